This design comes from an exercise in tuning for small area on the open sky130 flow, not from production work.
Function was checked by simulation only, so behaviour that the tests miss may differ from the original.
Runs are listed by start time; runs that overlapped did not see each other's results, and the first one shown may already differ from the original design.
Some runs may be left out. An edit can pass the tests and still lose a function that they never use.
No driver is modelled on the clock port, so clock power and skew are understated where the tree is cut down; a real chip needs a root buffer or a tree.
No activity file was given, so power comes from the tool's default toggle rates.

$ cat design.v
module a9(x0,x1,x2,x3,x4,x5,x6,x7,x8,x9,h0,h1,h2,h3,h4,h5,h6,h7,h8,h9,clk,reset,y);
input [3:0] x0,x1,x2,x3,x4,x5,x6,x7,x8,x9;
input [3:0] h0,h1,h2,h3,h4,h5,h6,h7,h8,h9;
input   reset,clk;
output reg [31:0]y;
reg [3:0] arr1[0:9];
reg [3:0] arr2[0:9];
integer i;
reg [7:0] arr3[0:9];
always @(*)
begin
arr1[0] <= x0;
arr1[1] <= x1;
arr1[2] <= x2;
arr1[3] <= x3;
arr1[4] <= x4;
arr1[5] <= x5;
arr1[6] <= x6;
arr1[7] <= x7;
arr1[8] <= x8;
arr1[9] <= x9;
arr2[0] <= h0;
arr2[1] <= h1;
arr2[2] <= h2;
arr2[3] <= h3;
arr2[4] <= h4;
arr2[5] <= h5;
arr2[6] <= h6;
arr2[7] <= h7;
arr2[8] <= h8;
arr2[9] <= h9;
end
always @(posedge clk or posedge reset)
begin
     y = 0;
    if(reset)
        y = 0;
     else 
     begin
        for(i=0; i<10 ; i++)
        y = y + arr1[i]*arr2[i];   
     end
end
endmodule
$ cat run.sh
#!/bin/bash
# synth_recipe.tcl (not shown) runs the flow's synth.tcl, then flattens the netlist and writes it again
# the make line also repeats each setting of config.mk as NAME=value (left out here)
make -C /OpenROAD-flow-scripts/flow DESIGN_CONFIG=/design/flow/config.mk WORK_HOME=/design/flow/orfs CLKGATE_MAP_FILE= SYNTH_SCRIPT=/design/flow/synth_recipe.tcl finish
$ cat config.mk
export PLATFORM = sky130hd
export DESIGN_NAME = a9
export DESIGN_NICKNAME = a9
export VERILOG_FILES = /design/flow/design.v
export SDC_FILE = /design/flow/constraint.sdc
export NUM_CORES = 4
export LEC_CHECK = 0
export CAP_MARGIN = 20
export CORE_MARGIN = 2
export CORE_UTILIZATION = 40
export SLEW_MARGIN = 20
$ cat constraint.sdc
create_clock -name core_clock -period 7.5 [get_ports {clk}]
set_input_delay 1.5000 -clock core_clock [delete_from_list [all_inputs] [get_ports {clk}]]
set_output_delay 1.5000 -clock core_clock [all_outputs]
set_load 0.01 [all_outputs]
==> run notes, run 1 <==
Overflow after GRT=0; drc violations=0; clk root buf=clkbuf_16; Syn Area/Cell=9.54 um2; Post-Syn Area=6160 um2; CP startpoint=h9[3]; CP peak stage delay=540 ps; ys async rst share=100%; Finish-stage setup viols=0; CP max FO=2; Post-synth EDFFs=0; Largest register FFs=12; part of the cycle the worst path needs=97.1%; status=complete, no violations; post-synth top area share=45.9%; main area contributors after synthesis=fa_1, ha_1, inv_1; routability congestion estimate=0.896; Synth area leader=fa_1; crit path launch type=input port; Fin Setup TNS=0 ps; Final Hold Viols=0; max-slew violation count=0; synth warn=3; Die Wd=128 um; n_diodes=0; All-Layer GR Usage=16.6%; vias in the first global route=4964; CP Capture Type=flip-flop; vias per cell=4.31; ys flop type=dfrtp_1; simple-gate share of the synthesized area=14.9%; Hold WC Path Type=in -> async; per-cell routed wire length=12.5 um; number of placement rows=45; DIE AREA=16400 um2; synth cell count leaders=inv_1, fa_1, and2_1, ha_1, nand2_1; Synth Instances=645; mux cell area share after synthesis=0%; starting density of the core=40.6%; share of cells above drive strength 1=9.94%; largest net degree at the start of global routing=13; CTS tree=done; first-pass GRT wire length=22.1 mm; minimum clock period=7280 ps; Die Ht=128 um; initial antenna violation count=0; Num CTS Buffers=3; NumNets Final=1114; CP Data Required Time=7660 ps; CP endpoint=y[10]; Post-Route WL=12.4 mm; Cell variety after synth=20; initial DRC count=77; largest family of logic cells by synthesized area=adder cells; sequential area share after synthesis=4.88%; Post-DRT Antenna Nets=0; Worst Path Class, Setup=in -> reg; Port Buffers=93; most frequent cell after synthesis=inv_1; Synth Area in Compound Gates=1.48%; htree depth=1; CP arrival=7440 ps; crit-path cells=clkdlybuf4s50_1, nand2_2, fa_1, inv_1, fa_1, inv_1, fa_1, fa_1, inv_1, fa_1, fa_1, inv_1, fa_1, fa_1, inv_2, fa_2, a21o_1, o2bb2ai_2, o41ai_2, xnor2_1; Hold Buf Count CTS=0; most used cell, CP=fa_1; Sink Count=12; io pins=114; Max clock buf depth=2; Synth-to-Final Area Change=27.6%; post-synthesis register bit count=12; Reg clk slew, reported paths=40 ps; post-synthesis xor/xnor area fraction=0.996%; HPWL Detailed=12.2 mm; slowest cell on the critical path=fa_1; total number of vias=4279; Core Region=15100 um2; First-pass DRT Iterations=4; Peak Freq=137 MHz; adder-cell share of the synthesized area=63.1%; Max-Cap Viols=0
## worst min-delay path by stage
stage          startpoint  cells past startpoint  endpoint  slack (ps)
6_report            reset                      2      y[6]        1560
5_1_grt             reset                      2      y[5]        1610
4_1_cts             reset                      2      y[6]        1580
3_5_place_dp        reset                      2      y[2]        1820
3_3_place_gp        reset                      2      y[2]        1810
2_1_floorplan       reset                      1      y[0]        1360
## per-layer routing
| layer | share of wire [%] | up-vias | GRT usage, % |
|---|---|---|---|
| met5 | 0 | - | 0 |
| met4 | 0.96 | 0 | 2.33 |
| met3 | 2.1 | 11 | 0.501 |
| met2 | 52 | 73 | 30.9 |
| met1 | 45 | 2069 | 22.2 |
| li1 | - | 2126 | - |
## repair_timing
item                       CTS  global route
setup endpoints to repair    1             6
gates resized for setup      4            14
pin swaps                    9            16
cloned                       0             0
buffers inserted             0             0
## cell type report
cell class	count	area, um2
clock buffers	4	88.8
fillers	1404	7290
inverters	198	743
multi-input cells	434	5060
flip-flops and latches	12	300
well taps	188	235
repair buffers	157	1430
## stage by stage
stage	utilization, %	std cells	area [um2]	setup WS (ps)	hold WS (ps)
finish	51.8	993	7850	220	1560
detailed placement	51.0	989	7720	-305	1820
global placement	51.0	989	7720	-242	1810
global route	51.8	993	7850	-2.19	1610
floorplan	-	664	6230	394	1360
CTS	51.6	993	7820	22.4	1580
## cells by family (layout without fill, tap and decap cells)
| group | Yosys count | after routing |
|---|---|---|
| DFF | 12 | 12 |
| buffers and inverters | 218 | 359 |
| other | 1 | 20 |
| xor gates and xnor gates | 7 | 7 |
| AOI/OAI and AO/OA | 13 | 13 |
| adders and majority gates | 226 | 226 |
| and+or+nand+nor | 168 | 168 |
## cells in the final DEF, fill, tap and decap left out, types with 2 or more instances in the layout
cell	instances
fa_2	2
xnor2_1	6
fa_1	139
nor2_1	3
clkbuf_16	3
a21oi_2	2
clkdlybuf4s50_1	86
nand2_2	2
inv_1	195
conb_1	20
dfrtp_1	12
ha_1	84
buf_4	64
nand2_1	47
o21ai_0	2
inv_2	3
dlymetal6s2s_1	6
a21oi_1	3
and2_1	114
a21o_1	2
## critical path: cells and delay by family
kind                     cells  cell delay [ps]
buffers and inverters        6              740
AND/OR/NAND/NOR              1               70
XOR/XNOR                     1              150
AO/OA/AOI/OAI                3              560
adder cells (fa/ha/maj)      9             4400
Power of run 1 is not shown: default switching activity piles up to over one toggle a cycle in this logic, so the estimate is an artifact.
==> run 2: changes to the inputs <==
==> design.v (replaced) <==
module fa(a, b, ci, s, co);
input a, b, ci;
output s, co;
assign s = a ^ b ^ ci;
assign co = (a & b) | (ci & (a ^ b));
endmodule
module or2(a, b, y);
input a, b;
output y;
assign y = a | b;
endmodule
module a9(x0,x1,x2,x3,x4,x5,x6,x7,x8,x9,h0,h1,h2,h3,h4,h5,h6,h7,h8,h9,clk,reset,y);
input [3:0] x0,x1,x2,x3,x4,x5,x6,x7,x8,x9;
input [3:0] h0,h1,h2,h3,h4,h5,h6,h7,h8,h9;
input   reset,clk;
output reg [31:0] y;
wire p0_00, p0_01, p0_02, p0_03, p0_10, p0_11, p0_12, p0_13, p0_20, p0_21, p0_22, p0_23, p0_30, p0_31, p0_32, p0_33;
wire p1_00, p1_01, p1_02, p1_03, p1_10, p1_11, p1_12, p1_13, p1_20, p1_21, p1_22, p1_23, p1_30, p1_31, p1_32, p1_33;
wire p2_00, p2_01, p2_02, p2_03, p2_10, p2_11, p2_12, p2_13, p2_20, p2_21, p2_22, p2_23, p2_30, p2_31, p2_32, p2_33;
wire p3_00, p3_01, p3_02, p3_03, p3_10, p3_11, p3_12, p3_13, p3_20, p3_21, p3_22, p3_23, p3_30, p3_31, p3_32, p3_33;
wire p4_00, p4_01, p4_02, p4_03, p4_10, p4_11, p4_12, p4_13, p4_20, p4_21, p4_22, p4_23, p4_30, p4_31, p4_32, p4_33;
wire p5_00, p5_01, p5_02, p5_03, p5_10, p5_11, p5_12, p5_13, p5_20, p5_21, p5_22, p5_23, p5_30, p5_31, p5_32, p5_33;
wire p6_00, p6_01, p6_02, p6_03, p6_10, p6_11, p6_12, p6_13, p6_20, p6_21, p6_22, p6_23, p6_30, p6_31, p6_32, p6_33;
wire p7_00, p7_01, p7_02, p7_03, p7_10, p7_11, p7_12, p7_13, p7_20, p7_21, p7_22, p7_23, p7_30, p7_31, p7_32, p7_33;
wire p8_00, p8_01, p8_02, p8_03, p8_10, p8_11, p8_12, p8_13, p8_20, p8_21, p8_22, p8_23, p8_30, p8_31, p8_32, p8_33;
wire p9_00, p9_01, p9_02, p9_03, p9_10, p9_11, p9_12, p9_13, p9_20, p9_21, p9_22, p9_23, p9_30, p9_31, p9_32, p9_33;
wire s1, c2, s3, c4, s5, c6, s7, c8, c9, s10, c11, s12, c13, s14, c15, s16;
wire c17, s18, c19, s20, c21, s22, c23, s24, c25, s26, c27, s28, c29, s30, c31, s32;
wire c33, s34, c35, s36, c37, s38, c39, s40, c41, s42, c43, s44, c45, s46, c47, s48;
wire c49, s50, c51, s52, c53, s54, c55, s56, c57, s58, c59, s60, c61, s62, c63, s64;
wire c65, s66, c67, s68, c69, s70, c71, s72, c73, c74, s75, c76, s77, c78, s79, c80;
wire s81, c82, s83, c84, s85, c86, s87, c88, s89, c90, s91, c92, s93, c94, s95, c96;
wire s97, c98, s99, c100, s101, c102, s103, c104, s105, c106, s107, c108, s109, c110, s111, c112;
wire s113, c114, s115, c116, s117, c118, s119, c120, s121, c122, s123, c124, s125, c126, s127, c128;
wire s129, c130, s131, c132, s133, c134, s135, c136, s137, c138, s139, c140, s141, c142, s143, c144;
wire s145, c146, s147, c148, s149, c150, s151, c152, s153, c154, s155, c156, s157, c158, s159, c160;
wire s161, c162, s163, c164, s165, c166, s167, c168, s169, c170, s171, c172, s173, c174, s175, c176;
wire s177, c178, s179, c180, s181, c182, s183, c184, s185, c186, s187, c188, s189, c190, s191, c192;
wire c193, s194, c195, s196, c197, s198, c199, s200, c201, s202, c203, s204, c205, s206, c207, s208;
wire c209, s210, c211, s212, c213, s214, c215, s216, c217, s218, c219, s220, c221, s222, c223, s224;
wire c225, s226, c227, s228, c229, s230, c231, s232, c233, s234, c235, s236, c237, s238, c239, s240;
wire c241, c242, s243, c244, s245, c246, s247, c248, s249, c250, s251, c252, s253, c254, s255, c256;
wire s257, c258, s259, c260, s261, c262, s263, c264, s265, c266, s267, c268, s269, c270, s271, c272;
wire s273, c274, s275, c276, s277, c278, s279, c280, s281, c282, s283, c284, s285, c286, s287, c288;
wire s289, c290, s291, c292, s293, c294, s295, c296, s297, c298, c299, s300, c301, c302, c303;
wire [11:0] sum;
assign p0_00 = ~(x0[0] & h0[0]);
assign p0_01 = ~(x0[0] & h0[1]);
assign p0_02 = ~(x0[0] & h0[2]);
assign p0_03 = ~(x0[0] & h0[3]);
assign p0_10 = ~(x0[1] & h0[0]);
assign p0_11 = ~(x0[1] & h0[1]);
assign p0_12 = ~(x0[1] & h0[2]);
assign p0_13 = ~(x0[1] & h0[3]);
assign p0_20 = ~(x0[2] & h0[0]);
assign p0_21 = ~(x0[2] & h0[1]);
assign p0_22 = ~(x0[2] & h0[2]);
assign p0_23 = ~(x0[2] & h0[3]);
assign p0_30 = ~(x0[3] & h0[0]);
assign p0_31 = ~(x0[3] & h0[1]);
assign p0_32 = ~(x0[3] & h0[2]);
assign p0_33 = ~(x0[3] & h0[3]);
assign p1_00 = ~(x1[0] & h1[0]);
assign p1_01 = ~(x1[0] & h1[1]);
assign p1_02 = ~(x1[0] & h1[2]);
assign p1_03 = ~(x1[0] & h1[3]);
assign p1_10 = ~(x1[1] & h1[0]);
assign p1_11 = ~(x1[1] & h1[1]);
assign p1_12 = ~(x1[1] & h1[2]);
assign p1_13 = ~(x1[1] & h1[3]);
assign p1_20 = ~(x1[2] & h1[0]);
assign p1_21 = ~(x1[2] & h1[1]);
assign p1_22 = ~(x1[2] & h1[2]);
assign p1_23 = ~(x1[2] & h1[3]);
assign p1_30 = ~(x1[3] & h1[0]);
assign p1_31 = ~(x1[3] & h1[1]);
assign p1_32 = ~(x1[3] & h1[2]);
assign p1_33 = ~(x1[3] & h1[3]);
assign p2_00 = ~(x2[0] & h2[0]);
assign p2_01 = ~(x2[0] & h2[1]);
assign p2_02 = ~(x2[0] & h2[2]);
assign p2_03 = ~(x2[0] & h2[3]);
assign p2_10 = ~(x2[1] & h2[0]);
assign p2_11 = ~(x2[1] & h2[1]);
assign p2_12 = ~(x2[1] & h2[2]);
assign p2_13 = ~(x2[1] & h2[3]);
assign p2_20 = ~(x2[2] & h2[0]);
assign p2_21 = ~(x2[2] & h2[1]);
assign p2_22 = ~(x2[2] & h2[2]);
assign p2_23 = ~(x2[2] & h2[3]);
assign p2_30 = ~(x2[3] & h2[0]);
assign p2_31 = ~(x2[3] & h2[1]);
assign p2_32 = ~(x2[3] & h2[2]);
assign p2_33 = ~(x2[3] & h2[3]);
assign p3_00 = ~(x3[0] & h3[0]);
assign p3_01 = ~(x3[0] & h3[1]);
assign p3_02 = ~(x3[0] & h3[2]);
assign p3_03 = ~(x3[0] & h3[3]);
assign p3_10 = ~(x3[1] & h3[0]);
assign p3_11 = ~(x3[1] & h3[1]);
assign p3_12 = ~(x3[1] & h3[2]);
assign p3_13 = ~(x3[1] & h3[3]);
assign p3_20 = ~(x3[2] & h3[0]);
assign p3_21 = ~(x3[2] & h3[1]);
assign p3_22 = ~(x3[2] & h3[2]);
assign p3_23 = ~(x3[2] & h3[3]);
assign p3_30 = ~(x3[3] & h3[0]);
assign p3_31 = ~(x3[3] & h3[1]);
assign p3_32 = ~(x3[3] & h3[2]);
assign p3_33 = ~(x3[3] & h3[3]);
assign p4_00 = ~(x4[0] & h4[0]);
assign p4_01 = ~(x4[0] & h4[1]);
assign p4_02 = ~(x4[0] & h4[2]);
assign p4_03 = ~(x4[0] & h4[3]);
assign p4_10 = ~(x4[1] & h4[0]);
assign p4_11 = ~(x4[1] & h4[1]);
assign p4_12 = ~(x4[1] & h4[2]);
assign p4_13 = ~(x4[1] & h4[3]);
assign p4_20 = ~(x4[2] & h4[0]);
assign p4_21 = ~(x4[2] & h4[1]);
assign p4_22 = ~(x4[2] & h4[2]);
assign p4_23 = ~(x4[2] & h4[3]);
assign p4_30 = ~(x4[3] & h4[0]);
assign p4_31 = ~(x4[3] & h4[1]);
assign p4_32 = ~(x4[3] & h4[2]);
assign p4_33 = ~(x4[3] & h4[3]);
assign p5_00 = ~(x5[0] & h5[0]);
assign p5_01 = ~(x5[0] & h5[1]);
assign p5_02 = ~(x5[0] & h5[2]);
assign p5_03 = ~(x5[0] & h5[3]);
assign p5_10 = ~(x5[1] & h5[0]);
assign p5_11 = ~(x5[1] & h5[1]);
assign p5_12 = ~(x5[1] & h5[2]);
assign p5_13 = ~(x5[1] & h5[3]);
assign p5_20 = ~(x5[2] & h5[0]);
assign p5_21 = ~(x5[2] & h5[1]);
assign p5_22 = ~(x5[2] & h5[2]);
assign p5_23 = ~(x5[2] & h5[3]);
assign p5_30 = ~(x5[3] & h5[0]);
assign p5_31 = ~(x5[3] & h5[1]);
assign p5_32 = ~(x5[3] & h5[2]);
assign p5_33 = ~(x5[3] & h5[3]);
assign p6_00 = ~(x6[0] & h6[0]);
assign p6_01 = ~(x6[0] & h6[1]);
assign p6_02 = ~(x6[0] & h6[2]);
assign p6_03 = ~(x6[0] & h6[3]);
assign p6_10 = ~(x6[1] & h6[0]);
assign p6_11 = ~(x6[1] & h6[1]);
assign p6_12 = ~(x6[1] & h6[2]);
assign p6_13 = ~(x6[1] & h6[3]);
assign p6_20 = ~(x6[2] & h6[0]);
assign p6_21 = ~(x6[2] & h6[1]);
assign p6_22 = ~(x6[2] & h6[2]);
assign p6_23 = ~(x6[2] & h6[3]);
assign p6_30 = ~(x6[3] & h6[0]);
assign p6_31 = ~(x6[3] & h6[1]);
assign p6_32 = ~(x6[3] & h6[2]);
assign p6_33 = ~(x6[3] & h6[3]);
assign p7_00 = ~(x7[0] & h7[0]);
assign p7_01 = ~(x7[0] & h7[1]);
assign p7_02 = ~(x7[0] & h7[2]);
assign p7_03 = ~(x7[0] & h7[3]);
assign p7_10 = ~(x7[1] & h7[0]);
assign p7_11 = ~(x7[1] & h7[1]);
assign p7_12 = ~(x7[1] & h7[2]);
assign p7_13 = ~(x7[1] & h7[3]);
assign p7_20 = ~(x7[2] & h7[0]);
assign p7_21 = ~(x7[2] & h7[1]);
assign p7_22 = ~(x7[2] & h7[2]);
assign p7_23 = ~(x7[2] & h7[3]);
assign p7_30 = ~(x7[3] & h7[0]);
assign p7_31 = ~(x7[3] & h7[1]);
assign p7_32 = ~(x7[3] & h7[2]);
assign p7_33 = ~(x7[3] & h7[3]);
assign p8_00 = ~(x8[0] & h8[0]);
assign p8_01 = ~(x8[0] & h8[1]);
assign p8_02 = ~(x8[0] & h8[2]);
assign p8_03 = ~(x8[0] & h8[3]);
assign p8_10 = ~(x8[1] & h8[0]);
assign p8_11 = ~(x8[1] & h8[1]);
assign p8_12 = ~(x8[1] & h8[2]);
assign p8_13 = ~(x8[1] & h8[3]);
assign p8_20 = ~(x8[2] & h8[0]);
assign p8_21 = ~(x8[2] & h8[1]);
assign p8_22 = ~(x8[2] & h8[2]);
assign p8_23 = ~(x8[2] & h8[3]);
assign p8_30 = ~(x8[3] & h8[0]);
assign p8_31 = ~(x8[3] & h8[1]);
assign p8_32 = ~(x8[3] & h8[2]);
assign p8_33 = ~(x8[3] & h8[3]);
assign p9_00 = ~(x9[0] & h9[0]);
assign p9_01 = ~(x9[0] & h9[1]);
assign p9_02 = ~(x9[0] & h9[2]);
assign p9_03 = ~(x9[0] & h9[3]);
assign p9_10 = ~(x9[1] & h9[0]);
assign p9_11 = ~(x9[1] & h9[1]);
assign p9_12 = ~(x9[1] & h9[2]);
assign p9_13 = ~(x9[1] & h9[3]);
assign p9_20 = ~(x9[2] & h9[0]);
assign p9_21 = ~(x9[2] & h9[1]);
assign p9_22 = ~(x9[2] & h9[2]);
assign p9_23 = ~(x9[2] & h9[3]);
assign p9_30 = ~(x9[3] & h9[0]);
assign p9_31 = ~(x9[3] & h9[1]);
assign p9_32 = ~(x9[3] & h9[2]);
assign p9_33 = ~(x9[3] & h9[3]);
fa u2 (.a(p0_00), .b(p1_00), .ci(p2_00), .s(s1), .co(c2));
fa u4 (.a(p3_00), .b(p4_00), .ci(p5_00), .s(s3), .co(c4));
fa u6 (.a(p6_00), .b(p7_00), .ci(p8_00), .s(s5), .co(c6));
fa u8 (.a(p9_00), .b(s1), .ci(s3), .s(s7), .co(c8));
or2 u9 (.a(s5), .b(s7), .y(c9));
fa u11 (.a(p0_01), .b(p0_10), .ci(p1_01), .s(s10), .co(c11));
fa u13 (.a(p1_10), .b(p2_01), .ci(p2_10), .s(s12), .co(c13));
fa u15 (.a(p3_01), .b(p3_10), .ci(p4_01), .s(s14), .co(c15));
fa u17 (.a(p4_10), .b(p5_01), .ci(p5_10), .s(s16), .co(c17));
fa u19 (.a(p6_01), .b(p6_10), .ci(p7_01), .s(s18), .co(c19));
fa u21 (.a(p7_10), .b(p8_01), .ci(p8_10), .s(s20), .co(c21));
fa u23 (.a(p9_01), .b(p9_10), .ci(c2), .s(s22), .co(c23));
fa u25 (.a(c4), .b(c6), .ci(s10), .s(s24), .co(c25));
fa u27 (.a(s12), .b(s14), .ci(s16), .s(s26), .co(c27));
fa u29 (.a(s18), .b(s20), .ci(s22), .s(s28), .co(c29));
fa u31 (.a(c8), .b(s24), .ci(s26), .s(s30), .co(c31));
fa u33 (.a(c9), .b(s28), .ci(s30), .s(s32), .co(c33));
fa u35 (.a(p0_02), .b(p0_11), .ci(p0_20), .s(s34), .co(c35));
fa u37 (.a(p1_02), .b(p1_11), .ci(p1_20), .s(s36), .co(c37));
fa u39 (.a(p2_02), .b(p2_11), .ci(p2_20), .s(s38), .co(c39));
fa u41 (.a(p3_02), .b(p3_11), .ci(p3_20), .s(s40), .co(c41));
fa u43 (.a(p4_02), .b(p4_11), .ci(p4_20), .s(s42), .co(c43));
fa u45 (.a(p5_02), .b(p5_11), .ci(p5_20), .s(s44), .co(c45));
fa u47 (.a(p6_02), .b(p6_11), .ci(p6_20), .s(s46), .co(c47));
fa u49 (.a(p7_02), .b(p7_11), .ci(p7_20), .s(s48), .co(c49));
fa u51 (.a(p8_02), .b(p8_11), .ci(p8_20), .s(s50), .co(c51));
fa u53 (.a(p9_02), .b(p9_11), .ci(p9_20), .s(s52), .co(c53));
fa u55 (.a(c11), .b(c13), .ci(c15), .s(s54), .co(c55));
fa u57 (.a(c17), .b(c19), .ci(c21), .s(s56), .co(c57));
fa u59 (.a(s34), .b(s36), .ci(s38), .s(s58), .co(c59));
fa u61 (.a(s40), .b(s42), .ci(s44), .s(s60), .co(c61));
fa u63 (.a(s46), .b(s48), .ci(s50), .s(s62), .co(c63));
fa u65 (.a(s52), .b(c23), .ci(s54), .s(s64), .co(c65));
fa u67 (.a(s56), .b(c25), .ci(c27), .s(s66), .co(c67));
fa u69 (.a(s58), .b(s60), .ci(s62), .s(s68), .co(c69));
fa u71 (.a(c29), .b(c31), .ci(s64), .s(s70), .co(c71));
fa u73 (.a(s66), .b(s68), .ci(s70), .s(s72), .co(c73));
or2 u74 (.a(c33), .b(s72), .y(c74));
fa u76 (.a(p0_03), .b(p0_12), .ci(p0_21), .s(s75), .co(c76));
fa u78 (.a(p0_30), .b(p1_03), .ci(p1_12), .s(s77), .co(c78));
fa u80 (.a(p1_21), .b(p1_30), .ci(p2_03), .s(s79), .co(c80));
fa u82 (.a(p2_12), .b(p2_21), .ci(p2_30), .s(s81), .co(c82));
fa u84 (.a(p3_03), .b(p3_12), .ci(p3_21), .s(s83), .co(c84));
fa u86 (.a(p3_30), .b(p4_03), .ci(p4_12), .s(s85), .co(c86));
fa u88 (.a(p4_21), .b(p4_30), .ci(p5_03), .s(s87), .co(c88));
fa u90 (.a(p5_12), .b(p5_21), .ci(p5_30), .s(s89), .co(c90));
fa u92 (.a(p6_03), .b(p6_12), .ci(p6_21), .s(s91), .co(c92));
fa u94 (.a(p6_30), .b(p7_03), .ci(p7_12), .s(s93), .co(c94));
fa u96 (.a(p7_21), .b(p7_30), .ci(p8_03), .s(s95), .co(c96));
fa u98 (.a(p8_12), .b(p8_21), .ci(p8_30), .s(s97), .co(c98));
fa u100 (.a(p9_03), .b(p9_12), .ci(p9_21), .s(s99), .co(c100));
fa u102 (.a(p9_30), .b(c35), .ci(c37), .s(s101), .co(c102));
fa u104 (.a(c39), .b(c41), .ci(c43), .s(s103), .co(c104));
fa u106 (.a(c45), .b(c47), .ci(c49), .s(s105), .co(c106));
fa u108 (.a(c51), .b(c53), .ci(s75), .s(s107), .co(c108));
fa u110 (.a(s77), .b(s79), .ci(s81), .s(s109), .co(c110));
fa u112 (.a(s83), .b(s85), .ci(s87), .s(s111), .co(c112));
fa u114 (.a(s89), .b(s91), .ci(s93), .s(s113), .co(c114));
fa u116 (.a(s95), .b(s97), .ci(s99), .s(s115), .co(c116));
fa u118 (.a(c55), .b(c57), .ci(s101), .s(s117), .co(c118));
fa u120 (.a(s103), .b(s105), .ci(c59), .s(s119), .co(c120));
fa u122 (.a(c61), .b(c63), .ci(s107), .s(s121), .co(c122));
fa u124 (.a(s109), .b(s111), .ci(s113), .s(s123), .co(c124));
fa u126 (.a(s115), .b(c65), .ci(c67), .s(s125), .co(c126));
fa u128 (.a(c69), .b(s117), .ci(s119), .s(s127), .co(c128));
fa u130 (.a(s121), .b(s123), .ci(c71), .s(s129), .co(c130));
fa u132 (.a(s125), .b(s127), .ci(c73), .s(s131), .co(c132));
fa u134 (.a(s129), .b(c74), .ci(s131), .s(s133), .co(c134));
fa u136 (.a(p0_13), .b(p0_22), .ci(p0_31), .s(s135), .co(c136));
fa u138 (.a(p1_13), .b(p1_22), .ci(p1_31), .s(s137), .co(c138));
fa u140 (.a(p2_13), .b(p2_22), .ci(p2_31), .s(s139), .co(c140));
fa u142 (.a(p3_13), .b(p3_22), .ci(p3_31), .s(s141), .co(c142));
fa u144 (.a(p4_13), .b(p4_22), .ci(p4_31), .s(s143), .co(c144));
fa u146 (.a(p5_13), .b(p5_22), .ci(p5_31), .s(s145), .co(c146));
fa u148 (.a(p6_13), .b(p6_22), .ci(p6_31), .s(s147), .co(c148));
fa u150 (.a(p7_13), .b(p7_22), .ci(p7_31), .s(s149), .co(c150));
fa u152 (.a(p8_13), .b(p8_22), .ci(p8_31), .s(s151), .co(c152));
fa u154 (.a(p9_13), .b(p9_22), .ci(p9_31), .s(s153), .co(c154));
fa u156 (.a(c100), .b(c76), .ci(c78), .s(s155), .co(c156));
fa u158 (.a(c80), .b(c82), .ci(c84), .s(s157), .co(c158));
fa u160 (.a(c86), .b(c88), .ci(c90), .s(s159), .co(c160));
fa u162 (.a(c92), .b(c94), .ci(c96), .s(s161), .co(c162));
fa u164 (.a(c98), .b(s135), .ci(s137), .s(s163), .co(c164));
fa u166 (.a(s139), .b(s141), .ci(s143), .s(s165), .co(c166));
fa u168 (.a(s145), .b(s147), .ci(s149), .s(s167), .co(c168));
fa u170 (.a(s151), .b(s153), .ci(c102), .s(s169), .co(c170));
fa u172 (.a(c104), .b(c106), .ci(s155), .s(s171), .co(c172));
fa u174 (.a(s157), .b(s159), .ci(s161), .s(s173), .co(c174));
fa u176 (.a(c108), .b(c110), .ci(c112), .s(s175), .co(c176));
fa u178 (.a(c114), .b(c116), .ci(s163), .s(s177), .co(c178));
fa u180 (.a(s165), .b(s167), .ci(c118), .s(s179), .co(c180));
fa u182 (.a(c120), .b(s169), .ci(c122), .s(s181), .co(c182));
fa u184 (.a(c124), .b(s171), .ci(s173), .s(s183), .co(c184));
fa u186 (.a(s175), .b(s177), .ci(c126), .s(s185), .co(c186));
fa u188 (.a(s179), .b(c128), .ci(s181), .s(s187), .co(c188));
fa u190 (.a(s183), .b(c130), .ci(s185), .s(s189), .co(c190));
fa u192 (.a(s187), .b(c132), .ci(s189), .s(s191), .co(c192));
or2 u193 (.a(c134), .b(s191), .y(c193));
fa u195 (.a(p0_23), .b(p0_32), .ci(p1_23), .s(s194), .co(c195));
fa u197 (.a(p1_32), .b(p2_23), .ci(p2_32), .s(s196), .co(c197));
fa u199 (.a(p3_23), .b(p3_32), .ci(p4_23), .s(s198), .co(c199));
fa u201 (.a(p4_32), .b(p5_23), .ci(p5_32), .s(s200), .co(c201));
fa u203 (.a(p6_23), .b(p6_32), .ci(p7_23), .s(s202), .co(c203));
fa u205 (.a(p7_32), .b(p8_23), .ci(p8_32), .s(s204), .co(c205));
fa u207 (.a(p9_23), .b(p9_32), .ci(c136), .s(s206), .co(c207));
fa u209 (.a(c138), .b(c140), .ci(c142), .s(s208), .co(c209));
fa u211 (.a(c144), .b(c146), .ci(c148), .s(s210), .co(c211));
fa u213 (.a(c150), .b(c152), .ci(c154), .s(s212), .co(c213));
fa u215 (.a(s194), .b(s196), .ci(s198), .s(s214), .co(c215));
fa u217 (.a(s200), .b(s202), .ci(s204), .s(s216), .co(c217));
fa u219 (.a(c156), .b(c158), .ci(c160), .s(s218), .co(c219));
fa u221 (.a(c162), .b(s206), .ci(s208), .s(s220), .co(c221));
fa u223 (.a(s210), .b(s212), .ci(c164), .s(s222), .co(c223));
fa u225 (.a(c166), .b(c168), .ci(s214), .s(s224), .co(c225));
fa u227 (.a(s216), .b(c170), .ci(c172), .s(s226), .co(c227));
fa u229 (.a(c174), .b(c176), .ci(s218), .s(s228), .co(c229));
fa u231 (.a(c178), .b(s220), .ci(s222), .s(s230), .co(c231));
fa u233 (.a(s224), .b(c180), .ci(c182), .s(s232), .co(c233));
fa u235 (.a(c184), .b(s226), .ci(s228), .s(s234), .co(c235));
fa u237 (.a(s230), .b(c186), .ci(c188), .s(s236), .co(c237));
fa u239 (.a(s232), .b(s234), .ci(c190), .s(s238), .co(c239));
fa u241 (.a(s236), .b(c192), .ci(s238), .s(s240), .co(c241));
or2 u242 (.a(c193), .b(s240), .y(c242));
fa u244 (.a(p0_33), .b(p1_33), .ci(p2_33), .s(s243), .co(c244));
fa u246 (.a(p3_33), .b(p4_33), .ci(p5_33), .s(s245), .co(c246));
fa u248 (.a(p6_33), .b(p7_33), .ci(p8_33), .s(s247), .co(c248));
fa u250 (.a(p9_33), .b(c195), .ci(c197), .s(s249), .co(c250));
fa u252 (.a(c199), .b(c201), .ci(c203), .s(s251), .co(c252));
fa u254 (.a(c205), .b(s243), .ci(s245), .s(s253), .co(c254));
fa u256 (.a(s247), .b(c207), .ci(c209), .s(s255), .co(c256));
fa u258 (.a(c211), .b(c213), .ci(s249), .s(s257), .co(c258));
fa u260 (.a(s251), .b(c215), .ci(c217), .s(s259), .co(c260));
fa u262 (.a(s253), .b(c219), .ci(c221), .s(s261), .co(c262));
fa u264 (.a(c223), .b(s255), .ci(c225), .s(s263), .co(c264));
fa u266 (.a(s257), .b(s259), .ci(c227), .s(s265), .co(c266));
fa u268 (.a(c229), .b(s261), .ci(c231), .s(s267), .co(c268));
fa u270 (.a(s263), .b(c233), .ci(c235), .s(s269), .co(c270));
fa u272 (.a(s265), .b(s267), .ci(c237), .s(s271), .co(c272));
fa u274 (.a(s269), .b(c239), .ci(s271), .s(s273), .co(c274));
fa u276 (.a(c241), .b(s273), .ci(c242), .s(s275), .co(c276));
fa u278 (.a(c244), .b(c246), .ci(c248), .s(s277), .co(c278));
fa u280 (.a(c250), .b(c252), .ci(s277), .s(s279), .co(c280));
fa u282 (.a(c254), .b(c256), .ci(c258), .s(s281), .co(c282));
fa u284 (.a(c260), .b(s279), .ci(c262), .s(s283), .co(c284));
fa u286 (.a(c264), .b(s281), .ci(c266), .s(s285), .co(c286));
fa u288 (.a(c268), .b(s283), .ci(c270), .s(s287), .co(c288));
fa u290 (.a(s285), .b(c272), .ci(s287), .s(s289), .co(c290));
fa u292 (.a(c274), .b(s289), .ci(c276), .s(s291), .co(c292));
fa u294 (.a(c278), .b(c280), .ci(c282), .s(s293), .co(c294));
fa u296 (.a(c284), .b(s293), .ci(c286), .s(s295), .co(c296));
fa u298 (.a(c288), .b(s295), .ci(c290), .s(s297), .co(c298));
or2 u299 (.a(s297), .b(c292), .y(c299));
fa u301 (.a(c294), .b(c296), .ci(c298), .s(s300), .co(c301));
or2 u302 (.a(s300), .b(c299), .y(c302));
or2 u303 (.a(c301), .b(c302), .y(c303));
assign sum[0] = s5 ^ s7;
assign sum[1] = ~s32;
assign sum[2] = c33 ^ s72;
assign sum[3] = ~s133;
assign sum[4] = c134 ^ s191;
assign sum[5] = c193 ^ s240;
assign sum[6] = ~s275;
assign sum[7] = ~s291;
assign sum[8] = s297 ^ c292;
assign sum[9] = s300 ^ c299;
assign sum[10] = c301 ^ c302;
assign sum[11] = ~c303;
always @(posedge clk or posedge reset)
  if (reset) y <= 32'd0;
  else y <= {20'd0, sum};
endmodule
--- a/config.mk
+++ b/config.mk
@@ -9,3 +9,4 @@
 export CORE_MARGIN = 2
 export CORE_UTILIZATION = 40
 export SLEW_MARGIN = 20
+export SYNTH_HIERARCHICAL = 1
==> run 2 against run 1 <==
  * Still clean on timing, DRC and antenna
  * Synthesized cell count decreased by 44%
  * Core utilization increased by 3.7 points
  * Final area decreased by 28%
  * Final cell count decreased by 35%
  * Die area decreased by 32%
  * Hold slack improved by 18 ps
  * First-iteration DRC count increased by 35%
  * Critical path type unchanged
  * Highest routed layer unchanged
==> run notes, run 2 <==
adder-cell share of the synthesized area=71.5% (+8.3 points); Reg clk slew, reported paths=60 ps (+20 ps); io pins=114 (unchanged); most frequent cells in the layout=nand2_1, fa_1, clkdlybuf4s50_1; clk root buf=clkbuf_8; largest family of logic cells by synthesized area=adder cells; CTS tree=done; clock power share=2.4%; Overflow after GRT=0 (unchanged); Worst Path Class, Setup=in -> reg; Post-CTS Setup Bufs=0 (unchanged); Post-synth EDFFs=0 (unchanged); Max VDD drop=0.555 mV; Hold WC Path Type=in -> async; Peak Freq=137 MHz (about the same); post-synth top area share=71.5% (+26 points); Slew @ Worst Pin=504 ps; Inst Count DP=642 (-35%); First-pass DRT Iterations=4 (unchanged); Post-DRT Antenna Nets=0 (unchanged); power density of the placed cells=529 nW/um2; crit path launch type=input port; CP Capture Type=flip-flop; Pint=1.67 mW; sequential area share after synthesis=7.24% (+2.4 points); ys async rst share=100% (unchanged); ys flop type=dfrtp_1; starting density of the core=40.7% (+0.056 points); DIE AREA=11200 um2 (-32%); Hold Buf Count CTS=0 (unchanged); Sink Count=12 (unchanged); NumNets Final=741 (-33%); leakage power=2.13 nW; simple-gate share of the synthesized area=15.5% (+0.61 points); RSZ-0062 raised after global routing=false; Cell variety after synth=8 (-60%); Die Wd=106 um (-17%); Synth Instances=361 (-44%); Port Buffers=93 (unchanged); Finish-stage setup viols=0 (unchanged); final std cells w/o fill=646 (-35%); Core Region=10200 um2 (-33%); Syn Area/Cell=11.5 um2 (+20%); number of placement rows=37 (-18%); Min Hold Slack=1580 ps (+17.8 ps); Final WS setup=219 ps (-0.237 ps); first-pass GRT wire length=16.9 mm (-23%); max-slew violation count=0 (unchanged); main area contributors after synthesis=fa_1, nand2_1, dfrtp_1; Max clock buf depth=2 (unchanged); Post-Route WL=10.7 mm (-14%); Die Ht=106 um (-17%); post-synthesis xor/xnor area fraction=1.48% (+0.48 points); Comb power frac=91.7%; Num CTS Buffers=3 (unchanged); largest net degree at the start of global routing=13 (unchanged); CP max FO=3 (+1); Max-Cap Viols=0 (unchanged); Final Hold Viols=0 (unchanged); htree depth=1 (unchanged); Synth-to-Final Area Change=36.4%; synth cell count leaders=nand2_1, fa_1, buf_4, dfrtp_1; total number of vias=2920 (-32%); Max-slew headroom=66.4%; n_diodes=0 (unchanged); mux cell area share after synthesis=0% (unchanged); filler cell count=898 (-36%); vias in the first global route=3439 (-31%); share of cells above drive strength 1=12.9% (+3.0 points); Largest register FFs=12 (unchanged); vias per cell=4.52 (+4.9%); All-Layer GR Usage=20.4% (+3.8 points); CP Data Required Time=7690 ps (+30 ps); Synth area leader=fa_1; initial DRC count=104 (+35%); commonest non-fill, non-tap cell in the layout=nand2_1; HPWL Detailed=10.5 mm (-14%); post-synthesis register bit count=12 (unchanged); part of the cycle the worst path needs=97.1% (about the same); per-cell routed wire length=16.5 um (+32%); DP Worst Slack=-236 ps (+69.0 ps); synth warn=7 (+4); Switching Fraction=44.0%; status=complete, no violations; most frequent cell after synthesis=nand2_1; Post-Syn Area=4150 um2 (-33%); drc violations=0 (unchanged); CP arrival=7470 ps (+30 ps); Reg power frac=5.9%; Synth Area in Compound Gates=0% (-1.5 points); routability congestion estimate=0.940 (+4.9%); minimum clock period=7280 ps (+0.237 ps); initial antenna violation count=0 (unchanged); NetSw=1.32 mW
-- run 2: Yosys stat by module, one instance, submodules excluded --
module  cells inside  area (um2)  copies in the design
a9               206        1140                     1
fa                 1        20.0                   148
or2                1        6.26                     7
-- run 2: per-layer routing --
layer	wire length [um]	global-route usage, %
met5	0	0
met3	544	3.03
met1	4280	27.5
met4	61	1.60
met2	5780	36.8
-- run 2: final cells by class --
cell class                      count  area [um2]  share of cell area (%)
Timing Repair Buffer              146        1340                    23.7
Tap cell                          136         170                    3.01
Multi-Input combinational cell    342        3770                    66.6
Inverter                            6        22.5                   0.398
Sequential cell                    12         300                    5.31
Clock buffer                        4        55.1                   0.973
-- run 2: critical path: stages --
cell and delay (ps):
clkdlybuf4s50_1 500, nand2_1 140, fa_2 570, fa_1 430
fa_1 410, fa_1 430, fa_2 360, fa_1 410
fa_1 510, fa_1 430, or2_1 260, fa_2 350
fa_1 380, or2_1 250, or2_1 250, or2_1 230
inv_1 50
-- run 2: what timing repair did --
item | CTS | global route
endpoints found under the setup margin | 0 | 2
endpoints found under the hold margin | 0 | 0
gates resized for setup | 0 | 14
-- run 2: power by group through the flow --
stage | clock, mW | combinational [mW] | sequential, mW
2_1_floorplan | 0 | 1.68 | 0.194
4_1_cts | 0.0736 | 2.73 | 0.177
3_5_place_dp | 0 | 2.72 | 0.178
6_report | 0.0724 | 2.74 | 0.176
5_1_grt | 0.0756 | 3.11 | 0.179
3_3_place_gp | 0 | 2.67 | 0.177
-- run 2: stage by stage --
stage               power, mW  TNS (ps)  cell area, um2  util (%)
floorplan                1.87         0            4220         -
CTS                      2.98         0            5620      55.2
global placement         2.85      -287            5570      54.6
finish                   2.99         0            5660      55.5
global route             3.37         0            5660      55.5
detailed placement       2.90      -476            5570      54.6
-- run 2: cell families after synthesis --
logic type / Yosys count
xor gates and xnor gates: 7
adders and majority gates: 148
buffers and inverters: 26
DFF: 12
other: 1
and+or+nand+nor: 167
-- run 2: final timing paths --
path	start	end	cells after the start
max in group asynchronous	reset	y[8]	2
max	h5[0]	y[11]	17
min	reset	y[0]	2
min in group core_clock	h8[0]	y[0]	4
==> run 3: changes to the inputs <==
==> flow/run.sh (new file) <==
#!/bin/bash
# The standard layout, with every port buffered by the smallest buffer
# (sky130_fd_sc_hd__buf_1) instead of the one buffer_ports picks itself.
set -euo pipefail
export BUFFER_PORTS_ARGS="-buffer_cell sky130_fd_sc_hd__buf_1"
bash standard.sh synth > synth.log 2>&1
bash standard.sh finish > finish.log 2>&1
==> standard.sh (new file) <==
#!/bin/bash
# synth_recipe.tcl (not shown) runs the flow's synth.tcl, then flattens the netlist and writes it again
# the make line also repeats each setting of config.mk as NAME=value (left out here)
make -C /OpenROAD-flow-scripts/flow DESIGN_CONFIG=/design/flow/config.mk WORK_HOME=/design/flow/orfs CLKGATE_MAP_FILE= SYNTH_SCRIPT=/design/flow/synth_recipe.tcl "${@:-finish}"
removed: run.sh
==> run 3 against run 2 <==
  * Final cell count down 8.2%
  * Core utilization shrank 10 points
  * Area after synthesis unchanged
  * Flip-flop and latch count unchanged
  * Non-clock buffer count decreased by 53
  * Die area stayed put
  * Critical path depth unchanged
==> run notes, run 3 <==
Fin Setup TNS=0 ps (unchanged); synth warn=7 (unchanged); Max clock buf depth=2 (unchanged); Worst Path Class, Setup=in -> reg; NumNets Final=688 (-7.2%); io pins=114 (unchanged); CP max FO=4 (+1); vias in the first global route=3160 (-8.1%); slowest cell on the critical path=fa_1; most frequent cell after synthesis=nand2_1; status=complete, no violations; Die Wd=106 um (unchanged); FF/Latch Area=300 um2 (unchanged); Reg clk slew, reported paths=50 ps (about the same); Die Ht=106 um (unchanged); first-pass GRT wire length=16.2 mm (-4.2%); main area contributors after synthesis=fa_1, nand2_1, dfrtp_1; Final Hold Viols=0 (unchanged); Synth Instances=361 (unchanged); post-synthesis register bit count=12 (unchanged); ys flop type=dfrtp_1; htree depth=1 (unchanged); minimum clock period=7120 ps (-165 ps); number of placement rows=37 (unchanged); routability congestion estimate=0.908 (-3.4%); CP Data Required Time=7680 ps (about the same); CP arrival=7300 ps (-170 ps); Core Region=10200 um2 (unchanged); met2 usage=34.3% (-2.5 points); per-cell routed wire length=17.1 um (+3.3%); Hold Buf Count CTS=0 (unchanged); cts repair resizes=0 (unchanged); n_diodes=0 (unchanged); ys async rst share=100% (unchanged); drc violations=0 (unchanged); Synth area leader=fa_1; initial antenna violation count=0 (unchanged); Post-synth EDFFs=0 (unchanged); sequential area share after synthesis=7.24% (unchanged); Largest register FFs=12 (unchanged); most frequent cells in the layout=nand2_1, fa_1, buf_1; synth cell count leaders=nand2_1, fa_1, buf_4, dfrtp_1; total number of vias=2781 (-4.8%); All-Layer GR Usage=19.5% (-0.90 points); CP bufs+invs=2 (unchanged); M1 GR Usage=26.7% (-0.74 points); Hold WC Path Type=in -> async; filler cell count=1009 (+12%); met3 Use GR=2.97% (-0.062 points); initial DRC count=71 (-32%); Overflow after GRT=0 (unchanged); vias per cell=4.69 (+3.8%); Max-Cap Viols=0 (unchanged); crit-path leading delay family=adder cells; Post-CTS Setup Bufs=0 (unchanged); post-synth top area share=71.5% (unchanged); Port Buffers=93 (unchanged); Post-Route WL=10.1 mm (-5.2%); Post-Syn Area=4150 um2 (unchanged); share of cells above drive strength 1=0.875% (-12 points); Peak Freq=141 MHz (+2.3%); CTS tree=done; Post-DRT Antenna Nets=0 (unchanged); Num CTS Buffers=3 (unchanged); CP peak stage delay=520 ps (-50 ps); part of the cycle the worst path needs=94.9% (-2.2 points); crit path launch type=input port; HPWL Detailed=9.86 mm (-5.7%); starting density of the core=40.7% (unchanged); Sink Count=12 (unchanged); multi-input logic area=3740 um2 (-0.60%); crit-path cells=buf_1, nand2_1, fa_1, fa_1, fa_1, fa_1, fa_1, fa_1, fa_1, fa_1, or2_1, fa_1, fa_1, or2_1, or2_1, or2_1, inv_1; Cell variety after synth=8 (unchanged); clk root buf=clkbuf_8; Synth-to-Final Area Change=12.0%; most used cell, CP=fa_1; GRT busiest layer=met2; RSZ-0062 raised after global routing=false; First-pass DRT Iterations=4 (unchanged); Finish-stage setup viols=0 (unchanged); commonest non-fill, non-tap cell in the layout=nand2_1; max-slew violation count=0 (unchanged); DIE AREA=11200 um2 (unchanged); CP Capture Type=flip-flop; Syn Area/Cell=11.5 um2 (unchanged); largest net degree at the start of global routing=13 (unchanged)
run 3: cell counts after synthesis:
Identical to the previous run, type by type.
run 3: worst max path at each step:
| stage | from | end | slack (ps) | depth (start not counted) |
|---|---|---|---|---|
| final | x4[1] | y[11] | 380 | 17 |
| after global routing | h4[0] | y[11] | 120 | 17 |
| after CTS | h4[0] | y[11] | 350 | 17 |
| after detailed placement | h4[0] | y[11] | 110 | 17 |
| after global placement | h4[0] | y[11] | 180 | 17 |
| after floorplan | x4[1] | y[11] | 550 | 16 |
run 3: layout make-up:
cell class,count,share of cell area [%]
sequential,12,6.47
multi-input combinational,342,80.7
tap,136,3.67
clock buffer,4,1.19
inverter,6,0.485
timing repair buffer,93,7.52
run 3: cell families (layout without fill, tap and decap cells):
family	Yosys count	count (layout)	synth area share, %
flip-flops	12	12	7.24
buffers and inverters	26	103	4.17
XOR/XNOR	7	7	1.48
AND/OR/NAND/NOR	167	167	15.5
adder cells (fa/ha/maj)	148	148	71.5
other	1	20	0.0905
run 3: modules after synthesis (local to each module, per instance):
module  area [um2]  times used
or2           6.26           7
a9            1140           1
fa            20.0         148
run 3: through the flow:
stage	setup slack, ps	cell area [um2]	instances	hold WS (ps)	util, %
finish	385	4640	593	1250	45.6
global route	119	4640	593	1300	45.6
CTS	351	4640	593	1270	45.6
detailed placement	108	4590	589	1520	45.0
global placement	179	4590	589	1510	45.0
floorplan	548	4220	380	1360	-
run 3: routing by layer:
layer	part of all wire (%)	vias to the layer above	routed length, um
li1	-	1230	-
met1	40	1449	4060
met2	54	96	5430
met3	5.3	6	533
met4	0.88	0	89
met5	0	-	0
Power of run 3 is not shown: the default activity estimate is doubtful for this run.
==> run 4: changes to the inputs <==
==> flow/run.sh (replaced) <==
#!/bin/bash
# The standard layout, with every port buffered by the smallest buffer
# (sky130_fd_sc_hd__buf_1) instead of the one buffer_ports picks itself.
set -euo pipefail
# One tie cell drives all the constant outputs.
export SKIP_REPAIR_TIE_FANOUT=1
export BUFFER_PORTS_ARGS="-buffer_cell sky130_fd_sc_hd__buf_1"
bash standard.sh synth > synth.log 2>&1
bash standard.sh finish > finish.log 2>&1
--- a/config.mk
+++ b/config.mk
@@ -8,5 +8,8 @@
 export CAP_MARGIN = 20
 export CORE_MARGIN = 2
 export CORE_UTILIZATION = 40
+export CTS_BUF_LIST = sky130_fd_sc_hd__clkbuf_2
+export CTS_CLUSTER_DIAMETER = 500
+export CTS_CLUSTER_SIZE = 30
 export SLEW_MARGIN = 20
 export SYNTH_HIERARCHICAL = 1
==> run 4 against run 3 <==
  * Still clean on timing, DRC and antenna
  * Global-route usage shrank 0.22 points
  * Setup slack worse by 85 ps
  * Critical path depth stayed put
  * Final area decreased by 2.3%
  * Sequential share of layout area increased by 0.15 points
  * Flip-flop and latch count is the same
  * Hold slack got worse by 41 ps
  * Non-clock buffer count did not move
  * Fmax fell by 1.2%
  * Count of clock-buffer cells in the layout down 1
  * Wire length down 0.22%
  * Largest cell class unchanged
==> run notes, run 4 <==
status=complete, no violations; synth warn=7 (unchanged); Peak Freq=139 MHz (-1.2%); ys flop type=dfrtp_1; Post-CTS Setup Bufs=0 (unchanged); Fin Setup TNS=0 ps (unchanged); htree depth=1 (unchanged); CP bufs+invs=2 (unchanged); NumNets Final=669 (-2.8%); All-Layer GR Usage=19.3% (-0.22 points); crit-path cells=buf_1, nand2_1, fa_1, fa_1, fa_1, fa_1, fa_1, fa_1, fa_1, fa_1, or2_1, fa_1, fa_1, or2_1, or2_1, or2_1, inv_1; most used cell, CP=fa_1; synth cell count leaders=nand2_1, fa_1, buf_4, dfrtp_1; Cell variety after synth=8 (unchanged); HPWL Detailed=9.80 mm (-0.67%); Inst Count DP=570 (-3.2%); Max-Cap Viols=0 (unchanged); vias per cell=4.84 (+3.2%); DIE AREA=11200 um2 (unchanged); final std cells w/o fill=574 (-3.2%); clk root buf=clkbuf_2; max-slew violation count=0 (unchanged); Die Wd=106 um (unchanged); Num CTS Buffers=3 (unchanged); Sink Count=12 (unchanged); Die Ht=106 um (unchanged); crit-path leading delay family=adder cells; initial antenna violation count=0 (unchanged); post-synthesis register bit count=12 (unchanged); vias in the first global route=3176 (+0.51%); CP Data Required Time=7710 ps (+30 ps); Post-Route WL=10.1 mm (-0.22%); CTS tree=done; Syn Area/Cell=11.5 um2 (unchanged); most frequent cell after synthesis=nand2_1; io pins=114 (unchanged); cts repair resizes=0 (unchanged); Finish-stage setup viols=0 (unchanged); post-synth top area share=71.5% (unchanged); starting density of the core=40.7% (unchanged); routability congestion estimate=0.931 (+2.6%); fin util=44.5% (-1.1 points); Largest register FFs=12 (unchanged); drc violations=0 (unchanged); Port Buffers=93 (unchanged); Synth area leader=fa_1; crit path launch type=input port; Hold Buf Count CTS=0 (unchanged); minimum clock period=7200 ps (+84.9 ps); First-pass DRT Iterations=4 (unchanged); part of the cycle the worst path needs=96.0% (+1.1 points); RSZ-0062 raised after global routing=false; sequential area share after synthesis=7.24% (unchanged); initial DRC count=143 (+100%); Max clock buf depth=2 (unchanged); ys async rst share=100% (unchanged); CP arrival=7410 ps (+110 ps); Min Hold Slack=1210 ps (-41.0 ps); filler cell count=977 (-3.2%); Reg clk slew, reported paths=120 ps (+70 ps); Post-synth EDFFs=0 (unchanged); CP Capture Type=flip-flop; Post-DRT Antenna Nets=0 (unchanged); Hold WC Path Type=in -> async; share of cells above drive strength 1=0.685% (-0.19 points); commonest non-fill, non-tap cell in the layout=nand2_1; main area contributors after synthesis=fa_1, nand2_1, dfrtp_1; slowest cell on the critical path=fa_1; total number of vias=2778 (-0.11%); CP max FO=4 (unchanged); largest net degree at the start of global routing=21 (+8); Worst Path Class, Setup=in -> reg; Core Region=10200 um2 (unchanged); CP peak stage delay=560 ps (+40 ps); Overflow after GRT=0 (unchanged); per-cell routed wire length=17.6 um (+3.1%); Final Hold Viols=0 (unchanged); Post-Syn Area=4150 um2 (unchanged); n_diodes=0 (unchanged); first-pass GRT wire length=16.1 mm (-0.97%); Synth-to-Final Area Change=9.36%; number of placement rows=37 (unchanged); most frequent cells in the layout=nand2_1, fa_1, buf_1; Synth Instances=361 (unchanged)
==> run 4: cell counts after synthesis <==
Identical to the previous run, type by type.
==> run 4: modules after synthesis, one instance, submodules excluded <==
| module | flops+latches | copies in the design | cell area, um2 | cells inside |
|---|---|---|---|---|
| or2 | 0 | 7 | 6.26 | 1 |
| fa | 0 | 148 | 20.0 | 1 |
| a9 | 12 | 1 | 1140 | 206 |
==> run 4: cell families (layout without fill, tap and decap cells) <==
group | count (synthesis) | count (layout) | share of synthesized area [%]
fa+ha+maj | 148 | 148 | 71.5
xor+xnor | 7 | 7 | 1.48
buf+inv | 26 | 103 | 4.17
simple gates | 167 | 167 | 15.5
other cells | 1 | 1 | 0.0905
flops | 12 | 12 | 7.24
==> run 4: cell type report <==
cell class	count	area (um2)	area share (%)
timing repair buffer	93	349	7.70
multi-input combinational	323	3670	81.0
clock inverter	1	3.75	0.0828
tap	136	170	3.75
clock buffer	3	15.0	0.331
inverter	6	22.5	0.497
sequential	12	300	6.62
==> run 4: worst paths after layout <==
kind | slack (ps) | endpoint | from | cells after the start
setup / recovery | 300 | y[11] | h1[0] | 17
hold / removal | 1210 | y[11] | reset | 2
max in group asynchronous | 5970 | y[5] | reset | 2
min in group core_clock | 1750 | y[0] | x8[0] | 4
==> run 4: per-stage QoR <==
| step | cell area (um2) | setup WS [ps] |
|---|---|---|
| 3_5_place_dp | 4510 | 13.0 |
| 6_report | 4530 | 300 |
| 2_1_floorplan | 4150 | 548 |
| 5_1_grt | 4530 | 168 |
| 3_3_place_gp | 4510 | 90.5 |
| 4_1_cts | 4530 | 303 |
==> run 4: metal layers <==
| metal | GRT usage [%] | up-vias | share of wire, % |
|---|---|---|---|
| li1 | - | 1210 | - |
| met1 | 24.6 | 1461 | 38 |
| met2 | 36.5 | 101 | 56 |
| met3 | 2.04 | 6 | 5.0 |
| met4 | 2.35 | 0 | 0.92 |
| met5 | 0 | - | 0 |
Power of run 4 is not shown: the default activity estimate is doubtful for this run.
==> run 5: changes to the inputs <==
--- a/config.mk
+++ b/config.mk
@@ -8,7 +8,7 @@
 export CAP_MARGIN = 20
 export CORE_MARGIN = 2
 export CORE_UTILIZATION = 40
-export CTS_BUF_LIST = sky130_fd_sc_hd__clkbuf_2
+export CTS_BUF_LIST = sky130_fd_sc_hd__clkbuf_4
 export CTS_CLUSTER_DIAMETER = 500
 export CTS_CLUSTER_SIZE = 30
 export SLEW_MARGIN = 20
==> run 5 against run 4 <==
  * Wire length fell by 0.28%
  * First-iteration DRC count fell by 0.70%
  * Area after synthesis did not move
  * Setup slack improved by 18 ps
  * Core utilization rose by 0.074 points
  * Count of clock-buffer cells in the layout did not move
  * Critical endpoint unchanged
  * Final cell count did not move
  * Non-clock buffer count did not move
  * Global-route usage did not move
  * Sequential share of layout area barely moved
  * Flip-flop and latch count did not move
  * Die area did not move
  * Highest routed layer unchanged
==> run notes, run 5 <==
most used cell, CP=fa_1; total number of vias=2773 (-0.18%); Max-Cap Viols=0 (unchanged); DIE AREA=11200 um2 (unchanged); Finish-stage setup viols=0 (unchanged); Hold Buf Count CTS=0 (unchanged); sequential area share after synthesis=7.24% (unchanged); per-cell routed wire length=17.5 um (-0.28%); HPWL Detailed=9.80 mm (unchanged); RSZ-0062 raised after global routing=false; Post-DRT Antenna Nets=0 (unchanged); Max clock buf depth=2 (unchanged); Die Ht=106 um (unchanged); Post-Syn Area=4150 um2 (unchanged); CP arrival=7400 ps (about the same); Synth-to-Final Area Change=9.54%; routability congestion estimate=0.931 (unchanged); First-pass DRT Iterations=4 (unchanged); Die Wd=106 um (unchanged); share of cells above drive strength 1=0.685% (unchanged); post-synth top area share=71.5% (unchanged); largest net degree at the start of global routing=21 (unchanged); Synth Instances=361 (unchanged); synth warn=7 (unchanged); multi-input logic area=3670 um2 (unchanged); CP Capture Type=flip-flop; initial antenna violation count=0 (unchanged); ys async rst share=100% (unchanged); NumNets Final=669 (unchanged); CP Data Required Time=7720 ps (about the same); post-route cell area=4540 um2 (+0.17%); crit-path leading delay family=adder cells; number of placement rows=37 (unchanged); cts repair resizes=0 (unchanged); initial DRC count=142 (-0.70%); Post-Route WL=10.1 mm (-0.28%); Reg clk slew, reported paths=70 ps (-50 ps); All-Layer GR Usage=19.3% (unchanged); minimum clock period=7180 ps (-18.3 ps); Hold WC Path Type=in -> async; Port Buffers=93 (unchanged); Largest register FFs=12 (unchanged); Syn Area/Cell=11.5 um2 (unchanged); ys flop type=dfrtp_1; crit path launch type=input port; vias in the first global route=3176 (unchanged); most frequent cells in the layout=nand2_1, fa_1, buf_1; n_diodes=0 (unchanged); commonest non-fill, non-tap cell in the layout=nand2_1; part of the cycle the worst path needs=95.8% (-0.24 points); status=complete, no violations; WP depth=17 (unchanged); crit-path cells=buf_1, nand2_1, fa_1, fa_1, fa_1, fa_1, fa_1, fa_1, fa_1, fa_1, or2_1, fa_1, fa_1, or2_1, or2_1, or2_1, inv_1; post-synthesis register bit count=12 (unchanged); area post-placement=4510 um2 (unchanged); Cell variety after synth=8 (unchanged); starting density of the core=40.7% (unchanged); slowest cell on the critical path=fa_1; CP peak stage delay=560 ps (about the same); Fin Setup TNS=0 ps (unchanged); FF/Latch Area=300 um2 (unchanged); Final Hold Viols=0 (unchanged); max-slew violation count=0 (unchanged); Sink Count=12 (unchanged); most frequent cell after synthesis=nand2_1; Post-synth EDFFs=0 (unchanged); htree depth=1 (unchanged); Overflow after GRT=0 (unchanged); synth cell count leaders=nand2_1, fa_1, buf_4, dfrtp_1; clk root buf=clkbuf_4; Num CTS Buffers=3 (unchanged); CP endpoint=y[11]; first-pass GRT wire length=16.1 mm (unchanged); vias per cell=4.83 (-0.18%); filler cell count=976 (-0.10%); main area contributors after synthesis=fa_1, nand2_1, dfrtp_1; Worst Path Class, Setup=in -> reg; drc violations=0 (unchanged); io pins=114 (unchanged); CP bufs+invs=2 (unchanged); CP startpoint=h1[0]; Post-CTS Setup Bufs=0 (unchanged); Synth area leader=fa_1; Peak Freq=139 MHz (+0.26%); Core Region=10200 um2 (unchanged); CP max FO=4 (unchanged); CTS tree=done
[run 5: cell type report]
| class | instances | area share (%) |
|---|---|---|
| Multi-Input combinational cell | 323 | 80.9 |
| Timing Repair Buffer | 93 | 7.69 |
| Sequential cell | 12 | 6.61 |
| Tap cell | 136 | 3.75 |
| Clock buffer | 3 | 0.496 |
| Inverter | 6 | 0.496 |
| Clock inverter | 1 | 0.0827 |
[run 5: cells by family (layout without fill, tap and decap cells)]
group                      after synthesis  count (layout)  synth area share, %
xor gates and xnor gates                 7               7                 1.48
buffers and inverters                   26             103                 4.17
other                                    1               1               0.0905
and+or+nand+nor                        167             167                 15.5
DFF                                     12              12                 7.24
adders and majority gates              148             148                 71.5
[run 5: Yosys stat by module, one instance, submodules excluded]
module | flops+latches | cells | copies in the design
a9 | 12 | 206 | 1
fa | 0 | 1 | 148
or2 | 0 | 1 | 7
[run 5: how the worst min path moves through the flow]
stage	startpoint	endpoint	slack (ps)
after floorplan	reset	y[0]	1360
after global placement	reset	y[0]	1520
after detailed placement	reset	y[0]	1530
after CTS	reset	y[0]	1230
after global routing	reset	y[0]	1250
final	reset	y[11]	1210
[run 5: metrics by stage]
step / setup WS, ps / hold WS, ps / instances / utilization, %
global route: 159 / 1250 / 574 / 44.6
CTS: 300 / 1230 / 574 / 44.6
finish: 318 / 1210 / 574 / 44.6
global placement: 90.5 / 1520 / 570 / 44.3
detailed placement: 13.0 / 1530 / 570 / 44.3
floorplan: 548 / 1360 / 361 / -
[run 5: per-layer routing]
metal / track usage [%] / routed length, um
met5: 0 / 0
met4: 2.35 / 93
met3: 2.04 / 525
met2: 36.5 / 5650
met1: 24.6 / 3790
Power of run 5 is not shown: the default activity estimate is doubtful for this run.
==> run 6: changes to the inputs <==
--- a/design.v
+++ b/design.v
@@ -9,6 +9,11 @@
 output y;
 assign y = a | b;
 endmodule
+module nor2(a, b, y);
+input a, b;
+output y;
+assign y = ~(a | b);
+endmodule
 module a9(x0,x1,x2,x3,x4,x5,x6,x7,x8,x9,h0,h1,h2,h3,h4,h5,h6,h7,h8,h9,clk,reset,y);
 input [3:0] x0,x1,x2,x3,x4,x5,x6,x7,x8,x9;
 input [3:0] h0,h1,h2,h3,h4,h5,h6,h7,h8,h9;
@@ -358,7 +363,7 @@
 or2 u299 (.a(s297), .b(c292), .y(c299));
 fa u301 (.a(c294), .b(c296), .ci(c298), .s(s300), .co(c301));
 or2 u302 (.a(s300), .b(c299), .y(c302));
-or2 u303 (.a(c301), .b(c302), .y(c303));
+nor2 u303 (.a(c301), .b(c302), .y(c303));
 assign sum[0] = s5 ^ s7;
 assign sum[1] = ~s32;
 assign sum[2] = c33 ^ s72;
@@ -370,7 +375,7 @@
 assign sum[8] = s297 ^ c292;
 assign sum[9] = s300 ^ c299;
 assign sum[10] = c301 ^ c302;
-assign sum[11] = ~c303;
+assign sum[11] = c303;
 always @(posedge clk or posedge reset)
   if (reset) y <= 32'd0;
   else y <= {20'd0, sum};
==> flow/run.sh (replaced) <==
#!/bin/bash
# The standard layout (standard.sh, synthesis unchanged), with two
# changes to how it is built:
#  - every port is buffered with the smallest buffer, sky130_fd_sc_hd__buf_1,
#    instead of the one buffer_ports picks itself;
#  - the constant outputs y[31:12] share one tie cell instead of one each.
set -euo pipefail
export SKIP_REPAIR_TIE_FANOUT=1
export BUFFER_PORTS_ARGS="-buffer_cell sky130_fd_sc_hd__buf_1"
bash standard.sh synth > synth.log 2>&1
bash standard.sh finish > finish.log 2>&1
==> run 6 against run 5 <==
  * Still clean on timing, DRC and antenna
  * Wire length shrank 1.8%
  * Synthesized cell count is 0.28% lower
  * Flip-flop and latch count did not move
  * Hold slack worse by 6.7 ps
  * Final area fell by 0.14%
  * Area after synthesis decreased by 0.15%
  * Via count is 1.1% lower
  * Non-clock buffer count is the same
  * First-iteration DRC count is 0.70% lower
  * Sequential share of layout area about the same
  * Critical path type unchanged
  * Largest cell class unchanged
==> run notes, run 6 <==
Num CTS Buffers=3 (unchanged); vias in the first global route=3086 (-2.8%); main area contributors after synthesis=fa_1, nand2_1, dfrtp_1; clk root buf=clkbuf_4; post-synth top area share=71.6% (+0.11 points); crit-path cells=buf_1, nand2_1, fa_1, fa_1, fa_1, fa_1, fa_1, fa_1, fa_1, fa_1, or2_1, fa_1, fa_1, or2_1, or2_1, xor2_1; routability congestion estimate=0.890 (-4.4%); DIE AREA=11200 um2 (-0.15%); post-synthesis register bit count=12 (unchanged); io pins=114 (unchanged); Peak Freq=141 MHz (+1.2%); per-cell routed wire length=17.3 um (-1.6%); slowest cell on the critical path=fa_1; Max clock buf depth=2 (unchanged); Inst Count DP=569 (-0.18%); Finish-stage setup viols=0 (unchanged); CP Data Required Time=7660 ps (-60 ps); first-pass GRT wire length=15.7 mm (-2.3%); final std cells w/o fill=573 (-0.17%); status=complete, no violations; minimum clock period=7100 ps (-83.8 ps); Largest register FFs=12 (unchanged); synth warn=7 (unchanged); Core Region=10200 um2 (unchanged); starting density of the core=40.6% (-0.061 points); CP max FO=4 (unchanged); crit path launch type=input port; commonest non-fill, non-tap cell in the layout=nand2_1; total number of vias=2742 (-1.1%); Final Hold Viols=0 (unchanged); Synth Instances=360 (-0.28%); NumNets Final=668 (-0.15%); Final WS setup=402 ps (+83.8 ps); part of the cycle the worst path needs=94.6% (-1.1 points); Synth-to-Final Area Change=9.55% (about the same); Hold Buf Count CTS=0 (unchanged); Overflow after GRT=0 (unchanged); CP bufs+invs=1 (-1); CP arrival=7260 ps (-140 ps); cts repair resizes=0 (unchanged); crit-path leading delay family=adder cells; Cell variety after synth=9 (+1); Syn Area/Cell=11.5 um2 (+0.13%); CP peak stage delay=520 ps (-40 ps); ys flop type=dfrtp_1; Max-Cap Viols=0 (unchanged); Reg clk slew, reported paths=80 ps (about the same); Sink Count=12 (unchanged); First-pass DRT Iterations=4 (unchanged); ys async rst share=100% (unchanged); max-slew violation count=0 (unchanged); Port Buffers=93 (unchanged); initial DRC count=141 (-0.70%); RSZ-0062 raised after global routing=false; Min Hold Slack=1210 ps (-6.69 ps); largest net degree at the start of global routing=21 (unchanged); Worst Path Class, Setup=in -> reg; All-Layer GR Usage=19.0% (-0.34 points); Post-CTS Setup Bufs=0 (unchanged); most frequent cells in the layout=nand2_1, fa_1, buf_1; synth cell count leaders=nand2_1, fa_1, buf_4, dfrtp_1, xor2_1; CTS tree=done; DP Worst Slack=76.5 ps (+63.5 ps); CP startpoint=h1[0]; Fin Setup TNS=0 ps (unchanged); most frequent cell after synthesis=nand2_1; Die Wd=106 um (about the same); initial antenna violation count=0 (unchanged); Post-synth EDFFs=0 (unchanged); drc violations=0 (unchanged); share of cells above drive strength 1=0.686% (+0.0016 points); vias per cell=4.79 (-0.95%); Die Ht=106 um (about the same); Post-Route WL=9.89 mm (-1.8%); Synth area leader=fa_1; n_diodes=0 (unchanged); Hold WC Path Type=in -> async; HPWL Detailed=9.56 mm (-2.4%); Post-DRT Antenna Nets=0 (unchanged); htree depth=1 (unchanged); number of placement rows=37 (unchanged); Post-Syn Area=4140 um2 (-0.15%); CP Capture Type=flip-flop; sequential area share after synthesis=7.26% (+0.011 points); most used cell, CP=fa_1
run 6: cell types whose count changed after synthesis:
| cell | change |
|---|---|
| inv_1 | -1 |
| nor2_1 | +1 |
| or2_1 | -1 |
run 6: area by class of cell:
type,count,area [um2]
clock buffers,3,22.5
clock inverters,1,3.75
fillers,1003,5650
inverters,5,18.8
multi-input cells,323,3670
flip-flops and latches,12,300
well taps,136,170
repair buffers,93,349
run 6: cells by family after synthesis:
| kind of cell | share of synthesized area, % |
|---|---|
| flops | 7.26 |
| other cells | 0.0906 |
| fa+ha+maj | 71.6 |
| simple gates | 15.5 |
| xor+xnor | 1.48 |
| buf+inv | 4.08 |
run 6: routing by layer:
layer | GRT usage [%] | wire [um]
met3 | 1.30 | 377
met2 | 35.2 | 5440
met1 | 25.1 | 3990
met5 | 0 | 0
met4 | 2.63 | 76
run 6: per-stage QoR:
| stage | area (um2) | util [%] |
|---|---|---|
| 2_1_floorplan | 4140 | - |
| 3_3_place_gp | 4510 | 44.3 |
| 3_5_place_dp | 4510 | 44.3 |
| 4_1_cts | 4530 | 44.5 |
| 5_1_grt | 4530 | 44.5 |
| 6_report | 4530 | 44.5 |
run 6: path summary, 6_finish.rpt:
kind	end	slack (ps)	cells past startpoint
worst max-delay path	y[10]	400	16
worst min-delay path	y[8]	1210	2
max in group asynchronous	y[2]	5970	2
min in group core_clock	y[0]	1740	4
run 6: per-module statistics from Yosys (local to each module, per instance):
module | times used | cells | cell area, um2
a9 | 1 | 205 | 1130
fa | 148 | 1 | 20.0
nor2 | 1 | 1 | 3.75
or2 | 6 | 1 | 6.26
Power of run 6 is not shown: the default activity estimate is doubtful for this run.
==> run 7: changes to the inputs <==
==> flow/run.sh (replaced) <==
#!/bin/bash
# The standard layout (standard.sh, synthesis unchanged), with three
# changes to how it is built:
#  - every port is buffered with the smallest buffer, sky130_fd_sc_hd__buf_1,
#    instead of the one buffer_ports picks itself;
#  - the constant outputs y[31:12] share one tie cell instead of one each;
#  - after CTS, the clock tree of the 12 registers is collapsed into its
#    root buffer (flow/post_cts.tcl), so all registers are clocked by one
#    sky130_fd_sc_hd__clkbuf_8 placed at their centre.
set -euo pipefail
export SKIP_REPAIR_TIE_FANOUT=1
export BUFFER_PORTS_ARGS="-buffer_cell sky130_fd_sc_hd__buf_1"
export POST_CTS_TCL="$PWD/flow/post_cts.tcl"
bash standard.sh synth > synth.log 2>&1
bash standard.sh finish > finish.log 2>&1
==> flow/post_cts.tcl (new file) <==
# Collapse the clock tree CTS built for the 12 registers into its root
# buffer: every register clock pin is moved onto the root buffer's output,
# and the leaf buffers and dummy loads CTS added are removed.  The root is
# then made a sky130_fd_sc_hd__clkbuf_8, moved to the centre of its
# registers, and the placement legalised again.
set block [ord::get_db_block]
set clk_net [$block findNet clk]
set root ""
foreach it [$clk_net getITerms] {
  set inst [$it getInst]
  if {[string match sky130_fd_sc_hd__clkbuf_* [[$inst getMaster] getName]]} {
    set root $inst
  }
}
if {$root eq ""} { error "post_cts: no root clock buffer on net clk" }
set root_out ""
foreach it [$root getITerms] {
  if {[$it isOutputSignal]} { set root_out [$it getNet] }
}
puts "post_cts: root [$root getName] drives [$root_out getName]"
set moved 0
foreach it [$root_out getITerms] {
  set inst [$it getInst]
  if {$inst eq $root} { continue }
  set mname [[$inst getMaster] getName]
  if {[string match sky130_fd_sc_hd__clkbuf_* $mname]} {
    set onet ""
    foreach o [$inst getITerms] { if {[$o isOutputSignal]} { set onet [$o getNet] } }
    foreach s [$onet getITerms] {
      if {[$s getInst] eq $inst} { continue }
      set sinst [$s getInst]
      if {[string match sky130_fd_sc_hd__clkinv_* [[$sinst getMaster] getName]] && [string match clkload* [$sinst getName]]} {
        puts "post_cts: remove dummy load [$sinst getName]"
        odb::dbInst_destroy $sinst
        continue
      }
      $s disconnect
      $s connect $root_out
      incr moved
    }
    puts "post_cts: remove [$inst getName]"
    odb::dbInst_destroy $inst
    odb::dbNet_destroy $onet
  } elseif {[string match clkload* [$inst getName]]} {
    puts "post_cts: remove dummy load [$inst getName]"
    odb::dbInst_destroy $inst
  }
}
puts "post_cts: moved $moved clock pins onto [$root_out getName]"
set sx 0; set sy 0; set n 0
foreach it [$root_out getITerms] {
  set inst [$it getInst]
  if {$inst eq $root} { continue }
  set loc [$inst getLocation]
  incr sx [lindex $loc 0]; incr sy [lindex $loc 1]; incr n
}
replace_cell [$root getName] sky130_fd_sc_hd__clkbuf_8
$root setPlacementStatus PLACED
$root setLocation [expr {$sx / $n}] [expr {$sy / $n}]
detailed_placement
check_placement -verbose
estimate_parasitics -placement
report_checks -path_delay min_max -format end
--- a/config.mk
+++ b/config.mk
@@ -9,7 +9,5 @@
 export CORE_MARGIN = 2
 export CORE_UTILIZATION = 40
 export CTS_BUF_LIST = sky130_fd_sc_hd__clkbuf_4
-export CTS_CLUSTER_DIAMETER = 500
-export CTS_CLUSTER_SIZE = 30
 export SLEW_MARGIN = 20
 export SYNTH_HIERARCHICAL = 1
==> run 7 against run 6 <==
  * Core utilization shrank 0.12 points
  * Hold slack gained 130 ps
  * Critical path type unchanged
  * Synthesized cell count did not move
  * First-iteration DRC count is 23% higher
  * Final cell count decreased by 0.52%
==> run notes, run 7 <==
Fin Setup TNS=0 ps (unchanged); drc violations=0 (unchanged); Worst Path Class, Setup=in -> reg; Sink Count=12 (unchanged); CP Data Required Time=7530 ps (-130 ps); FF/Latch Area=300 um2 (unchanged); total number of vias=2752 (+0.36%); Largest register FFs=12 (unchanged); Reg clk slew, reported paths=80 ps (about the same); multi-input logic area=3670 um2 (unchanged); most frequent cell after synthesis=nand2_1; vias in the first global route=3069 (-0.55%); Syn Area/Cell=11.5 um2 (unchanged); CP peak stage delay=520 ps (about the same); routability congestion estimate=0.890 (unchanged); post-synthesis register bit count=12 (unchanged); share of cells above drive strength 1=0.230% (-0.46 points); largest net degree at the start of global routing=21 (unchanged); starting density of the core=40.6% (unchanged); Peak Freq=138 MHz (-1.8%); CP max FO=4 (unchanged); initial DRC count=173 (+23%); NumNets Final=666 (-0.30%); most used cell, CP=fa_1; Synth area leader=fa_1; crit-path cells=buf_1, nand2_1, fa_1, fa_1, fa_1, fa_1, fa_1, fa_1, fa_1, fa_1, or2_1, fa_1, fa_1, or2_1, or2_1, xor2_1; DIE AREA=11200 um2 (unchanged); most frequent cells in the layout=nand2_1, fa_1, buf_1; RSZ-0062 raised after global routing=false; Final WS setup=274 ps (-128 ps); vias per cell=4.83 (+0.89%); DP Worst Slack=76.5 ps (unchanged); Finish-stage setup viols=0 (unchanged); synth warn=7 (unchanged); Die Ht=106 um (unchanged); All-Layer GR Usage=19.2% (+0.25 points); ys flop type=dfrtp_1; Final Hold Viols=0 (unchanged); post-route cell area=4520 um2 (-0.28%); max-slew violation count=0 (unchanged); Synth Instances=360 (unchanged); Port Buffers=93 (unchanged); status=complete, no violations; Post-synth EDFFs=0 (unchanged); main area contributors after synthesis=fa_1, nand2_1, dfrtp_1; post-synth top area share=71.6% (unchanged); per-cell routed wire length=17.4 um (+0.93%); slowest cell on the critical path=fa_1; Die Wd=106 um (unchanged); fin util=44.4% (-0.12 points); part of the cycle the worst path needs=96.3% (+1.7 points); minimum clock period=7230 ps (+128 ps); Post-DRT Antenna Nets=0 (unchanged); sequential area share after synthesis=7.26% (unchanged); First-pass DRT Iterations=5 (+1); Post-Syn Area=4140 um2 (unchanged); synth cell count leaders=nand2_1, fa_1, buf_4, dfrtp_1, xor2_1; CP startpoint=h1[0]; Post-Route WL=9.93 mm (+0.40%); CP Capture Type=flip-flop; number of placement rows=37 (unchanged); first-pass GRT wire length=15.6 mm (-0.35%); Max-Cap Viols=0 (unchanged); Synth-to-Final Area Change=9.25%; CP bufs+invs=1 (unchanged); area post-placement=4510 um2 (unchanged); io pins=114 (unchanged); Overflow after GRT=0 (unchanged); commonest non-fill, non-tap cell in the layout=nand2_1; filler cell count=1003 (unchanged); Cell variety after synth=9 (unchanged); Core Region=10200 um2 (unchanged); Hold WC Path Type=in -> async; crit-path leading delay family=adder cells; n_diodes=0 (unchanged); initial antenna violation count=0 (unchanged); CP arrival=7260 ps (about the same); crit path launch type=input port; ys async rst share=100% (unchanged); HPWL Detailed=9.56 mm (unchanged)
## run 7: logic make-up after synthesis
kind of cell	synth area share, %
adders and majority gates	71.6
other	0.0906
buffers and inverters	4.08
DFF	7.26
and+or+nand+nor	15.5
xor gates and xnor gates	1.48
## run 7: layout make-up
class | count | area share (%)
multi-input cells | 323 | 81.2
clock buffers | 1 | 0.304
repair buffers | 93 | 7.72
inverters | 5 | 0.415
flip-flops and latches | 12 | 6.64
well taps | 136 | 3.76
## run 7: path summary, 6_finish.rpt
| kind | end | slack (ps) | depth (start not counted) |
|---|---|---|---|
| min in group core_clock | y[0] | 1870 | 4 |
| max in group asynchronous | y[10] | 5840 | 2 |
| worst max-delay path | y[10] | 270 | 16 |
| worst min-delay path | y[0] | 1340 | 2 |
## run 7: routing by layer
metal | global-route usage (%) | part of all wire, % | up-vias
met4 | 1.50 | 0.61 | 0
li1 | - | - | 1202
met5 | 0 | 0 | -
met1 | 26.1 | 40 | 1443
met2 | 35.8 | 55 | 103
met3 | 0.928 | 4.1 | 4
## run 7: metrics by stage
stage,cells,hold WS [ps]
after floorplan,360,1360
after global routing,570,1370
final,570,1340
after detailed placement,569,1510
after global placement,569,1510
## run 7: modules after synthesis (local to each module, per instance)
| module | flops+latches | copies in the design | cell area, um2 | cells |
|---|---|---|---|---|
| a9 | 12 | 1 | 1130 | 205 |
| nor2 | 0 | 1 | 3.75 | 1 |
| fa | 0 | 148 | 20.0 | 1 |
| or2 | 0 | 6 | 6.26 | 1 |
Power of run 7 is not shown: the default activity estimate is doubtful for this run.

afterwards: timing with drivers on the ports:
In the flow no input, the clock included, has a driving cell. The finished layouts below were timed again as built, in two steps. Step 1: set_driving_cell puts a clkbuf_16 on clk and a buf_2 on each other input, an assumption about the parent block. Step 2 also shifts input and output timing later by t, the mid clock arrival at the registers, as if the neighbouring blocks saw the same clock. a / b / c = ideal ports / drivers / drivers and shift; a / b = the first two.
| run | t (ns) | setup slack, ns | worst register clock-pin slew, ns |
|---|---|---|---|
| run 1 | 0.262 | 0.220 / 0.222 / -0.040 | 0.04 / 0.04 |
| run 2 | 0.270 | 0.219 / 0.218 / -0.052 | 0.06 / 0.06 |
| run 3 | 0.264 | 0.385 / 0.388 / 0.124 | 0.05 / 0.05 |
| run 4 | 0.283 | 0.300 / 0.300 / 0.017 | 0.12 / 0.12 |
| run 5 | 0.292 | 0.318 / 0.319 / 0.027 | 0.07 / 0.07 |
| run 6 | 0.295 | 0.402 / 0.406 / 0.111 | 0.08 / 0.08 |
| run 7 | 0.169 | 0.274 / 0.280 / 0.111 | 0.08 / 0.08 |
With both steps, setup timing fails in run 1 and run 2, where it was met with ideal ports.
